Background: an optimization exercise with open tools, aiming at small area. Do not read the settings as production practice.
Function was checked by simulation only, so behaviour that the tests miss may differ from the original.
The runs stand in the order in which they began. Some may have run side by side, so a run need not build on the results above it, and the first need not be the original design.
Not every run is shown, and edits may drop behaviour that the tests do not exercise.
Power is estimated from default activity; no workload was simulated.

File: design/flow/config.mk
export PLATFORM = sky130hd
export DESIGN_NAME = top
export DESIGN_NICKNAME = top
export VERILOG_FILES = /design/flow/design.v
export SDC_FILE = /design/flow/constraint.sdc
export NUM_CORES = 4
export LEC_CHECK = 0
export CAP_MARGIN = 20
export CORE_MARGIN = 2
export CORE_UTILIZATION = 40
export SLEW_MARGIN = 20
File: design/flow/constraint.sdc
create_clock -name core_clock -period 7.0 [get_ports {clock}]
set_input_delay 1.4000 -clock core_clock [delete_from_list [all_inputs] [get_ports {clock}]]
set_output_delay 1.4000 -clock core_clock [all_outputs]
set_load 0.01 [all_outputs]
File: design/flow/design.v
module top (
    input clock,
    input resetn,
    input pkt_valid,
    input [7:0] data_in,
    input [2:0] read_en,
    output [2:0] vld_out,
    output [7:0] data_out_0,
    output [7:0] data_out_1,
    output [7:0] data_out_2,
    output [2:0] full,
    output [2:0] empty,
    output busy,
    output err
);
    wire [2:0] write_en;
    wire [2:0] soft_reset;
    wire fifo_full;
    wire [1:0] add;
    wire [7:0] dout;
    wire parity_done, low_pkt_valid;
    wire detect_add, lfd_state, ld_state, write_enb_reg, full_state, laf_state, rst_int_reg;
    fifo fifo_0 (
        .clock(clock),
        .resetn(resetn),
        .soft_reset(soft_reset[0]),
        .write_en(write_en[0]),
        .read_en(read_en[0]),
        .lfd_state(lfd_state),
        .data_in(dout),
        .data_out(data_out_0),
        .empty(empty[0]),
        .full(full[0])
    );
    fifo fifo_1 (
        .clock(clock),
        .resetn(resetn),
        .soft_reset(soft_reset[1]),
        .write_en(write_en[1]),
        .read_en(read_en[1]),
        .lfd_state(lfd_state),
        .data_in(dout),
        .data_out(data_out_1),
        .empty(empty[1]),
        .full(full[1])
    );
    fifo fifo_2 (
        .clock(clock),
        .resetn(resetn),
        .soft_reset(soft_reset[2]),
        .write_en(write_en[2]),
        .read_en(read_en[2]),
        .lfd_state(lfd_state),
        .data_in(dout),
        .data_out(data_out_2),
        .empty(empty[2]),
        .full(full[2])
    );
    register reg_inst (
        .clock(clock),
        .resetn(resetn),
        .pkt_valid(pkt_valid),
        .data_in(data_in),
        .fifo_full(fifo_full),
        .rst_int_reg(rst_int_reg),
        .detect_add(detect_add),
        .lfd_state(lfd_state),
        .ld_state(ld_state),
        .laf_state(laf_state),
        .full_state(full_state),
        .parity_done(parity_done),
        .low_pkt_valid(low_pkt_valid),
        .dout(dout),
        .err(err)
    );
    router_sync sync_inst (
        .clock(clock),
        .resetn(resetn),
        .detect_add(detect_add),
        .data_in(data_in[1:0]),
        .write_en_reg(write_enb_reg),
        .empty(empty),
        .full(full),
        .read_en(read_en),
        .write_en(write_en),
        .fifo_full(fifo_full),
        .vld_out(vld_out),
        .soft_reset(soft_reset),
        .add(add)
    );
    router_fsm fsm_inst (
        .clock(clock),
        .resetn(resetn),
        .pkt_valid(pkt_valid),
        .fifo_full(fifo_full),
        .data_in(data_in[1:0]),
        .add(add),
        .fifo_empty(empty),
        .parity_done(parity_done),
        .low_pkt_valid(low_pkt_valid),
        .soft_reset_0(soft_reset[0]),
        .soft_reset_1(soft_reset[1]),
        .soft_reset_2(soft_reset[2]),
        .busy(busy),
        .detect_add(detect_add),
        .lfd_state(lfd_state),
        .ld_state(ld_state),
        .write_enb_reg(write_enb_reg),
        .full_state(full_state),
        .laf_state(laf_state),
        .rst_int_reg(rst_int_reg)
    );
endmodule
module router_fsm (
    input clock,
    input resetn,
    input pkt_valid,
    input fifo_full,
    input [1:0] data_in,
    input [1:0] add,
    input [2:0] fifo_empty,
    input parity_done,
    input low_pkt_valid,
    input soft_reset_0,
    input soft_reset_1,
    input soft_reset_2,
    output reg busy,
    output reg detect_add,
    output reg lfd_state,
    output reg ld_state,
    output reg write_enb_reg,
    output reg full_state,
    output reg laf_state,
    output reg rst_int_reg
);
localparam [3:0] DECODE_ADDRESS  = 4'b0000,
                 LOAD_FIRST_DATA = 4'b0001,
                 LOAD_DATA       = 4'b0010,
                 LOAD_PARITY     = 4'b0011,
                 FIFO_FULL_STATE = 4'b0100,
                 LOAD_AFTER_FULL = 4'b0101,
                 WAIT_TILL_EMPTY = 4'b0110,
                 CHECK_PARITY_ERR= 4'b0111;
    reg [3:0] current_state, next_state;
    reg new_empty, cur_empty, cur_soft_reset;
    always @(*) begin
        case (data_in)
            2'b00: new_empty = fifo_empty[0];
            2'b01: new_empty = fifo_empty[1];
            2'b10: new_empty = fifo_empty[2];
            default: new_empty = 1'b0;
        endcase
        case (add)
            2'b00: begin cur_empty = fifo_empty[0]; cur_soft_reset = soft_reset_0; end
            2'b01: begin cur_empty = fifo_empty[1]; cur_soft_reset = soft_reset_1; end
            2'b10: begin cur_empty = fifo_empty[2]; cur_soft_reset = soft_reset_2; end
            default: begin cur_empty = 1'b0; cur_soft_reset = 1'b0; end
        endcase
    end
    always @(posedge clock) begin
        if (!resetn) begin
            current_state <= DECODE_ADDRESS;
        end else if (current_state != DECODE_ADDRESS && cur_soft_reset) begin
            current_state <= DECODE_ADDRESS;  
        end else begin
            current_state <= next_state;
        end
    end
    always @(*) begin
        next_state = current_state;
        {busy, detect_add, lfd_state, ld_state, write_enb_reg, full_state, laf_state, rst_int_reg} = 0;
        case (current_state)
            DECODE_ADDRESS: begin
                detect_add = 1;
                if (pkt_valid && (data_in != 2'b11)) begin
                    if (new_empty) next_state = LOAD_FIRST_DATA;
                    else next_state = WAIT_TILL_EMPTY;
                end
            end
            LOAD_FIRST_DATA: begin
                lfd_state = 1;
                busy = 1;
                next_state = LOAD_DATA;
            end
            LOAD_DATA: begin
                ld_state = 1;
                write_enb_reg = 1;
                if (fifo_full) next_state = FIFO_FULL_STATE;
                else if (!pkt_valid) next_state = LOAD_PARITY;
            end
            LOAD_PARITY: begin
                busy = 1;
                write_enb_reg = 1;
                if (!fifo_full) next_state = CHECK_PARITY_ERR;
            end
            CHECK_PARITY_ERR: begin
                busy = 1;
                rst_int_reg = 1;
                next_state = DECODE_ADDRESS;
            end
            FIFO_FULL_STATE: begin
                busy = 1;
                full_state = 1;
                if (!fifo_full) next_state = LOAD_AFTER_FULL;
            end
            LOAD_AFTER_FULL: begin
                busy = 1;
                laf_state = 1;
                write_enb_reg = 1;
                if (!parity_done && low_pkt_valid) next_state = LOAD_PARITY;
                else if (parity_done) next_state = DECODE_ADDRESS;
                else next_state = LOAD_DATA;
            end
            WAIT_TILL_EMPTY: begin
                busy = 1;
                if (cur_empty) next_state = LOAD_FIRST_DATA;
            end
            default: next_state = DECODE_ADDRESS;
        endcase
    end
endmodule
module router_sync(
    input clock,
    input resetn,
    input detect_add,
    input [1:0] data_in,
    input write_en_reg,
    input [2:0] empty,
    input [2:0] full,
    input [2:0] read_en,
    output reg [2:0] write_en,
    output reg fifo_full,
  output [2:0]vld_out,
    output reg [2:0] soft_reset,
    output [1:0] add
);
    reg [1:0] add_r;
    reg [4:0] count_read [2:0];  
    assign add = add_r;
    always @(posedge clock) begin
        if (detect_add)
            add_r <= data_in;
    end
    always @(*) begin
        if (!write_en_reg)
            write_en = 3'b000;
        else begin
            case (add_r)
                2'b00: write_en = 3'b001;
                2'b01: write_en = 3'b010;
                2'b10: write_en = 3'b100;
                default: write_en = 3'b000;
            endcase
        end
    end
  assign vld_out[0] = !empty[0];
  assign vld_out[1] = !empty[1];
  assign vld_out[2] = !empty[2];
    genvar i;
    generate
        for (i = 0; i < 3; i = i + 1) begin : soft_reset_logic
            always @(posedge clock) begin
                if (!resetn) begin
                    count_read[i] <= 0;
                    soft_reset[i] <= 0;
                end else if (!vld_out[i]) begin
                    count_read[i] <= 0;
                    soft_reset[i] <= 0;
                end else if (read_en[i]) begin
                    count_read[i] <= 0;
                    soft_reset[i] <= 0;
                end else begin
                    if (count_read[i] == 29) begin
                        count_read[i] <= 0;
                        soft_reset[i] <= 1;  
                    end else begin
                        count_read[i] <= count_read[i] + 1;
                        soft_reset[i] <= 0;
                    end
                end
            end
        end
    endgenerate
   always@(*)
    begin
      case(add_r)
        2'b00:fifo_full=full[0];
        2'b01:fifo_full=full[1];
        2'b10:fifo_full=full[2];
        default:fifo_full=0;
      endcase
    end
endmodule
module fifo(input clock,
            input resetn,
            input soft_reset,
            input write_en,
            input read_en,
            input lfd_state,
            input [7:0] data_in,
            output reg [7:0] data_out,
            output empty,
            output full);
  reg [8:0] memory[15:0];
  reg [4:0] write_ptr,read_ptr;
  reg [6:0] count;
  integer i;
  assign empty=(write_ptr == read_ptr);
  assign full=(write_ptr =={!read_ptr[4],read_ptr[3:0]});
               always@(posedge clock)
                 begin
                   if(!resetn)
                     begin
                       write_ptr<=0;
                       for (i=0;i<16;i=i+1)
                         memory[i]<=0;
                     end
                   else if(soft_reset)
                     begin
                       write_ptr <=0;
                       for(i=0;i<16;i=i+1)
                         memory[i]<=0;
                     end
                   else
                     begin
                       if(write_en && !full)
                       begin
                       write_ptr <=write_ptr+1;
                         memory[write_ptr[3:0]] <={lfd_state,data_in};
                     end
                                end
                  end
 always@(posedge clock) begin
    if (!resetn || soft_reset) begin
        read_ptr <= 0;
        data_out <= 8'h00;
    end else if (read_en && !empty) begin
        data_out <= memory[read_ptr[3:0]][7:0];  
        read_ptr <= read_ptr + 1;
    end else if (!read_en) begin
        data_out <= 8'h00;  
    end
end
   always@(posedge clock)
     begin
       if(!resetn)
         count<=0;
       else if(soft_reset)
         count<=0;
       else if(read_en && !empty)
         begin
         if(memory[read_ptr[3:0]][8] ==1)
           count<=memory[read_ptr[3:0]][7:2]+1'b1;
           else if (count!=0)
			count<=count-1'b1;
         end
     end
         endmodule
 module register(
    input wire clock,
    input wire resetn,
    input wire pkt_valid,
    input wire [7:0] data_in,
    input wire fifo_full,
    input wire rst_int_reg,
    input wire detect_add,
    input wire lfd_state,
    input wire ld_state,
    input wire laf_state,
    input wire full_state,
    output reg parity_done,
    output reg low_pkt_valid,
    output reg [7:0] dout,
    output reg err
);
    reg [7:0] full_state_byte, pkt_parity, first_byte, internal_parity;
    always @(posedge clock) begin
        if (!resetn)
            parity_done <= 1'b0;
        else if ((ld_state && !fifo_full && !pkt_valid) || (laf_state && !parity_done && low_pkt_valid))
            parity_done <= 1'b1;
        else if (detect_add)
            parity_done <= 1'b0;
    end
    always @(posedge clock) begin
        if (!resetn)
            low_pkt_valid <= 1'b0;
        else if (ld_state && !pkt_valid)
            low_pkt_valid <= 1'b1;
        else if (rst_int_reg || detect_add)
            low_pkt_valid <= 1'b0;
    end
    always @(posedge clock) begin
        if (!resetn) begin
            dout <= 8'h00;
            first_byte <= 8'h00;
            full_state_byte <= 8'h00;
        end else begin
            if (detect_add && pkt_valid && data_in[1:0] != 2'b11)
                first_byte <= data_in;
            else if (lfd_state)
                dout <= first_byte;
            else if (laf_state)
                dout <= full_state_byte;
            else if (ld_state) begin
                if (!fifo_full)
                    dout <= data_in;
                else
                    full_state_byte <= data_in;
            end
        end
    end
    always @(posedge clock) begin
        if (!resetn)
            internal_parity <= 8'h00;
        else if (detect_add)
            internal_parity <= 8'h00;
        else if (lfd_state)
            internal_parity <= internal_parity ^ first_byte;
        else if (ld_state && !full_state && pkt_valid)
            internal_parity <= internal_parity ^ data_in;
    end
    always @(posedge clock) begin
        if (!resetn)
            err <= 1'b0;
        else if (!parity_done)
            err <= 1'b0;
        else
            err <= (pkt_parity != internal_parity) ? 1'b1 : 1'b0;
    end
    always @(posedge clock) begin
        if (!resetn)
            pkt_parity <= 8'h00;
        else if (detect_add)
            pkt_parity <= 8'h00;
        else if (ld_state && !pkt_valid && !fifo_full)
            pkt_parity <= data_in;
        else if (laf_state && low_pkt_valid && !parity_done)
            pkt_parity <= full_state_byte;
    end
endmodule
File: design/flow/run.sh
#!/bin/bash
# synth_recipe.tcl (not shown) runs the flow's synth.tcl, then flattens the netlist and writes it again
# the make line also repeats each setting of config.mk as NAME=value (left out here)
make -C /OpenROAD-flow-scripts/flow DESIGN_CONFIG=/design/flow/config.mk WORK_HOME=/design/flow/orfs CLKGATE_MAP_FILE= SYNTH_SCRIPT=/design/flow/synth_recipe.tcl finish
==> results.json, run 1 <==
{
  "outcome": "finished clean",
  "overflow": 0,
  "detail_route.first_pass.iterations": 5,
  "setup_slack_ns": 2.02,
  "nets": 1770,
  "finalSetupViolCount": 0,
  "max_freq_mhz": 201,
  "grt_pass1_wl_um": 85800,
  "synthesis.nets": 1768,
  "core_sq_um": 58800,
  "antenna_found_initial": 5,
  "slew-limit-headroom_pct": 26.9,
  "synth_top_area_cell": "edfxtp_1",
  "cts_buffers": 55,
  "clock-sinks": 516,
  "maxCapViolations": 0,
  "finalSetupTns_ns": 0,
  "rsz0062_at_grt": "no",
  "avgRoutedWirePerCell_um": 21.8,
  "cts_tree": "done",
  "dieHeight_um": 247,
  "clk_pin_slew_ns": 0.06,
  "avgSynthCellArea_sq_um": 13.6,
  "grt_pass1_vias": 13979,
  "fin_util_pct": 45.3,
  "critPathKind": "reg -> out",
  "portBuffers": 48,
  "cts_resized": 0,
  "syn_to_final_growth_pct": 12.5,
  "crit_arrival_ns": 3.58,
  "worstMarginPinSlew_ns": 1.09,
  "endpoint_kind": "output pin",
  "ir_drop_mv": 0.230,
  "rows": 89,
  "hold_viol": 0,
  "synth_edf_count": 386,
  "vias": 13527,
  "synthArstFlopShare_pct": 0,
  "ant_nets": 0,
  "grt_max_degree": 50,
  "required_ns": 5.60,
  "clk_latency_ns": 0.62,
  "synth.ff_latch_count": 516,
  "clockBufferDepth": 3,
  "ys_seq_area_share_pct": 60.0,
  "die_x_um": 247,
  "start_kind": "flip-flop",
  "synth_cells": 1733,
  "gp_congestion": 0.783,
  "grt.total_usage_pct": 18.8,
  "drc": 0,
  "die-area_sq_um": 61100,
  "post_cts_buffers": 0,
  "cts_hold_buffers": 0,
  "period_needed_ns": 4.98,
  "hold_class": "reg -> reg",
  "drt_iter0_drc": 1132,
  "start_util_pct": 40.2,
  "io_pins": 49,
  "crit_fanout": 13,
  "skew_ns": 0.0319,
  "power_leakage_uw": 0.00937,
  "final_min_period_over_clock_period_pct": 71.1,
  "pre_cts_slack_ns": 2.09,
  "totalWireLength_um": 55800,
  "vias_per_cell": 5.30,
  "drv_slew": 0,
  "hpwl_um": 36600,
  "ys_warn_count": 5,
  "n_antenna_cell": 0,
  "yosys_most_used_dff": "edfxtp_1",
  "layout-drive-gt1-share_pct": 16.4,
  "cts_root_buf": "clkbuf_16",
  "synth_top_area_share_pct": 49.0,
  "synth_area_sq_um": 23700,
  "ys_top_cells_by_area": "edfxtp_1 49%, mux4_2 11%, dfxtp_1 11%",
  "power_density_nw_per_um2": 301,
  "htree_levels": 2,
  "netlist-cell-type-count": 58
}
cells in the final DEF, fill, tap and decap left out, drive strengths merged, types with 14 or more instances in the layout:
cell             n
clkinv          14
nor3            14
clkdlybuf4s50   48
nor2           102
and3            17
xnor2           20
edfxtp         386
buf             21
o21ai           38
a21oi           28
and2           390
mux2i           47
nand4           16
inv             14
ha              21
xor2            47
nor2b           31
mux4           120
nand3           19
clkbuf          90
nand2b          30
nand2           78
dfxtp          130
layer usage:
layer	global-route usage, %	share of wire [%]
met5	0	0.077
met3	3.25	5.2
met2	31.3	49
met1	25.1	43
met4	5.88	2.6
cells in the mapped netlist, drive strengths merged (3+ instances only):
master,n
and2,390
edfxtp,386
dfxtp,130
mux4,120
nor2,102
clkbuf,101
nand2,78
mux2i,47
xor2,47
o21ai,38
nor2b,31
nand2b,30
a21oi,28
buf,25
ha,21
xnor2,20
nand3,19
and3,17
nand4,16
nor3,14
inv,13
a22oi,8
mux2,8
nor4,6
nor4b,5
or4,5
a31oi,3
clkinv,3
nand4b,3
where the power goes:
group          switching [uW]  internal [uW]  leakage (uW)
clock                    1190           1720      0.000904
sequential                224           3450       0.00504
combinational             868            562       0.00342
total                    2280           5730       0.00937
worst max-delay path, stage by stage, from the launching register on:
cell             delay, ns
dfxtp_1               0.79
xor2_2                0.14
nor4_2                0.45
nand2_1               0.51
clkinv_1              0.45
clkdlybuf4s50_1       0.61
cell families (layout without fill, tap and decap cells):
| family | after synthesis | in the layout | share of synthesized area [%] |
|---|---|---|---|
| adders and majority gates | 21 | 21 | 1.11 |
| xor gates and xnor gates | 67 | 67 | 2.51 |
| muxes | 175 | 175 | 13.8 |
| AOI/OAI and AO/OA | 84 | 84 | 2.00 |
| and+or+nand+nor | 728 | 728 | 18.1 |
| DFF | 516 | 516 | 60.0 |
| buffers and inverters | 142 | 189 | 2.44 |
registers in the layout (all words and copies together), names as in the netlist, 8 cells and up, named ones only:
name and count:
fifo_1.memory 128, reg_inst.dout 8, reg_inst.pkt_parity 8, fifo_1.data_out 8
fifo_2.data_out 8, fifo_2.memory 128, fifo_0.memory 128, reg_inst.full_state_byte 8
reg_inst.internal_parity 8, sync_inst.count_read 15, fifo_0.data_out 8, reg_inst.first_byte 8
final timing paths:
path / start / to / slack (ns) / cells after the start
max reg2reg: fsm_inst.current_state[2]$_SDFFE_PP0P_ / fifo_0.memory[1][2]$_SDFFCE_PN0P_ / 3.12 / 7
min reg2reg: fifo_1.data_out[7]$_SDFFE_PP0P_ / fifo_1.data_out[7]$_SDFFE_PP0P_ / 0.45 / 2
min: fifo_1.data_out[7]$_SDFFE_PP0P_ / fifo_1.data_out[7]$_SDFFE_PP0P_ / 0.45 / 2
max: fifo_1.write_ptr[3]$_SDFFE_PP0N_ / empty[1] / 2.02 / 5
through the flow:
| stage | instances | total power [uW] | hold slack (ns) | cell area (sq um) |
|---|---|---|---|---|
| 2_1_floorplan | 1733 | 4600 | 0.433 | 23700 |
| 4_1_cts | 2551 | 8100 | 0.453 | 26600 |
| 3_3_place_gp | 2448 | 5180 | 0.443 | 24800 |
| 6_report | 2553 | 8010 | 0.450 | 26600 |
| 5_1_grt | 2553 | 8330 | 0.469 | 26600 |
| 3_5_place_dp | 2449 | 5190 | 0.443 | 24800 |
final cells by class:
cell class	count	area, sq um
Multi-Input combinational cell	1075	8910
Clock buffer	88	1720
Sequential cell	516	14200
Timing Repair Buffer	71	646
Inverter	16	60.1
Tap cell	773	967
Clock inverter	14	109
Fill cell	5304	32200
==> run 2, diff against run 1 <==
==> design/flow/design.v (replaced) <==
module top (
    input clock,
    input resetn,
    input pkt_valid,
    input [7:0] data_in,
    input [2:0] read_en,
    output [2:0] vld_out,
    output [7:0] data_out_0,
    output [7:0] data_out_1,
    output [7:0] data_out_2,
    output [2:0] full,
    output [2:0] empty,
    output busy,
    output err
);
    localparam [2:0] DEC  = 3'd0,    
                     LD   = 3'd1,    
                     LFD  = 3'd2,    
                     LP   = 3'd3,    
                     CPE  = 3'd4,    
                     FFS  = 3'd5,    
                     LAF  = 3'd6,    
                     WTE  = 3'd7;    
    localparam [4:0] S0  = 5'b00001;
    localparam [4:0] S30 = 5'b10000;
    localparam [4:0] ZS  = 5'b00000;
    reg  [2:0] state;
    reg  [1:0] add;
    reg  [7:0] dout, fsb, ip;
    reg        lpv, pd, err_r;
    wire is_dec = (state == DEC);
    wire is_ld  = (state == LD);
    wire is_lp  = (state == LP);
    wire is_laf = (state == LAF);
    wire wen    = is_ld | is_lp | is_laf;
    reg  [3:0] wq [0:2];
    reg  [3:0] rq [0:2];
    reg  [2:0] wrap;
    reg  [4:0] cnt [0:2];
    reg  [7:0] mem0 [0:15];
    reg  [7:0] mem1 [0:15];
    reg  [7:0] mem2 [0:15];
    wire [2:0] eq, srst, zs, wr, rd, sel;
    assign sel = {add[1], add[0], ~(add[1] | add[0])};
    genvar g;
    generate
        for (g = 0; g < 3; g = g + 1) begin : ctl
            assign eq[g]    = (wq[g] == rq[g]);
            assign empty[g] = eq[g] & ~wrap[g];
            assign full[g]  = eq[g] & wrap[g];
            assign vld_out[g] = ~empty[g];
            assign srst[g]  = (cnt[g] == S30);
            assign zs[g]    = (cnt[g] == ZS);
            assign wr[g]    = wen & sel[g] & ~full[g];
            assign rd[g]    = read_en[g] & ~empty[g];
            always @(posedge clock) begin
                if (!resetn || srst[g]) begin
                    wq[g]   <= 4'd0;
                    rq[g]   <= 4'd0;
                    wrap[g] <= 1'b0;
                end else begin
                    wq[g]   <= wq[g] + {3'd0, wr[g]};
                    rq[g]   <= rq[g] + {3'd0, rd[g]};
                    wrap[g] <= wrap[g] ^ (wr[g] & (&wq[g])) ^ (rd[g] & (&rq[g]));
                end
            end
            always @(posedge clock) begin
                if (!resetn)
                    cnt[g] <= S0;
                else if (srst[g])
                    cnt[g] <= ZS;
                else if (empty[g] || read_en[g])
                    cnt[g] <= S0;
                else
                    cnt[g] <= {cnt[g][3:0], cnt[g][4] ^ cnt[g][2]};
            end
        end
    endgenerate
    integer k;
    always @(posedge clock) begin
        for (k = 0; k < 16; k = k + 1) begin
            if (wr[0] && wq[0] == k[3:0] - 4'd1) mem0[k] <= dout;
            if (wr[1] && wq[1] == k[3:0] - 4'd1) mem1[k] <= dout;
            if (wr[2] && wq[2] == k[3:0] - 4'd1) mem2[k] <= dout;
        end
    end
    assign data_out_0 = zs[0] ? 8'h00 : mem0[rq[0]];
    assign data_out_1 = zs[1] ? 8'h00 : mem1[rq[1]];
    assign data_out_2 = zs[2] ? 8'h00 : mem2[rq[2]];
    wire ffull  = add[1] ? full[2]  : add[0] ? full[1]  : full[0];
    wire cempty = add[1] ? empty[2] : add[0] ? empty[1] : empty[0];
    wire csrst  = add[1] ? srst[2]  : add[0] ? srst[1]  : srst[0];
    wire nempty = data_in[1] ? empty[2] : data_in[0] ? empty[1] : empty[0];
    wire hdr    = pkt_valid & ~(data_in[1] & data_in[0]);
    reg [2:0] nxt;
    always @(*) begin
        nxt = state;
        case (state)
            DEC: if (hdr) nxt = nempty ? LFD : WTE;
            LFD: nxt = LD;
            LD:  if (ffull) nxt = FFS; else if (!pkt_valid) nxt = LP;
            LP:  if (!ffull) nxt = CPE;
            CPE: nxt = DEC;
            FFS: if (!ffull) nxt = LAF;
            LAF: nxt = lpv ? LP : LD;
            WTE: if (cempty) nxt = LFD;
        endcase
    end
    always @(posedge clock) begin
        if (!resetn || (!is_dec && csrst))
            state <= DEC;
        else
            state <= nxt;
    end
    assign busy = ~(is_dec | is_ld);
    always @(posedge clock) begin
        if (is_dec) add <= data_in[1:0];
        if (is_dec || is_laf || (is_ld && !ffull))
            dout <= is_laf ? fsb : data_in;
        if (is_ld && ffull) fsb <= data_in;
        if (is_dec) ip <= data_in;
        else if (is_ld) ip <= ip ^ data_in;
        if (is_ld) lpv <= ~pkt_valid;
    end
    always @(posedge clock) begin
        if (!resetn || is_dec)
            pd <= 1'b0;
        else if ((is_ld && !ffull && !pkt_valid) || (is_laf && lpv))
            pd <= 1'b1;
        if (!resetn)
            err_r <= 1'b0;
        else
            err_r <= pd & (|ip);
    end
    assign err = err_r;
endmodule
==> run 2 against run 1 <==
  * Synthesized cell count fell by 21%
  * Area after synthesis fell by 19%
  * Critical path depth rose by 2
  * Count of clock-buffer cells in the layout fell by 21
  * Non-clock buffer count rose by 10
  * Global-route usage rose by 1.0 points
  * Die area fell by 19%
  * Sequential cell count fell by 58
  * First-iteration DRC count fell by 4.0%
  * Via count fell by 12%
  * Setup slack got worse by 0.20 ns
==> results.json, run 2 <==
{
  "cts_root_buf": "clkbuf_16",
  "n_fill_cell": 4276,
  "cp-endpoint": "data_out_1[7]",
  "htree_levels": 2,
  "drc": 0,
  "ys_top_cells_by_area": "edfxtp_1 65%, dfxtp_1 4.9%, nor2_1 2.2%",
  "worstMarginPinSlew_ns": 1.14,
  "final_min_period_over_clock_period_pct": 74.0,
  "dieHeight_um": 223,
  "crit_fanout": 24,
  "die-area_sq_um": 49600,
  "io_pins": 49,
  "clk_latency_ns": 0.60,
  "die_x_um": 223,
  "yosys_most_used_dff": "edfxtp_1",
  "power_uw": 7750,
  "yosys-top-cells-count": "411 x edfxtp_1, 111 x nor2_1, 105 x nand2_1, 60 x a21oi_1, 57 x o21ai_0",
  "synth_top_area_cell": "edfxtp_1",
  "hold_viol": 0,
  "power_frac_clock_pct": 32.0,
  "p_switching_uw": 2320,
  "r2r_start": "state[1]$_SDFFE_PP0P_",
  "cts_hold_buffers": 0,
  "combPwrFrac_pct": 20.9,
  "largest_registers": "mem0 x128, mem1 x128, mem2 x128",
  "portBuffers": 48,
  "switching_share_pct": 30.0,
  "synthMostInstantiatedCell": "edfxtp_1",
  "outcome": "finished clean",
  "synth.ff_latch_count": 458,
  "dpl-instance-area_sq_um": 20300,
  "crit_arrival_ns": 3.78,
  "slew-limit-headroom_pct": 23.8,
  "reg2reg_to": "mem0[11][2]$_DFFE_PP_",
  "start_kind": "flip-flop",
  "final_cell_mix": "411 x edfxtp_1, 108 x nor2_1, 105 x nand2_1",
  "clock-sinks": 458,
  "nets": 1451,
  "period_needed_ns": 5.18,
  "antenna_found_initial": 0,
  "core_sq_um": 47400,
  "synthArstFlopShare_pct": 0,
  "synth_edf_count": 411,
  "clk_pin_slew_ns": 0.06,
  "gp_congestion": 0.837,
  "rows": 80,
  "grt_max_degree": 49,
  "ir_drop_mv": 0.286,
  "skew_ns": 0.0163,
  "vias": 11969,
  "hpwl_um": 30400,
  "post_cts_buffers": 0,
  "drv_slew": 0,
  "grt_pass1_wl_um": 74700,
  "crit_start": "rq[1][1]$_SDFF_PP0_",
  "detail_route.first_pass.iterations": 5,
  "final_area_sq_um": 21800,
  "layout-drive-gt1-share_pct": 11.9,
  "cts_buffers": 49,
  "p_int_uw": 5430,
  "avgRoutedWirePerCell_um": 23.5,
  "start_util_pct": 40.3,
  "synth_cells": 1371,
  "rsz0062_at_grt": "no",
  "endpoint_kind": "output pin",
  "hold_class": "reg -> reg",
  "maxCapViolations": 0,
  "grt.total_usage_pct": 19.8,
  "rrSetupSlack_ns": 3.57,
  "ys_warn_count": 7,
  "power_leakage_uw": 0.00704,
  "synth_area_sq_um": 19100,
  "whs_ns": 0.454,
  "vias_per_cell": 5.75,
  "ant_nets": 0,
  "drt_iter0_drc": 1087,
  "avgSynthCellArea_sq_um": 13.9,
  "synth_top_area_share_pct": 64.6,
  "required_ns": 5.60,
  "n_antenna_cell": 0,
  "grt_pass1_vias": 11816,
  "syn_to_final_growth_pct": 14.3,
  "synthesis.nets": 1397,
  "worst_r2r_path_depth": 6,
  "clockBufferDepth": 3,
  "critPathKind": "reg -> out",
  "cts_tree": "done",
  "max_freq_mhz": 193,
  "finalSetupTns_ns": 0,
  "ys_seq_area_share_pct": 69.5,
  "cts_resized": 0,
  "overflow": 0,
  "netlist-cell-type-count": 68,
  "totalWireLength_um": 48900,
  "seqPwrFrac_pct": 47.1,
  "finalSetupViolCount": 0,
  "layout_commonest_cell": "edfxtp_1",
  "power_density_nw_per_um2": 355
}
run 2: changes by cell type in the layout (fill, tap and decap cells not counted), sizes merged, moves of 16 or more:
cell	before	now
o21ai	38	59
nand3	19	43
clkbuf	90	67
mux4	120	13
a21oi	28	60
edfxtp	386	411
dfxtp	130	47
xor2	47	8
inv	14	30
nand2	78	105
a221oi	0	24
and2	390	16
run 2: kinds of logic after synthesis:
logic type,Yosys count,synth area share [%]
mux,70,4.66
compound gates,283,10.4
simple gates,401,10.1
xor+xnor,41,2.21
buf+inv,106,2.41
fa+ha+maj,12,0.785
flops,458,69.5
run 2: layer usage:
layer,up-vias,GRT usage [%],wire length [um]
met5,-,0,0
met4,0,6.78,1490
met3,99,3.81,3520
met2,481,30.9,22600
met1,5997,28.0,21200
li1,5392,-,-
run 2: how the worst min path moves through the flow:
stage / end / slack (ns) / cells past startpoint / from
2_1_floorplan: err_r$_SDFF_PN0_ / 0.41 / 2 / pd$_SDFFE_PP0P_
3_3_place_gp: cnt[1][2]$_SDFF_PP0_ / 0.44 / 1 / cnt[1][1]$_SDFF_PP0_
3_5_place_dp: cnt[2][1]$_SDFF_PP0_ / 0.45 / 1 / cnt[2][0]$_SDFF_PN1_
4_1_cts: cnt[2][4]$_SDFF_PP0_ / 0.46 / 1 / cnt[2][3]$_SDFF_PP0_
5_1_grt: cnt[2][1]$_SDFF_PP0_ / 0.48 / 1 / cnt[2][0]$_SDFF_PN1_
6_report: cnt[2][4]$_SDFF_PP0_ / 0.45 / 1 / cnt[2][3]$_SDFF_PP0_
run 2: stage by stage:
step | instances | worst slack [ns] | utilization (%)
final | 2080 | 1.82 | 46.0
after global routing | 2080 | 1.63 | 46.0
after CTS | 2080 | 1.81 | 46.0
after detailed placement | 1989 | 2.43 | 42.9
after global placement | 1989 | 2.55 | 42.8
after floorplan | 1371 | 3.79 | -
run 2: power by group through the flow:
stage	Combinational, uW	Clock [uW]	Sequential [uW]
2_1_floorplan	837	0	3710
3_3_place_gp	1600	0	3700
3_5_place_dp	1620	0	3710
4_1_cts	1620	2520	3650
5_1_grt	1750	2620	3680
6_report	1620	2480	3650
run 2: final cells by class:
cell class | instances | area, sq um | area share (%)
clock buffers | 67 | 1320 | 6.06
multi-input cells | 807 | 5450 | 24.9
well taps | 615 | 769 | 3.52
inverters | 28 | 105 | 0.481
clock inverters | 24 | 185 | 0.848
repair buffers | 81 | 728 | 3.33
flip-flops and latches | 458 | 13300 | 60.8
run 2: worst max-delay path: stages, from the launching register on:
cell,delay (ns)
dfxtp_1,0.83
buf_4,0.40
mux2_2,0.37
a22oi_1,0.13
o21ai_0,0.12
a2111oi_0,0.69
nor2_1,0.12
clkdlybuf4s50_1,0.51
==> run 3, diff against run 2 <==
--- a/design/flow/config.mk
+++ b/design/flow/config.mk
@@ -6,6 +6,9 @@
 export NUM_CORES = 4
 export LEC_CHECK = 0
+export ABC_AREA = 1
 export CAP_MARGIN = 20
 export CORE_MARGIN = 2
-export CORE_UTILIZATION = 40
+export CORE_UTILIZATION = 60
+export CTS_BUF_LIST = sky130_fd_sc_hd__clkbuf_8
+export CTS_CLUSTER_SIZE = 40
 export SLEW_MARGIN = 20
==> run 3 against run 2 <==
  * Still clean on timing, DRC and antenna
  * Setup slack better by 0.52 ns
  * Area after synthesis is 3.5% lower
  * Cell count is 2.3% higher
  * Highest routed layer unchanged
==> results.json, run 3 <==
{
  "seqPwrFrac_pct": 50.4,
  "post_cts_buffers": 0,
  "ir_drop_mv": 0.265,
  "drc": 0,
  "final_cell_mix": "419 x nand2_1, 411 x edfxtp_1, 181 x inv_1",
  "critPathKind": "reg -> out",
  "synthMostInstantiatedCell": "nand2_1",
  "switching_share_pct": 29.5,
  "grt_max_degree": 49,
  "required_ns": 5.60,
  "cts_resized": 0,
  "p_switching_uw": 2060,
  "drv_slew": 0,
  "hold_class": "reg -> reg",
  "vias_per_cell": 5.65,
  "detail_route.first_pass.iterations": 5,
  "portBuffers": 48,
  "dieHeight_um": 179,
  "yosys_most_used_dff": "edfxtp_1",
  "start_util_pct": 60.7,
  "htree_levels": 3,
  "nets": 1702,
  "overflow": 0,
  "final_area_sq_um": 20800,
  "dpl-instance-area_sq_um": 19400,
  "synthArstFlopShare_pct": 0,
  "p_int_uw": 4920,
  "ys_seq_area_share_pct": 72.0,
  "gp_congestion": 0.854,
  "finalSetupTns_ns": 0,
  "max_freq_mhz": 214,
  "finalSetupViolCount": 0,
  "vias": 12024,
  "rsz0062_at_grt": "no",
  "synth_area_sq_um": 18500,
  "cts_buffers": 73,
  "power_uw": 6980,
  "grt_pass1_wl_um": 66900,
  "power_leakage_uw": 0.00783,
  "die_x_um": 179,
  "crit_fanout": 11,
  "crit_arrival_ns": 3.27,
  "rows": 64,
  "period_needed_ns": 4.67,
  "totalWireLength_um": 43600,
  "clock-sinks": 458,
  "final_min_period_over_clock_period_pct": 66.6,
  "cts_tree": "done",
  "core_sq_um": 30400,
  "endpoint_kind": "output pin",
  "avgRoutedWirePerCell_um": 20.5,
  "start_kind": "flip-flop",
  "die-area_sq_um": 32200,
  "yosys-top-cells-count": "419 x nand2_1, 411 x edfxtp_1, 153 x inv_1, 146 x nor2_1, 91 x nand3_1",
  "netlist-cell-type-count": 46,
  "ys_top_cells_by_area": "edfxtp_1 67%, nand2_1 8.5%, dfxtp_1 5.1%",
  "combPwrFrac_pct": 19.0,
  "holdPathStages": 2,
  "clk_pin_slew_ns": 0.06,
  "clk_latency_ns": 0.60,
  "ys_warn_count": 7,
  "power_frac_clock_pct": 30.5,
  "drt_iter0_drc": 1140,
  "ant_nets": 0,
  "layout-drive-gt1-share_pct": 9.02,
  "n_fill_cell": 2299,
  "grt.total_usage_pct": 27.2,
  "hold_viol": 0,
  "clockBufferDepth": 3,
  "antenna_found_initial": 1,
  "outcome": "finished clean",
  "worst_r2r_path_depth": 9,
  "synth_top_area_cell": "edfxtp_1",
  "setup_slack_ns": 2.33,
  "io_pins": 49,
  "worstMarginPinSlew_ns": 0.870,
  "slew-limit-headroom_pct": 41.8,
  "cts_root_buf": "clkbuf_8",
  "largest_registers": "mem0 x128, mem1 x128, mem2 x128",
  "hpwl_um": 27600,
  "layout_commonest_cell": "nand2_1",
  "pre_cts_slack_ns": 3.02,
  "whs_ns": 0.429,
  "syn_to_final_growth_pct": 12.6,
  "skew_ns": 0.0245,
  "synth_top_area_share_pct": 66.9,
  "grt_pass1_vias": 11836,
  "synth.ff_latch_count": 458,
  "synth_cells": 1559,
  "synth_edf_count": 411,
  "maxCapViolations": 0,
  "cts_hold_buffers": 0,
  "avgSynthCellArea_sq_um": 11.8,
  "power_density_nw_per_um2": 336,
  "synthesis.nets": 1585
}
run 3: cell count changes in the layout (fill, tap and decap cells not counted), sizes merged, moves of 38 or more:
cell,change
nand4,+43
inv,+175
nand3,+57
a21oi,-41
nor2,+55
o21ai,-38
nand2,+319
run 3: kinds of logic after synthesis:
family / Yosys count / share of synthesized area (%)
buf+inv: 191 / 4.02
xor+xnor: 23 / 1.09
fa+ha+maj: 12 / 0.813
compound gates: 101 / 3.78
flops: 458 / 72.0
simple gates: 774 / 18.3
run 3: final timing paths:
kind	from	slack [ns]	to
worst min-delay path	cnt[0][3]$_SDFF_PP0_	0.43	cnt[0][4]$_SDFF_PP0_
worst max register to register	state[0]$_SDFFE_PP0P_	3.90	mem2[3][6]$_DFFE_PP_
worst max-delay path	rq[0][0]$_SDFF_PP0_	2.33	data_out_0[7]
worst min register to register	cnt[0][3]$_SDFF_PP0_	0.43	cnt[0][4]$_SDFF_PP0_
run 3: final cells by class:
type                            count  area (sq um)  share of cell area [%]
Sequential cell                   458         13300                    63.9
Multi-Input combinational cell    910          4430                    21.3
Clock buffer                       82          1130                    5.43
Inverter                          176           661                    3.18
Timing Repair Buffer               57           548                    2.64
Tap cell                          396           495                    2.38
Clock inverter                     47           230                    1.11
Antenna cell                        1          2.50                  0.0120
run 3: metal layers:
layer	GRT usage, %	vias to the layer above	share of wire [%]
met2	43.3	488	48
met5	0	-	0
met3	4.17	86	7.1
met1	38.6	5798	43
li1	-	5652	-
met4	10.1	0	2.5
run 3: power groups by stage:
stage               logic (uW)  registers (uW)  clock network, uW
floorplan                  578            3680                  0
global placement          1310            3570                  0
detailed placement        1320            3580                  0
CTS                       1330            3520               2160
global route              1440            3530               2290
finish                    1330            3520               2130
run 3: per-stage QoR:
stage	std cells	util (%)
floorplan	1559	-
global placement	1997	63.8
detailed placement	1997	63.8
CTS	2126	68.3
global route	2127	68.3
finish	2127	68.3
run 3: critical path, stage by stage (launching register included):
cell	delay (ns)
dfxtp_1	0.47
inv_2	0.06
nor2_1	0.63
nand2_1	0.10
inv_1	0.25
nand2_1	0.09
o2111ai_1	0.16
nor2_1	0.14
a31oi_1	0.20
clkdlybuf4s50_1	0.57
==> run 4, diff against run 3 <==
--- a/design/flow/config.mk
+++ b/design/flow/config.mk
@@ -10,5 +10,4 @@
 export CORE_MARGIN = 2
 export CORE_UTILIZATION = 60
-export CTS_BUF_LIST = sky130_fd_sc_hd__clkbuf_8
-export CTS_CLUSTER_SIZE = 40
+export CTS_BUF_LIST = sky130_fd_sc_hd__clkbuf_4
 export SLEW_MARGIN = 20
==> run 4 against run 3 <==
  * Critical path depth unchanged
  * Sequential share of layout area down 0.21 points
  * Power up 0.12%
  * Utilization up 0.23 points
  * Largest cell class unchanged
  * Cell area up 0.33%
  * Via count up 1.7%
  * Global-route usage down 0.054 points
  * Largest power group unchanged
  * Register-to-register slack worse by 0.02 ns
  * First-iteration DRC count down 14%
  * Count of clock-buffer cells in the layout up 85
  * Clock power about the same
  * Still clean on timing, DRC and antenna
  * Setup slack worse by 0.18 ns
==> results.json, run 4 <==
{
  "yosys-top-cells-count": "419 x nand2_1, 411 x edfxtp_1, 153 x inv_1, 146 x nor2_1, 91 x nand3_1",
  "synth_top_area_cell": "edfxtp_1",
  "slew-limit-headroom_pct": 40.6,
  "grt_max_degree": 49,
  "dpl-instance-area_sq_um": 19400,
  "cts_hold_buffers": 0,
  "yosys_most_used_dff": "edfxtp_1",
  "portBuffers": 48,
  "whs_ns": 0.401,
  "nets": 1741,
  "overflow": 0,
  "cts_tree": "done",
  "start_kind": "flip-flop",
  "layout_commonest_cell": "nand2_1",
  "io_pins": 49,
  "core_sq_um": 30400,
  "cts_resized": 0,
  "finalSetupTns_ns": 0,
  "critPathKind": "reg -> out",
  "final_cell_mix": "419 x nand2_1, 411 x edfxtp_1, 167 x clkbuf_4",
  "max_freq_mhz": 206,
  "hpwl_um": 27600,
  "layout-drive-gt1-share_pct": 13.2,
  "crit_fanout": 11,
  "die_x_um": 179,
  "drt-met1-wl_um": 18300,
  "clockBufferDepth": 3,
  "vias": 12227,
  "syn_to_final_growth_pct": 13.0,
  "highest_layer": "met4",
  "totalWireLength_um": 43500,
  "avgSynthCellArea_sq_um": 11.8,
  "hold_viol": 0,
  "power_density_nw_per_um2": 335,
  "synth_top_area_share_pct": 66.9,
  "required_ns": 5.60,
  "path_delay_family": "simple AND/OR/NAND/NOR gates",
  "grt.total_usage_pct": 27.1,
  "post_cts_buffers": 0,
  "antenna_found_initial": 2,
  "hold_class": "reg -> reg",
  "synth_cells": 1559,
  "outcome": "finished clean",
  "finalSetupViolCount": 0,
  "cts_root_buf": "clkbuf_4",
  "synthArstFlopShare_pct": 0,
  "n_fill_cell": 2359,
  "gp_congestion": 0.854,
  "crit_arrival_ns": 3.45,
  "max_stage_delay_ns": 0.66,
  "start_util_pct": 60.7,
  "ant_nets": 0,
  "rsz0062_at_grt": "no",
  "worstMarginPinSlew_ns": 0.887,
  "die-area_sq_um": 32200,
  "synthMostInstantiatedCell": "nand2_1",
  "synth_edf_count": 411,
  "final_min_period_over_clock_period_pct": 69.3,
  "cpMaxStageDelayCell": "nor2_1",
  "final_area_sq_um": 20900,
  "skew_ns": 0.0758,
  "drt_iter0_drc": 977,
  "grt_pass1_wl_um": 66900,
  "ir_drop_mv": 0.255,
  "largest_registers": "mem0 x128, mem1 x128, mem2 x128",
  "netlist-cell-type-count": 46,
  "path_cells": "inv_2, nor2_1, nand2_1, inv_1, nand2_1, o2111ai_1, nor2_1, a31oi_1, clkdlybuf4s50_1",
  "power_leakage_uw": 0.00787,
  "synth.ff_latch_count": 458,
  "rows": 64,
  "ys_warn_count": 7,
  "dieHeight_um": 179,
  "clock-sinks": 458,
  "endpoint_kind": "output pin",
  "avgRoutedWirePerCell_um": 19.7,
  "wl_met2_um": 20600,
  "grt_pass1_vias": 12172,
  "cts_buffers": 112,
  "drc": 0,
  "clk_pin_slew_ns": 0.07,
  "htree_levels": 3,
  "ys_top_cells_by_area": "edfxtp_1 67%, nand2_1 8.5%, dfxtp_1 5.1%",
  "synthesis.nets": 1585,
  "wl_met3_um": 3420,
  "drv_slew": 0,
  "ys_seq_area_share_pct": 72.0,
  "vias_per_cell": 5.55,
  "critPathBufInv": 3,
  "synth_area_sq_um": 18500,
  "period_needed_ns": 4.85,
  "clk_latency_ns": 0.80,
  "detail_route.first_pass.iterations": 6,
  "maxCapViolations": 0
}
run 4: path summary, 6_finish.rpt:
| path | cells past startpoint | slack [ns] | to | startpoint |
|---|---|---|---|---|
| worst max register to register | 9 | 3.88 | mem2[3][3]$_DFFE_PP_ | state[0]$_SDFFE_PP0P_ |
| worst max-delay path | 9 | 2.15 | data_out_0[7] | rq[0][0]$_SDFF_PP0_ |
| worst min register to register | 2 | 0.40 | cnt[2][1]$_SDFF_PP0_ | cnt[2][0]$_SDFF_PN1_ |
| worst min-delay path | 2 | 0.40 | cnt[2][1]$_SDFF_PP0_ | cnt[2][0]$_SDFF_PN1_ |
run 4: kinds of logic (layout without fill, tap and decap cells):
family / after synthesis / after routing / synth area share (%)
AO/OA/AOI/OAI: 101 / 101 / 3.78
XOR/XNOR: 23 / 23 / 1.09
adder cells (fa/ha/maj): 12 / 12 / 0.813
buffers and inverters: 191 / 439 / 4.02
flip-flops: 458 / 458 / 72.0
other: 0 / 2 / 0
AND/OR/NAND/NOR: 774 / 774 / 18.3
run 4: worst min-delay path, cell delays in order (launching register included):
cell,delay [ns]
dfxtp_1,0.31
inv_1,0.05
nor2_1,0.04
run 4: per-layer routing:
layer	up-vias	global-route usage (%)
li1	5810	-
met1	5858	37.5
met2	477	43.1
met3	82	5.61
met4	0	10.3
met5	-	0
run 4: cell type report:
cell class	instances	area (sq um)	share of cell area [%]
Antenna cell	2	5.00	0.0240
Clock buffer	167	1250	6.01
Clock inverter	39	171	0.822
Inverter	176	661	3.17
Multi-Input combinational cell	910	4430	21.3
Sequential cell	458	13300	63.7
Tap cell	396	495	2.38
Timing Repair Buffer	57	548	2.63
run 4: power by group:
part / switching (uW) / internal (uW)
Clock: 1050 / 1100
Sequential: 85.4 / 3430
Combinational: 952 / 378
Total: 2080 / 4900
run 4: stage by stage:
stage | total power, uW | cells | util [%] | setup WS (ns)
after global placement | 4880 | 1997 | 63.8 | 3.00
final | 6990 | 2205 | 68.5 | 2.15
after detailed placement | 4900 | 1997 | 63.8 | 3.02
after floorplan | 4260 | 1559 | - | 4.18
after CTS | 7030 | 2203 | 68.5 | 2.17
after global routing | 7300 | 2205 | 68.5 | 1.93
==> run 5, diff against run 4 <==
==> design/flow/flow/run.sh (new file) <==
#!/bin/bash
# Own layout flow:
#  1. the standard synthesis (standard.sh synth), unchanged;
#  2. its combinational logic re-mapped by ABC with an area-oriented script
#     (flow/remap.tcl); every flip-flop instance is kept as it is: same
#     name, same cell;
#  3. the standard layout (standard.sh) on that netlist, with buf_1 as
#     the port buffer and a clock tree built from clkbuf_4 without dummy loads.
# Each tool's output goes to a log file of its own in the work folder.
set -euo pipefail
W=$(pwd)
R=$W/orfs/results/$FLOW_PLATFORM/top/base
YOSYS=$(command -v yosys || echo "$FLOW_HOME/../tools/install/yosys/bin/yosys")

bash standard.sh synth > "$W/1_standard_synth.log" 2>&1
cp "$R/1_2_yosys.v" "$W/standard_synth.v"

LIBFILE=$FLOW_HOME/platforms/$FLOW_PLATFORM/lib/sky130_fd_sc_hd__tt_025C_1v80.lib \
DONT_USE="$(cat "$W/flow/dont_use.txt")" \
NETIN=$W/standard_synth.v NETOUT=$W/remap.v STATOUT=$W/remap_stat.txt \
ABCSCRIPT=$W/flow/area.abc \
    "$YOSYS" -c "$W/flow/remap.tcl" > "$W/2_remap.log" 2>&1

grep -oE '^ *sky130_fd_sc_hd__[a-z0-9_]*df[a-z0-9_]* [^ ]+' "$W/standard_synth.v" | sort > "$W/ff_std.txt"
grep -oE '^ *sky130_fd_sc_hd__[a-z0-9_]*df[a-z0-9_]* [^ ]+' "$W/remap.v" | sort > "$W/ff_remap.txt"
cmp "$W/ff_std.txt" "$W/ff_remap.txt"
if grep -qE 'sky130_fd_sc_hd__(lpflow|probe)' "$W/remap.v"; then
    echo "re-mapped netlist uses a don't-use cell" >&2
    exit 1
fi

cp "$W/remap.v" "$R/1_2_yosys.v"
touch "$R/1_2_yosys.v"

export BUFFER_PORTS_ARGS="-buffer_cell sky130_fd_sc_hd__buf_1"
export CTS_ARGS="$(cat "$W/flow/cts_args.txt")"
bash standard.sh > "$W/3_standard_layout.log" 2>&1
==> design/flow/flow/area.abc (new file) <==
strash; ifraig; scorr; dc2; strash; &get -n; &dch -f; &nf -a -R 1000; &put; topo
==> design/flow/flow/cts_args.txt (new file) <==
-sink_clustering_enable -repair_clock_nets -dont_use_dummy_load -buf_list sky130_fd_sc_hd__clkbuf_16 -sink_clustering_size 22 -sink_clustering_max_diameter 80
==> design/flow/flow/dont_use.txt (new file) <==
sky130_fd_sc_hd__probe_p_8
sky130_fd_sc_hd__probec_p_8
sky130_fd_sc_hd__lpflow_bleeder_1
sky130_fd_sc_hd__lpflow_clkbufkapwr_1
sky130_fd_sc_hd__lpflow_clkbufkapwr_16
sky130_fd_sc_hd__lpflow_clkbufkapwr_2
sky130_fd_sc_hd__lpflow_clkbufkapwr_4
sky130_fd_sc_hd__lpflow_clkbufkapwr_8
sky130_fd_sc_hd__lpflow_clkinvkapwr_1
sky130_fd_sc_hd__lpflow_clkinvkapwr_16
sky130_fd_sc_hd__lpflow_clkinvkapwr_2
sky130_fd_sc_hd__lpflow_clkinvkapwr_4
sky130_fd_sc_hd__lpflow_clkinvkapwr_8
sky130_fd_sc_hd__lpflow_decapkapwr_12
sky130_fd_sc_hd__lpflow_decapkapwr_3
sky130_fd_sc_hd__lpflow_decapkapwr_4
sky130_fd_sc_hd__lpflow_decapkapwr_6
sky130_fd_sc_hd__lpflow_decapkapwr_8
sky130_fd_sc_hd__lpflow_inputiso0n_1
sky130_fd_sc_hd__lpflow_inputiso0p_1
sky130_fd_sc_hd__lpflow_inputiso1n_1
sky130_fd_sc_hd__lpflow_inputiso1p_1
sky130_fd_sc_hd__lpflow_inputisolatch_1
sky130_fd_sc_hd__lpflow_isobufsrc_1
sky130_fd_sc_hd__lpflow_isobufsrc_16
sky130_fd_sc_hd__lpflow_isobufsrc_2
sky130_fd_sc_hd__lpflow_isobufsrc_4
sky130_fd_sc_hd__lpflow_isobufsrc_8
sky130_fd_sc_hd__lpflow_isobufsrckapwr_16
sky130_fd_sc_hd__lpflow_lsbuf_lh_hl_isowell_tap_1
sky130_fd_sc_hd__lpflow_lsbuf_lh_hl_isowell_tap_2
sky130_fd_sc_hd__lpflow_lsbuf_lh_hl_isowell_tap_4
sky130_fd_sc_hd__lpflow_lsbuf_lh_isowell_4
sky130_fd_sc_hd__lpflow_lsbuf_lh_isowell_tap_1
sky130_fd_sc_hd__lpflow_lsbuf_lh_isowell_tap_2
sky130_fd_sc_hd__lpflow_lsbuf_lh_isowell_tap_4
==> design/flow/flow/remap.tcl (new file) <==
# Re-map the combinational logic of the standard synthesis netlist with an
# area-oriented ABC script. Flip-flops are kept as they are (same instances,
# names and cell types).
yosys -import
set lib $::env(LIBFILE)
set in  $::env(NETIN)
set out $::env(NETOUT)
set script $::env(ABCSCRIPT)
read_liberty -overwrite -ignore_miss_func -setattr liberty_cell $lib
read_verilog -overwrite $in
hierarchy -top top
set ffs [list]
foreach c [split [string trim [tee -q -s result.string select -list-mod =A:liberty_cell]] "\n"] {
    if {[regexp {__(df|edf|sdf|dl|sedf)} $c]} { lappend ffs $c }
}
foreach c $ffs { setattr -mod -set keep_hierarchy 1 $c }
flatten
foreach c $ffs { blackbox $c }
opt_clean -purge
set du [list]
foreach c $::env(DONT_USE) { lappend du -dont_use $c }
abc -liberty $lib {*}$du -script $script
opt_clean -purge
setundef -zero
hilomap -singleton -hicell sky130_fd_sc_hd__conb_1 HI -locell sky130_fd_sc_hd__conb_1 LO
splitnets
opt_clean -purge
insbuf -buf sky130_fd_sc_hd__buf_4 A X
# left out here: hide names made inside functions
yosys tee -o $::env(STATOUT) stat -liberty $lib
write_verilog -noattr -nohex -nodec $out
==> design/flow/standard.sh (new file) <==
#!/bin/bash
# synth_recipe.tcl (not shown) runs the flow's synth.tcl, then flattens the netlist and writes it again
# the make line also repeats each setting of config.mk as NAME=value (left out here)
make -C /OpenROAD-flow-scripts/flow DESIGN_CONFIG=/design/flow/config.mk WORK_HOME=/design/flow/orfs CLKGATE_MAP_FILE= SYNTH_SCRIPT=/design/flow/synth_recipe.tcl "${@:-finish}"
--- a/design/flow/config.mk
+++ b/design/flow/config.mk
@@ -9,5 +9,4 @@
 export CAP_MARGIN = 20
 export CORE_MARGIN = 2
-export CORE_UTILIZATION = 60
-export CTS_BUF_LIST = sky130_fd_sc_hd__clkbuf_4
+export CORE_UTILIZATION = 70
 export SLEW_MARGIN = 20
removed: design/flow/run.sh
==> run 5 against run 4 <==
  * Largest power group unchanged
  * Critical path type unchanged
  * Critical endpoint is now data_out_2[0]
  * Maximum frequency up 6.6%
  * Sequential cell count unchanged
  * Cell count down 32%
  * Critical path depth down 1
  * Largest cell class unchanged
  * Power down 14%
  * Worst hold slack better by 0.067 ns
  * Register-to-register slack worse by 0.51 ns
  * Still clean
==> results.json, run 5 <==
{
  "drt_iter0_drc": 1756,
  "grt_pass1_wl_um": 62300,
  "cts_tree": "done",
  "overflow": 0,
  "totalWireLength_um": 41300,
  "power_density_nw_per_um2": 326,
  "vias_per_cell": 7.04,
  "cpMaxStageDelayCell": "nor2_1",
  "path_cells": "nand2_1, nor2_1, a22oi_1, nand4_1, a221oi_1, a31oi_1, o21a_1, buf_1",
  "synthesis.nets": 1077,
  "die-area_sq_um": 25500,
  "largest_registers": "mem0 x128, mem1 x128, mem2 x128",
  "clk_pin_slew_ns": 0.10,
  "n_fill_cell": 1469,
  "slew-limit-headroom_pct": 24.5,
  "synth_area_sq_um": 17000,
  "hold_class": "reg -> reg",
  "clockBufferDepth": 3,
  "clk_latency_ns": 0.55,
  "portBuffers": 48,
  "layout_commonest_cell": "edfxtp_1",
  "ys_warn_count": 7,
  "clock-sinks": 458,
  "whs_ns": 0.467,
  "cts_resized": 0,
  "final_min_period_over_clock_period_pct": 65.0,
  "final_cell_mix": "411 x edfxtp_1, 98 x nor2_1, 80 x nand2_1",
  "hold_viol": 0,
  "syn_to_final_growth_pct": 8.90,
  "nets": 1185,
  "holdPathStages": 1,
  "crit_arrival_ns": 3.15,
  "r2r_start": "rq[2][2]$_SDFF_PP0_",
  "post_cts_buffers": 0,
  "cts_buffers": 24,
  "detail_route.first_pass.iterations": 8,
  "min_from": "cnt[2][1]$_SDFF_PP0_",
  "critPathKind": "reg -> out",
  "avgRoutedWirePerCell_um": 27.7,
  "drv_slew": 0,
  "ant_nets": 0,
  "worstMarginPinSlew_ns": 1.13,
  "power_uw": 6030,
  "hpwl_um": 26000,
  "skew_ns": 0.0195,
  "start_util_pct": 70.5,
  "finalSetupViolCount": 0,
  "pre_cts_slack_ns": 3.02,
  "gp_congestion": 0.876,
  "ir_drop_mv": 0.311,
  "drc": 0,
  "crit_start": "rq[2][2]$_SDFF_PP0_",
  "required_ns": 5.60,
  "start_kind": "flip-flop",
  "power_leakage_uw": 0.00578,
  "outcome": "finished clean",
  "grt_pass1_vias": 10046,
  "max_freq_mhz": 220,
  "path_delay_family": "simple AND/OR/NAND/NOR gates",
  "rsz0062_at_grt": "no",
  "critPathBufInv": 1,
  "core_sq_um": 24100,
  "maxCapViolations": 0,
  "dieHeight_um": 160,
  "die_x_um": 160,
  "n_antenna_cell": 0,
  "max_stage_delay_ns": 0.78,
  "crit_fanout": 11,
  "vias": 10515,
  "io_pins": 49,
  "rrSetupSlack_ns": 3.37,
  "synth_cells": 1063,
  "rows": 57,
  "layout-drive-gt1-share_pct": 6.24,
  "reg2reg_to": "state[2]$_SDFFE_PP0P_",
  "grt_max_degree": 49,
  "period_needed_ns": 4.55,
  "cts_hold_buffers": 0,
  "cts_root_buf": "clkbuf_16",
  "endpoint_kind": "output pin",
  "avgSynthCellArea_sq_um": 16.0,
  "htree_levels": 1,
  "holdPathEnd": "cnt[2][2]$_SDFF_PP0_",
  "finalSetupTns_ns": 0,
  "antenna_found_initial": 0,
  "worst_r2r_path_depth": 9,
  "grt.total_usage_pct": 32.8,
  "setup_slack_ns": 2.45
}
==> run 5: worst register-to-register path, delay by kind of cell, from the launching register on <==
family	cells	cell delay, ns
flops	1	0.60
compound gates	2	1.15
simple gates	6	1.65
xor+xnor	1	0.13
==> run 5: per-layer routing <==
layer | up-vias | GRT usage (%) | share of wire (%)
li1 | 4546 | - | -
met1 | 5179 | 49.4 | 38
met2 | 701 | 51.4 | 48
met3 | 89 | 4.99 | 11
met4 | 0 | 9.66 | 2.8
met5 | - | 0 | 0
==> run 5: power breakdown <==
| group | switching (uW) | internal [uW] | total, uW |
|---|---|---|---|
| clock network | 782 | 611 | 1390 |
| registers | 121 | 3470 | 3600 |
| logic | 785 | 255 | 1040 |
| total | 1690 | 4340 | 6030 |
==> run 5: area by class of cell <==
cell class	count	area [sq um]	share of cell area, %
sequential	458	13300	71.8
multi-input combinational	594	3740	20.2
clock buffer	24	601	3.25
timing repair buffer	82	435	2.35
tap	324	405	2.19
inverter	11	41.3	0.223
==> run 5: how the worst max path moves through the flow <==
| stage | slack [ns] | endpoint | cells past startpoint |
|---|---|---|---|
| 2_1_floorplan | 3.73 | data_out_0[5] | 6 |
| 3_3_place_gp | 2.99 | data_out_2[6] | 8 |
| 3_5_place_dp | 3.02 | data_out_2[7] | 8 |
| 4_1_cts | 2.42 | data_out_1[5] | 8 |
| 5_1_grt | 2.29 | data_out_1[1] | 8 |
| 6_report | 2.45 | data_out_2[0] | 8 |
==> run 5: stage by stage <==
stage          utilization [%]  std cells  cell area [sq um]
6_report                  76.8       1493              18500
5_1_grt                   76.8       1493              18500
4_1_cts                   76.6       1492              18500
3_5_place_dp              74.1       1468              17900
3_3_place_gp              74.1       1468              17900
2_1_floorplan                -       1063              17000
==> run 6, diff against run 5 <==
==> design/flow/flow/cts_args.txt (replaced) <==
-sink_clustering_enable -repair_clock_nets -dont_use_dummy_load -buf_list sky130_fd_sc_hd__clkbuf_8 -sink_clustering_size 14 -sink_clustering_max_diameter 60
==> run 6 against run 5 <==
  * Still clean on timing, DRC and antenna
  * Highest routed layer unchanged
  * Setup slack better by 0.0069 ns
  * Largest power group unchanged
  * Combinational power about the same
  * Power fell by 2.1%
  * Sequential share of layout area increased by 0.29 points
==> results.json, run 6 <==
{
  "max_freq_mhz": 220,
  "dieHeight_um": 160,
  "largest_registers": "mem0 x128, mem1 x128, mem2 x128",
  "drv_slew": 0,
  "synthesis.nets": 1077,
  "cts_tree": "done",
  "start_util_pct": 70.5,
  "finalSetupViolCount": 0,
  "antenna_found_initial": 0,
  "dpl-instance-area_sq_um": 17900,
  "multi_input_area_sq_um": 3740,
  "htree_levels": 2,
  "power_leakage_uw": 0.00576,
  "grt_pass1_wl_um": 62400,
  "rows": 57,
  "period_needed_ns": 4.54,
  "slew-limit-headroom_pct": 25.2,
  "final_area_sq_um": 18400,
  "endpoint_kind": "output pin",
  "crit_fanout": 11,
  "clock-sinks": 458,
  "nets": 1199,
  "clk_pin_slew_ns": 0.09,
  "vias": 10458,
  "crit_arrival_ns": 3.14,
  "path_cells": "nand2_1, nor2_1, a22oi_1, nand4_1, a221oi_1, a31oi_1, o21a_1, buf_1",
  "required_ns": 5.60,
  "final_cell_mix": "411 x edfxtp_1, 98 x nor2_1, 80 x nand2_1",
  "ir_drop_mv": 0.304,
  "totalWireLength_um": 41300,
  "syn_to_final_growth_pct": 8.46,
  "synth_cells": 1063,
  "avgRoutedWirePerCell_um": 27.4,
  "hold_viol": 0,
  "hold_class": "reg -> reg",
  "final-seq-area_sq_um": 13300,
  "rsz0062_at_grt": "no",
  "finalSetupTns_ns": 0,
  "hpwl_um": 26000,
  "skew_ns": 0.0587,
  "max_stage_delay_ns": 0.79,
  "ys_warn_count": 7,
  "power_density_nw_per_um2": 320,
  "grt.total_usage_pct": 32.9,
  "gp_congestion": 0.876,
  "layout_commonest_cell": "edfxtp_1",
  "core_sq_um": 24100,
  "cts_root_buf": "clkbuf_8",
  "n_antenna_cell": 0,
  "grt_max_degree": 49,
  "drc": 0,
  "outcome": "finished clean",
  "overflow": 0,
  "portBuffers": 48,
  "layout-drive-gt1-share_pct": 7.35,
  "synth_area_sq_um": 17000,
  "drt_iter0_drc": 1716,
  "post_cts_buffers": 0,
  "die_x_um": 160,
  "cts_buffers": 38,
  "cts_resized": 0,
  "worstMarginPinSlew_ns": 1.12,
  "start_kind": "flip-flop",
  "io_pins": 49,
  "die-area_sq_um": 25500,
  "detail_route.first_pass.iterations": 6,
  "avgSynthCellArea_sq_um": 16.0,
  "cpMaxStageDelayCell": "nor2_1",
  "final_min_period_over_clock_period_pct": 64.9,
  "clk_latency_ns": 0.57,
  "ant_nets": 0,
  "grt_pass1_vias": 10085,
  "cts_hold_buffers": 0,
  "n_fill_cell": 1492,
  "vias_per_cell": 6.94,
  "maxCapViolations": 0,
  "clockBufferDepth": 3,
  "critPathKind": "reg -> out"
}
[run 6: cell type report]
class	count	share of cell area, %
Inverter	11	0.224
Timing Repair Buffer	82	2.38
Tap cell	324	2.20
Clock buffer	38	2.84
Multi-Input combinational cell	594	20.3
Sequential cell	458	72.1
[run 6: worst max-delay path: cells and delay by family, from the launching register on]
family	cells	cell delay (ns)
DFF	1	0.60
and+or+nand+nor	3	1.17
AOI/OAI and AO/OA	4	0.64
buffers and inverters	1	0.16
[run 6: power breakdown]
group / total (uW) / switching [uW] / internal (uW)
combinational: 1040 / 783 / 255
sequential: 3590 / 120 / 3470
clock: 1270 / 782 / 488
total: 5900 / 1690 / 4220
[run 6: per-stage QoR]
| step | utilization [%] | instances | worst slack (ns) | hold slack, ns | total power [uW] |
|---|---|---|---|---|---|
| floorplan | - | 1063 | 3.73 | 0.418 | 4180 |
| global placement | 74.1 | 1468 | 2.99 | 0.440 | 4650 |
| detailed placement | 74.1 | 1468 | 3.02 | 0.450 | 4680 |
| CTS | 76.3 | 1506 | 2.39 | 0.464 | 5900 |
| global route | 76.5 | 1507 | 2.30 | 0.485 | 6100 |
| finish | 76.5 | 1507 | 2.46 | 0.466 | 5900 |
[run 6: routing by layer]
metal / up-vias / track usage [%] / routed length [um]
met5: - / 0 / 0
met4: 0 / 9.66 / 1080
met3: 84 / 5.95 / 4610
met2: 658 / 51.6 / 19600
met1: 5150 / 48.8 / 15900
li1: 4566 / - / -
[run 6: final timing paths]
check                                           from                    end  slack, ns  depth (start not counted)
worst max-delay path             rq[2][2]$_SDFF_PP0_          data_out_2[0]       2.46                          8
worst min register to register  cnt[2][3]$_SDFF_PP0_   cnt[2][4]$_SDFF_PP0_       0.47                          1
worst max register to register   rq[2][2]$_SDFF_PP0_  state[2]$_SDFFE_PP0P_       3.38                          9
worst min-delay path            cnt[2][3]$_SDFF_PP0_   cnt[2][4]$_SDFF_PP0_       0.47                          1
==> run 7, diff against run 6 <==
--- a/design/flow/config.mk
+++ b/design/flow/config.mk
@@ -10,3 +10,4 @@
 export CORE_MARGIN = 2
 export CORE_UTILIZATION = 70
+export GPL_TIMING_DRIVEN = 0
 export SLEW_MARGIN = 20
==> run 7 against run 6 <==
  * Still clean on timing, DRC and antenna
  * Combinational power rose by 12%
  * Power increased by 2.4%
  * Sequential share of layout area fell by 0.73 points
  * Non-clock buffer count fell by 10
  * Maximum frequency down 5.5%
  * Setup slack got worse by 0.26 ns
  * Global-route usage fell by 0.73 points
  * Area after synthesis did not move
  * Clock skew fell by 0.014 ns
  * Via count about the same
  * Die area did not move
  * Register-to-register slack worse by 0.03 ns
  * Critical path type unchanged
==> results.json, run 7 <==
{
  "finalSetupTns_ns": 0,
  "crit_fanout": 10,
  "clockBufferDepth": 3,
  "setup_slack_ns": 2.19,
  "detail_route.first_pass.iterations": 7,
  "clk_pin_slew_ns": 0.08,
  "critPathKind": "reg -> out",
  "drv_slew": 0,
  "final_cell_count_no_fill": 1497,
  "nets": 1189,
  "hold_viol": 0,
  "endpoint_kind": "output pin",
  "synth_cells": 1063,
  "crit_start": "rq[0][1]$_SDFF_PP0_",
  "layout-drive-gt1-share_pct": 8.18,
  "vias_per_cell": 6.99,
  "grt_max_degree": 28,
  "ir_drop_mv": 0.327,
  "start_kind": "flip-flop",
  "dpl.cell_count": 1459,
  "synth_area_sq_um": 17000,
  "cts_resized": 0,
  "largest_registers": "mem0 x128, mem1 x128, mem2 x128",
  "io_pins": 49,
  "ant_nets": 0,
  "hpwl_um": 26800,
  "die-area_sq_um": 25500,
  "portBuffers": 48,
  "min_from": "pd$_SDFFE_PP0P_",
  "crit_arrival_ns": 3.41,
  "htree_levels": 2,
  "dpl-instance-area_sq_um": 18100,
  "dieHeight_um": 160,
  "post_cts_buffers": 0,
  "cts_root_buf": "clkbuf_8",
  "drt_iter0_drc": 1790,
  "ys_warn_count": 7,
  "skew_ns": 0.0447,
  "n_fill_cell": 1488,
  "final_cell_mix": "411 x edfxtp_1, 99 x nor2_1, 80 x nand2_1",
  "final_area_sq_um": 18600,
  "multi_input_area_sq_um": 3840,
  "totalWireLength_um": 40500,
  "power_density_nw_per_um2": 325,
  "hold_class": "reg -> reg",
  "worstMarginPinSlew_ns": 1.17,
  "avgRoutedWirePerCell_um": 27.1,
  "slew-limit-headroom_pct": 21.6,
  "rows": 57,
  "maxCapViolations": 0,
  "grt_pass1_vias": 9917,
  "cts_hold_buffers": 0,
  "antenna_found_initial": 0,
  "syn_to_final_growth_pct": 9.57,
  "overflow": 0,
  "clock-sinks": 458,
  "outcome": "finished clean",
  "start_util_pct": 70.5,
  "final_min_period_over_clock_period_pct": 68.7,
  "synthesis.nets": 1077,
  "whs_ns": 0.457,
  "drc": 0,
  "core_sq_um": 24100,
  "finalSetupViolCount": 0,
  "cts_tree": "done",
  "rsz0062_at_grt": "no",
  "grt.total_usage_pct": 32.2,
  "gp_congestion": 0.854,
  "vias": 10461,
  "power_leakage_uw": 0.00584,
  "final-seq-area_sq_um": 13300,
  "cts_buffers": 38,
  "avgSynthCellArea_sq_um": 16.0,
  "n_antenna_cell": 0,
  "max_freq_mhz": 208,
  "period_needed_ns": 4.81,
  "r2r_start": "rq[2][2]$_SDFF_PP0_",
  "layout_commonest_cell": "edfxtp_1",
  "clk_latency_ns": 0.58,
  "grt_pass1_wl_um": 60200,
  "pre_cts_slack_ns": 2.84,
  "required_ns": 5.60,
  "die_x_um": 160
}
## run 7: metrics by stage
| stage | total power, uW | util (%) |
|---|---|---|
| after floorplan | 4180 | - |
| after global placement | 4610 | 72.9 |
| after detailed placement | 4820 | 75.0 |
| after CTS | 6020 | 77.2 |
| after global routing | 6250 | 77.2 |
| final | 6040 | 77.2 |
## run 7: worst paths after layout
check             slack (ns)                     to  cells after the start
setup / recovery        2.19          data_out_0[5]                      8
hold / removal          0.46       err_r$_SDFF_PN0_                      2
setup reg to reg        3.35  state[1]$_SDFFE_PP0P_                      9
hold reg to reg         0.46       err_r$_SDFF_PN0_                      2
## run 7: cell type report
cell class / count / share of cell area (%)
Timing Repair Buffer: 72 / 2.82
Sequential cell: 458 / 71.3
Inverter: 11 / 0.222
Clock buffer: 38 / 2.81
Multi-Input combinational cell: 594 / 20.6
Tap cell: 324 / 2.18
## run 7: worst max-delay path, stage by stage (launching register included)
cell      delay [ns]
dfxtp_1         0.59
nand2_1         0.22
nor2_1          0.85
a22oi_1         0.29
nand4_1         0.27
a221oi_1        0.08
a31o_1          0.26
a21oi_1         0.12
buf_1           0.18
## run 7: power by group
part	internal, uW	leakage, uW	switching (uW)
clock network	488	0.000273	782
logic	371	0.00147	788
registers	3470	0.00409	147
## run 7: metal layers
metal / part of all wire (%) / vias up / GRT usage [%]
met5: 0 / - / 0
met4: 3.0 / 0 / 10.1
met3: 11 / 90 / 6.81
met2: 47 / 658 / 50.6
met1: 39 / 5157 / 46.6
li1: - / 4556 / -
==> run 8, diff against run 7 <==
--- a/design/flow/config.mk
+++ b/design/flow/config.mk
@@ -7,7 +7,7 @@
 export LEC_CHECK = 0
 export ABC_AREA = 1
-export CAP_MARGIN = 20
+export CAP_MARGIN = 10
 export CORE_MARGIN = 2
 export CORE_UTILIZATION = 70
 export GPL_TIMING_DRIVEN = 0
-export SLEW_MARGIN = 20
+export SLEW_MARGIN = 10
==> run 8 against run 7 <==
  * Sequential cell count unchanged
  * Wire length decreased by 0.17%
  * Critical path depth increased by 1
  * Cell count decreased by 0.13%
  * Maximum frequency decreased by 0.22%
  * Utilization about the same
  * First-iteration DRC count decreased by 1.7%
  * Clock skew decreased by 0.0080 ns
  * Register-to-register slack got worse by 0.12 ns
  * Still clean on timing, DRC and antenna
==> results.json, run 8 <==
{
  "antenna_found_initial": 0,
  "drc": 0,
  "grt_max_degree": 30,
  "power_leakage_uw": 0.00583,
  "ant_nets": 0,
  "avgSynthCellArea_sq_um": 16.0,
  "finalSetupTns_ns": 0,
  "cts_resized": 0,
  "dieHeight_um": 160,
  "power_uw": 6080,
  "r2r_start": "wq[2][2]$_SDFF_PP0_",
  "hpwl_um": 26600,
  "hold_class": "reg -> reg",
  "required_ns": 5.60,
  "largest_registers": "mem0 x128, mem1 x128, mem2 x128",
  "ys_warn_count": 7,
  "drt_iter0_drc": 1760,
  "layout_commonest_cell": "edfxtp_1",
  "totalWireLength_um": 40500,
  "rrSetupSlack_ns": 3.23,
  "power_density_nw_per_um2": 326,
  "grt_pass1_vias": 9861,
  "outcome": "finished clean",
  "clockBufferDepth": 3,
  "critPathKind": "reg -> out",
  "period_needed_ns": 4.82,
  "max_freq_mhz": 207,
  "synth_cells": 1063,
  "final_area_sq_um": 18600,
  "rsz0062_at_grt": "no",
  "grt_pass1_wl_um": 60500,
  "syn_to_final_growth_pct": 9.61,
  "io_pins": 49,
  "fin_util_pct": 77.3,
  "clk_pin_slew_ns": 0.08,
  "layout-drive-gt1-share_pct": 7.26,
  "clk_latency_ns": 0.55,
  "portBuffers": 48,
  "pre_cts_slack_ns": 2.78,
  "core_sq_um": 24100,
  "crit_arrival_ns": 3.42,
  "cts_tree": "done",
  "final_cell_mix": "411 x edfxtp_1, 101 x nor2_1, 80 x nand2_1",
  "synthesis.nets": 1077,
  "synth_area_sq_um": 17000,
  "reg2reg_to": "state[1]$_SDFFE_PP0P_",
  "crit_fanout": 12,
  "post_cts_buffers": 0,
  "start_util_pct": 70.5,
  "cts_hold_buffers": 0,
  "nets": 1187,
  "dpl-instance-area_sq_um": 18100,
  "slew-limit-headroom_pct": 15.7,
  "vias": 10488,
  "worstMarginPinSlew_ns": 1.25,
  "vias_per_cell": 7.02,
  "crit_start": "rq[1][2]$_SDFF_PP0_",
  "rows": 57,
  "gp_congestion": 0.854,
  "overflow": 0,
  "skew_ns": 0.0367,
  "clock-sinks": 458,
  "final_min_period_over_clock_period_pct": 68.8,
  "grt.total_usage_pct": 32.2,
  "cts_buffers": 38,
  "setup_slack_ns": 2.18,
  "die_x_um": 160,
  "start_kind": "flip-flop",
  "cts_root_buf": "clkbuf_8",
  "worst_r2r_path_depth": 9,
  "finalSetupViolCount": 0,
  "hold_viol": 0,
  "holdPathStages": 1,
  "min_from": "cnt[1][1]$_SDFF_PP0_",
  "n_antenna_cell": 0,
  "endpoint_kind": "output pin",
  "drv_slew": 0,
  "maxCapViolations": 0,
  "ir_drop_mv": 0.301,
  "detail_route.first_pass.iterations": 6,
  "htree_levels": 2,
  "die-area_sq_um": 25500,
  "holdPathEnd": "cnt[1][2]$_SDFF_PP0_",
  "avgRoutedWirePerCell_um": 27.1
}
-- run 8: final cells by class --
type,instances,area (sq um)
Multi-Input combinational cell,594,3800
Fill cell,1450,5480
Sequential cell,458,13300
Clock buffer,38,523
Timing Repair Buffer,70,574
Inverter,11,41.3
Tap cell,324,405
-- run 8: per-stage QoR --
stage | cells | hold WS, ns
floorplan | 1063 | 0.418
global placement | 1435 | 0.442
detailed placement | 1456 | 0.453
CTS | 1494 | 0.470
global route | 1495 | 0.489
finish | 1495 | 0.474
-- run 8: where the power goes --
part	internal [uW]	leakage, uW	switching [uW]
combinational	404	0.00146	765
clock	488	0.000273	777
sequential	3470	0.00409	174
total	4360	0.00583	1720
-- run 8: metal layers --
metal  track usage (%)  vias up  wire length, um
met2              51.4      692            19500
met1              47.7     5156            15400
met4              8.23        0              993
met3              5.38       83             4480
li1                  -     4557                -
met5                 0        -                0
-- run 8: worst max-delay path by stage --
stage | endpoint | slack [ns] | cells after the start
finish | data_out_1[2] | 2.18 | 9
global route | data_out_1[2] | 2.00 | 9
CTS | data_out_0[5] | 2.11 | 8
detailed placement | data_out_0[5] | 2.78 | 8
global placement | data_out_0[7] | 2.47 | 5
floorplan | data_out_0[5] | 3.73 | 6
-- run 8: worst max-delay path: stages (launching register included) --
cell      delay, ns
dfxtp_1        0.61
nand2b_1       0.19
nor3_1         0.89
a222oi_1       0.30
nand2_1        0.17
a221oi_1       0.10
nand3_1        0.21
a221oi_1       0.07
nor2_1         0.17
buf_1          0.16
==> run 9, diff against run 8 <==
--- a/design/flow/config.mk
+++ b/design/flow/config.mk
@@ -7,7 +7,6 @@
 export LEC_CHECK = 0
 export ABC_AREA = 1
-export CAP_MARGIN = 10
+export CAP_MARGIN = 20
 export CORE_MARGIN = 2
-export CORE_UTILIZATION = 70
-export GPL_TIMING_DRIVEN = 0
-export SLEW_MARGIN = 10
+export CORE_UTILIZATION = 80
+export SLEW_MARGIN = 20
==> run 9 against run 8 <==
  * Critical path depth down 1
  * Setup slack worse by 0.066 ns
  * Combinational power decreased by 5%
  * Synthesized cell count is the same
  * Via count up 7.4%
  * Global-route usage up 9.7 points
  * Power fell by 1.5%
  * Register-to-register slack got worse by 0.02 ns
  * Largest power group unchanged
  * Highest routed layer unchanged
==> results.json, run 9 <==
{
  "finalSetupViolCount": 0,
  "clockBufferDepth": 3,
  "ys_warn_count": 7,
  "path_cells": "nand2_1, nor2_1, a22oi_1, nand4_1, a221oi_1, a31o_1, a21oi_1, buf_1",
  "rows": 53,
  "dieHeight_um": 150,
  "final_cell_mix": "411 x edfxtp_1, 100 x nor2_1, 80 x nand2_1",
  "rsz0062_at_grt": "no",
  "totalWireLength_um": 45500,
  "ant_nets": 0,
  "critPathKind": "reg -> out",
  "core_sq_um": 21000,
  "max_stage_delay_ns": 0.88,
  "final_cell_count_no_fill": 1454,
  "layout_commonest_cell": "edfxtp_1",
  "power_leakage_uw": 0.00574,
  "slew-limit-headroom_pct": 19.0,
  "endpoint_kind": "output pin",
  "avgRoutedWirePerCell_um": 31.3,
  "drc": 0,
  "hold_viol": 0,
  "grt_max_degree": 49,
  "final_min_period_over_clock_period_pct": 69.8,
  "cpMaxStageDelayCell": "nor2_1",
  "avgSynthCellArea_sq_um": 16.0,
  "hpwl_um": 27200,
  "largest_registers": "mem0 x128, mem1 x128, mem2 x128",
  "ir_drop_mv": 0.346,
  "outcome": "finished clean",
  "finalSetupTns_ns": 0,
  "worstMarginPinSlew_ns": 1.20,
  "n_fill_cell": 802,
  "max_freq_mhz": 205,
  "cts_buffers": 38,
  "htree_levels": 2,
  "hold_class": "reg -> reg",
  "synth_cells": 1063,
  "skew_ns": 0.0431,
  "n_antenna_cell": 0,
  "clk_latency_ns": 0.57,
  "clk_pin_slew_ns": 0.09,
  "vias": 11264,
  "required_ns": 5.60,
  "crit_arrival_ns": 3.49,
  "cts_hold_buffers": 0,
  "syn_to_final_growth_pct": 7.86,
  "grt_pass1_wl_um": 67400,
  "grt.total_usage_pct": 41.9,
  "die-area_sq_um": 22400,
  "synth_area_sq_um": 17000,
  "start_kind": "flip-flop",
  "overflow": 0,
  "power_density_nw_per_um2": 327,
  "nets": 1195,
  "detail_route.first_pass.iterations": 13,
  "cts_tree": "done",
  "critPathBufInv": 1,
  "gp_congestion": 0.933,
  "period_needed_ns": 4.89,
  "cts_resized": 0,
  "synthesis.nets": 1077,
  "io_pins": 49,
  "path_delay_family": "simple AND/OR/NAND/NOR gates",
  "die_x_um": 150,
  "post_cts_buffers": 0,
  "maxCapViolations": 0,
  "grt_pass1_vias": 10912,
  "portBuffers": 48,
  "vias_per_cell": 7.75,
  "crit_fanout": 11,
  "cts_root_buf": "clkbuf_8",
  "dpl.cell_count": 1415,
  "drv_slew": 0,
  "antenna_found_initial": 0,
  "drt_iter0_drc": 2352,
  "start_util_pct": 81.1,
  "layout-drive-gt1-share_pct": 6.87,
  "clock-sinks": 458
}
[run 9: path summary, 6_finish.rpt]
kind / slack, ns / endpoint / from / cells after the start
max: 2.11 / data_out_0[5] / rq[0][2]$_SDFF_PP0_ / 8
min reg2reg: 0.46 / cnt[0][2]$_SDFF_PP0_ / cnt[0][1]$_SDFF_PP0_ / 1
max reg2reg: 3.21 / state[2]$_SDFFE_PP0P_ / rq[2][2]$_SDFF_PP0_ / 9
min: 0.46 / cnt[0][2]$_SDFF_PP0_ / cnt[0][1]$_SDFF_PP0_ / 1
[run 9: layer usage]
layer  vias up  global-route usage, %  wire [um]
met5         -                      0          0
met4         0                   17.0       2330
met3       216                   10.6       7060
met2      1186                   66.7      21900
met1      5306                   56.8      14200
li1       4556                      -          -
[run 9: layout make-up]
type | count | area, sq um | area share, %
well taps | 275 | 344 | 1.88
multi-input cells | 594 | 3730 | 20.4
flip-flops and latches | 458 | 13300 | 72.5
clock buffers | 38 | 523 | 2.85
inverters | 11 | 41.3 | 0.225
repair buffers | 78 | 403 | 2.20
[run 9: stage by stage]
step | total power [uW] | area [sq um] | hold slack, ns | setup slack [ns] | utilization [%]
6_report | 5980 | 18300 | 0.456 | 2.11 | 87.5
2_1_floorplan | 4180 | 17000 | 0.418 | 3.73 | -
4_1_cts | 5900 | 18300 | 0.452 | 2.09 | 87.3
3_3_place_gp | 4610 | 17700 | 0.440 | 2.94 | 84.7
3_5_place_dp | 4660 | 17800 | 0.450 | 2.89 | 84.8
5_1_grt | 6110 | 18300 | 0.475 | 2.01 | 87.5
[run 9: worst reg2reg max path, cell delays in order (launching register included)]
cell	delay (ns)
dfxtp_1	0.64
xor2_1	0.15
nor4_1	0.45
nand2_1	0.25
and2_0	0.32
a211o_1	0.37
and2_0	0.19
a2111oi_0	0.94
nor3b_1	0.28
nor3_1	0.07
[run 9: where the power goes]
group          internal (uW)  leakage, uW  switching [uW]  total, uW
combinational            249      0.00137             857       1110
clock                    489     0.000273             822       1310
sequential              3470      0.00409            93.1       3570
==> run 10, diff against run 9 <==
--- a/design/flow/config.mk
+++ b/design/flow/config.mk
@@ -9,4 +9,4 @@
 export CAP_MARGIN = 20
 export CORE_MARGIN = 2
-export CORE_UTILIZATION = 80
+export CORE_UTILIZATION = 75
 export SLEW_MARGIN = 20
==> run 10 against run 9 <==
  * Still clean
  * Critical endpoint is now data_out_1[2]
  * Area after synthesis unchanged
  * Via count decreased by 5.6%
  * Largest cell class unchanged
  * Largest power group unchanged
  * Register-to-register slack improved by 0.24 ns
  * Highest routed layer unchanged
==> results.json, run 10 <==
{
  "ys_warn_count": 7,
  "largest_registers": "mem0 x128, mem1 x128, mem2 x128",
  "required_ns": 5.60,
  "die_x_um": 155,
  "worstMarginPinSlew_ns": 1.32,
  "grt_max_degree": 49,
  "clockBufferDepth": 3,
  "grtUsageMet1_pct": 49.5,
  "post_cts_buffers": 0,
  "crit_fanout": 11,
  "cts_tree": "done",
  "final_min_period_over_clock_period_pct": 67.1,
  "antenna_found_initial": 0,
  "drc": 0,
  "rows": 55,
  "syn_to_final_growth_pct": 7.87,
  "period_needed_ns": 4.70,
  "finalSetupViolCount": 0,
  "layout_commonest_cell": "edfxtp_1",
  "hold_viol": 0,
  "avgSynthCellArea_sq_um": 16.0,
  "crit_arrival_ns": 3.30,
  "cts_buffers": 38,
  "totalWireLength_um": 41400,
  "slew-limit-headroom_pct": 11.3,
  "finalSetupTns_ns": 0,
  "endpoint_kind": "output pin",
  "critPathKind": "reg -> out",
  "ir_drop_mv": 0.287,
  "ant_nets": 0,
  "hpwl_um": 26200,
  "synthesis.nets": 1077,
  "start_util_pct": 75.7,
  "maxCapViolations": 0,
  "power_leakage_uw": 0.00572,
  "die-area_sq_um": 23900,
  "pre_cts_slack_ns": 2.92,
  "vias": 10630,
  "met3_usage_pct": 7.23,
  "gp_congestion": 0.916,
  "synth_cells": 1063,
  "hold_class": "reg -> reg",
  "synth_area_sq_um": 17000,
  "portBuffers": 48,
  "power_density_nw_per_um2": 321,
  "grt_pass1_vias": 10233,
  "layout-drive-gt1-share_pct": 6.88,
  "cts_root_buf": "clkbuf_8",
  "nets": 1193,
  "dieHeight_um": 155,
  "final_cell_mix": "411 x edfxtp_1, 98 x nor2_1, 80 x nand2_1",
  "grt.total_usage_pct": 35.0,
  "avgRoutedWirePerCell_um": 28.3,
  "drv_slew": 0,
  "outcome": "finished clean",
  "cts_hold_buffers": 0,
  "core_sq_um": 22400,
  "drt_iter0_drc": 1826,
  "setup_slack_ns": 2.30,
  "io_pins": 49,
  "skew_ns": 0.0500,
  "detail_route.first_pass.iterations": 7,
  "grt_pass1_wl_um": 61100,
  "top_usage_layer": "met2",
  "start_kind": "flip-flop",
  "clk_pin_slew_ns": 0.09,
  "clk_latency_ns": 0.56,
  "clock-sinks": 458,
  "rsz0062_at_grt": "no",
  "n_antenna_cell": 0,
  "htree_levels": 2,
  "overflow": 0,
  "vias_per_cell": 7.27,
  "max_freq_mhz": 213,
  "grt_use_met2_pct": 56.1,
  "cts_resized": 0
}
[run 10: changes by cell type in the layout (fill, tap and decap cells not counted), sizes merged]
| cell | delta |
|---|---|
| buf | -2 |
[run 10: where the power goes]
part	switching [uW]	total [uW]	internal [uW]
clock	778	1270	488
sequential	77.0	3550	3470
combinational	824	1080	253
[run 10: through the flow]
stage	std cells	hold WS, ns	power [uW]	instance area (sq um)	util, %
after floorplan	1063	0.418	4180	17000	-
after CTS	1462	0.463	5870	18300	81.6
after detailed placement	1424	0.441	4670	17800	79.3
after global routing	1462	0.491	6060	18300	81.7
final	1462	0.463	5890	18300	81.7
after global placement	1422	0.439	4630	17800	79.1
[run 10: cell type report]
cell class	instances	area (sq um)
repair buffers	76	388
inverters	11	41.3
multi-input cells	594	3740
well taps	285	357
fillers	1237	4110
flip-flops and latches	458	13300
clock buffers	38	523
[run 10: path summary, 6_finish.rpt]
kind	start	endpoint	slack [ns]	depth (start not counted)
setup reg to reg	rq[2][2]$_SDFF_PP0_	state[2]$_SDFFE_PP0P_	3.45	9
hold / removal	pd$_SDFFE_PP0P_	err_r$_SDFF_PN0_	0.46	2
setup / recovery	rq[1][1]$_SDFF_PP0_	data_out_1[2]	2.30	9
hold reg to reg	pd$_SDFFE_PP0P_	err_r$_SDFF_PN0_	0.46	2
[run 10: critical path: stages, from the launching register on]
cell and delay, ns:
dfxtp_1 0.56, nand2b_1 0.17, nor3_1 1.02, a222oi_1 0.21, nand2_1 0.15, a221oi_1 0.10, nand3_1 0.19, a221oi_1 0.06
nor2_1 0.13, buf_1 0.16
[run 10: metal layers]
metal	vias up	part of all wire, %
met4	0	3.5
li1	4570	-
met3	138	13
met5	-	0
met1	5083	36
met2	839	47
==> run 11, diff against run 10 <==
==> design/flow/flow/cts_args.txt (replaced) <==
-sink_clustering_enable -repair_clock_nets -dont_use_dummy_load -buf_list sky130_fd_sc_hd__clkbuf_8 -sink_clustering_size 18 -sink_clustering_max_diameter 70
--- a/design/flow/config.mk
+++ b/design/flow/config.mk
@@ -9,4 +9,4 @@
 export CAP_MARGIN = 20
 export CORE_MARGIN = 2
-export CORE_UTILIZATION = 75
+export CORE_UTILIZATION = 80
 export SLEW_MARGIN = 20
==> run 11 against run 10 <==
  * Largest cell class unchanged
  * Count of clock-buffer cells in the layout shrank 9
  * Critical path type unchanged
  * Register-to-register slack lost 0.35 ns
  * Power shrank 1.5%
  * Sequential share of layout area grew 0.47 points
  * Critical path depth shrank 1
  * Highest routed layer unchanged
  * Area after synthesis is the same
  * First-iteration DRC count grew 30%
  * Maximum frequency shrank 5.1%
  * Largest power group unchanged
  * Worst hold slack gained 0.0063 ns
  * Clock power shrank 11%
==> results.json, run 11 <==
{
  "cpMaxStageDelayCell": "nor2_1",
  "rrSetupSlack_ns": 3.10,
  "grt_max_degree": 49,
  "required_ns": 5.60,
  "largest_registers": "mem0 x128, mem1 x128, mem2 x128",
  "htree_levels": 1,
  "max_stage_delay_ns": 0.86,
  "skew_ns": 0.0345,
  "cts_buffers": 29,
  "worstMarginPinSlew_ns": 1.16,
  "combPwrFrac_pct": 19.0,
  "clk_latency_ns": 0.61,
  "antenna_found_initial": 0,
  "power_uw": 5800,
  "power_density_nw_per_um2": 319,
  "cts_tree": "done",
  "drc": 0,
  "die-area_sq_um": 22400,
  "hold_viol": 0,
  "drv_slew": 0,
  "final_cell_mix": "411 x edfxtp_1, 100 x nor2_1, 80 x nand2_1",
  "hold_class": "reg -> reg",
  "slew-limit-headroom_pct": 21.8,
  "avgRoutedWirePerCell_um": 30.8,
  "cts_root_buf": "clkbuf_8",
  "rows": 53,
  "worst_r2r_path_depth": 9,
  "start_kind": "flip-flop",
  "ir_drop_mv": 0.355,
  "post_cts_buffers": 0,
  "clock-sinks": 458,
  "maxCapViolations": 0,
  "synth_area_sq_um": 17000,
  "start_util_pct": 81.1,
  "overflow": 0,
  "grt_pass1_wl_um": 66100,
  "synthesis.nets": 1077,
  "layout_commonest_cell": "edfxtp_1",
  "cts_resized": 0,
  "period_needed_ns": 4.95,
  "grt_pass1_vias": 10799,
  "avgSynthCellArea_sq_um": 16.0,
  "ant_nets": 0,
  "io_pins": 49,
  "layout-drive-gt1-share_pct": 6.24,
  "finalSetupViolCount": 0,
  "finalSetupTns_ns": 0,
  "portBuffers": 48,
  "seqPwrFrac_pct": 61.5,
  "grt.total_usage_pct": 41.0,
  "drt_iter0_drc": 2365,
  "rsz0062_at_grt": "no",
  "crit_arrival_ns": 3.55,
  "nets": 1186,
  "switching_share_pct": 29.4,
  "setup_slack_ns": 2.05,
  "gp_congestion": 0.933,
  "hpwl_um": 27200,
  "totalWireLength_um": 44500,
  "path_cells": "nand2_1, nor2_1, a22oi_1, nand4_1, a221oi_1, a31o_1, a21oi_1, buf_1",
  "holdPathStages": 1,
  "critPathKind": "reg -> out",
  "core_sq_um": 21000,
  "n_antenna_cell": 0,
  "vias": 11144,
  "clk_pin_slew_ns": 0.11,
  "synth_cells": 1063,
  "pre_cts_slack_ns": 2.89,
  "final_area_sq_um": 18200,
  "power_leakage_uw": 0.00568,
  "endpoint_kind": "output pin",
  "power_frac_clock_pct": 19.5,
  "clockBufferDepth": 3,
  "vias_per_cell": 7.71,
  "p_int_uw": 4090,
  "ys_warn_count": 7,
  "p_switching_uw": 1710,
  "crit_fanout": 11,
  "outcome": "finished clean",
  "dpl-instance-area_sq_um": 17800,
  "fin_util_pct": 86.9,
  "syn_to_final_growth_pct": 7.17,
  "max_freq_mhz": 202,
  "cts_hold_buffers": 0,
  "die_x_um": 150,
  "detail_route.first_pass.iterations": 10,
  "dieHeight_um": 150,
  "final_min_period_over_clock_period_pct": 70.7
}
[run 11: per-stage QoR]
step | instances | hold WS [ns]
4_1_cts | 1444 | 0.473
6_report | 1445 | 0.470
3_3_place_gp | 1415 | 0.440
2_1_floorplan | 1063 | 0.418
3_5_place_dp | 1415 | 0.450
5_1_grt | 1445 | 0.499
[run 11: final timing paths]
| kind | startpoint | endpoint |
|---|---|---|
| max | rq[0][2]$_SDFF_PP0_ | data_out_0[5] |
| min | cnt[2][1]$_SDFF_PP0_ | cnt[2][2]$_SDFF_PP0_ |
| min reg2reg | cnt[2][1]$_SDFF_PP0_ | cnt[2][2]$_SDFF_PP0_ |
| max reg2reg | rq[2][2]$_SDFF_PP0_ | state[2]$_SDFFE_PP0P_ |
[run 11: metal layers]
layer	share of wire [%]	vias to the layer above	GRT usage (%)
met5	0	-	0
met1	31	5211	56.0
met4	5.4	0	18.8
li1	-	4535	-
met3	16	206	9.91
met2	48	1192	64.3
[run 11: power groups by stage]
stage	clock, uW	sequential (uW)	combinational [uW]
5_1_grt	1200	3580	1160
2_1_floorplan	0	3760	425
3_3_place_gp	0	3610	999
4_1_cts	1110	3560	1060
6_report	1130	3570	1100
3_5_place_dp	0	3620	1040
[run 11: layout make-up]
| cell class | instances | area, sq um |
|---|---|---|
| flip-flops and latches | 458 | 13300 |
| multi-input cells | 594 | 3740 |
| fillers | 845 | 2750 |
| repair buffers | 78 | 405 |
| clock buffers | 29 | 399 |
| well taps | 275 | 344 |
| inverters | 11 | 41.3 |
[run 11: critical path: cells and delay by family (launching register included)]
family	cells	cell delay, ns
buffers and inverters	1	0.17
AO/OA/AOI/OAI	4	0.77
flip-flops	1	0.61
AND/OR/NAND/NOR	3	1.39
==> run 12, diff against run 11 <==
==> design/flow/flow/cts_args.txt (replaced) <==
-sink_clustering_enable -repair_clock_nets -dont_use_dummy_load -buf_list sky130_fd_sc_hd__clkbuf_4 -sink_clustering_size 9 -sink_clustering_max_diameter 45
--- a/design/flow/config.mk
+++ b/design/flow/config.mk
@@ -9,4 +9,4 @@
 export CAP_MARGIN = 20
 export CORE_MARGIN = 2
-export CORE_UTILIZATION = 80
+export CORE_UTILIZATION = 75
 export SLEW_MARGIN = 20
==> run 12 against run 11 <==
  * Sequential power about the same
  * Power down 0.58%
  * Highest routed layer unchanged
  * Combinational power about the same
  * Still clean
  * Clock skew grew 0.025 ns
  * Via count down 4.1%
==> results.json, run 12 <==
{
  "rows": 55,
  "vias": 10685,
  "clk_latency_ns": 0.74,
  "layout_commonest_cell": "edfxtp_1",
  "p_switching_uw": 1680,
  "hold_class": "reg -> reg",
  "cts_hold_buffers": 0,
  "clockBufferDepth": 3,
  "drc": 0,
  "avgRoutedWirePerCell_um": 27.9,
  "endpoint_kind": "output pin",
  "synth_area_sq_um": 17000,
  "required_ns": 5.60,
  "reg2reg_to": "state[2]$_SDFFE_PP0P_",
  "grt_max_degree": 49,
  "seqPwrFrac_pct": 61.5,
  "final_min_period_over_clock_period_pct": 68.4,
  "rsz0062_at_grt": "no",
  "grt.total_usage_pct": 35.1,
  "die-area_sq_um": 23900,
  "vias_per_cell": 7.21,
  "syn_to_final_growth_pct": 7.28,
  "totalWireLength_um": 41300,
  "skew_ns": 0.0594,
  "fin_util_pct": 81.3,
  "finalSetupViolCount": 0,
  "synth_cells": 1063,
  "cts_resized": 0,
  "antenna_found_initial": 1,
  "maxCapViolations": 0,
  "n_fill_cell": 1269,
  "min_from": "pd$_SDFFE_PP0P_",
  "power_frac_clock_pct": 19.8,
  "drt_iter0_drc": 1753,
  "dpl-instance-area_sq_um": 17800,
  "start_util_pct": 75.7,
  "finalSetupTns_ns": 0,
  "hpwl_um": 26200,
  "period_needed_ns": 4.79,
  "cts_buffers": 56,
  "critPathKind": "reg -> out",
  "power_density_nw_per_um2": 316,
  "crit_arrival_ns": 3.39,
  "final_cell_count_no_fill": 1481,
  "holdPathStages": 2,
  "cts_tree": "done",
  "drv_slew": 0,
  "dieHeight_um": 155,
  "clk_pin_slew_ns": 0.10,
  "switching_share_pct": 29.1,
  "avgSynthCellArea_sq_um": 16.0,
  "cts_root_buf": "clkbuf_4",
  "nets": 1211,
  "grt_pass1_vias": 10268,
  "hold_viol": 0,
  "r2r_start": "rq[2][2]$_SDFF_PP0_",
  "rrSetupSlack_ns": 3.44,
  "max_freq_mhz": 209,
  "p_int_uw": 4090,
  "io_pins": 49,
  "combPwrFrac_pct": 18.6,
  "grt_pass1_wl_um": 61100,
  "clock-sinks": 458,
  "largest_registers": "mem0 x128, mem1 x128, mem2 x128",
  "synthesis.nets": 1077,
  "start_kind": "flip-flop",
  "htree_levels": 2,
  "crit_fanout": 11,
  "gp_congestion": 0.916,
  "power_leakage_uw": 0.00571,
  "layout-drive-gt1-share_pct": 8.28,
  "whs_ns": 0.472,
  "final_area_sq_um": 18200,
  "core_sq_um": 22400,
  "die_x_um": 155,
  "portBuffers": 48,
  "dpl.cell_count": 1424,
  "worst_r2r_path_depth": 9,
  "ys_warn_count": 7,
  "detail_route.first_pass.iterations": 8,
  "slew-limit-headroom_pct": 19.2,
  "ir_drop_mv": 0.351,
  "holdPathEnd": "err_r$_SDFF_PN0_",
  "ant_nets": 0,
  "worstMarginPinSlew_ns": 1.20,
  "overflow": 0,
  "final_cell_mix": "411 x edfxtp_1, 98 x nor2_1, 80 x nand2_1",
  "outcome": "finished clean",
  "post_cts_buffers": 0
}
run 12: worst max path at each step:
stage | start | slack (ns) | endpoint | cells after the start
floorplan | rq[0][3]$_SDFF_PP0_ | 3.73 | data_out_0[5] | 6
global placement | rq[2][2]$_SDFF_PP0_ | 2.89 | data_out_2[5] | 8
detailed placement | rq[2][2]$_SDFF_PP0_ | 2.92 | data_out_2[7] | 8
CTS | rq[2][2]$_SDFF_PP0_ | 2.15 | data_out_2[7] | 8
global route | rq[2][0]$_SDFF_PP0_ | 1.99 | data_out_2[5] | 8
finish | rq[1][0]$_SDFF_PP0_ | 2.21 | data_out_1[6] | 8
run 12: layout make-up:
class                      count  area, sq um  share of cell area, %
multi-input combinational    594         3740                   20.5
sequential                   458        13300                   72.9
tap                          285          357                   1.96
inverter                      11         41.3                  0.227
antenna                        1         2.50                 0.0137
timing repair buffer          76          388                   2.13
clock buffer                  56          420                   2.31
run 12: routing by layer:
layer  track usage, %  part of all wire (%)  up-vias
met2             55.5                    48      812
met3             7.87                    13      125
met1             49.6                    36     5126
met5                0                     0        -
li1                 -                     -     4622
met4             12.3                   3.0        0
run 12: critical path: stages, from the launching register on:
cell,delay [ns]
dfxtp_1,0.57
nand2_1,0.19
nor3_1,0.87
a22oi_1,0.20
nand4_1,0.22
a221oi_1,0.07
a31oi_1,0.22
o21a_1,0.17
buf_1,0.18
run 12: through the flow:
| step | power (uW) | setup WS [ns] |
|---|---|---|
| finish | 5770 | 2.21 |
| global route | 5950 | 1.99 |
| CTS | 5740 | 2.15 |
| detailed placement | 4670 | 2.92 |
| global placement | 4630 | 2.89 |
| floorplan | 4180 | 3.73 |
run 12: power by group through the flow:
stage                     sequential (uW)  combinational, uW  clock, uW
final                                3550               1080       1140
after global placement               3600               1030          0
after floorplan                      3760                425          0
after global routing                 3570               1150       1230
after detailed placement             3610               1060          0
after CTS                            3550               1060       1140
==> run 13, diff against run 12 <==
--- a/design/flow/config.mk
+++ b/design/flow/config.mk
@@ -7,6 +7,6 @@
 export LEC_CHECK = 0
 export ABC_AREA = 1
-export CAP_MARGIN = 20
+export CAP_MARGIN = 10
 export CORE_MARGIN = 2
 export CORE_UTILIZATION = 75
-export SLEW_MARGIN = 20
+export SLEW_MARGIN = 10
==> run 13 against run 12 <==
  * Wire length up 0.42%
  * Sequential power barely moved
  * Sequential share of layout area rose by 0.11 points
  * Area after synthesis stayed put
  * Global-route usage barely moved
  * Power increased by 0.36%
  * Cell count about the same
  * Sequential cell count unchanged
  * Critical endpoint is now data_out_2[7]
  * Setup slack got worse by 0.11 ns
  * Utilization fell by 0.13 points
  * Still clean on timing, DRC and antenna
  * Clock power barely moved
==> results.json, run 13 <==
{
  "rsz0062_at_grt": "no",
  "final_min_period_over_clock_period_pct": 69.9,
  "cts_root_buf": "clkbuf_4",
  "cts_hold_buffers": 0,
  "finalSetupViolCount": 0,
  "layout-drive-gt1-share_pct": 7.71,
  "reg2reg_to": "state[2]$_SDFFE_PP0P_",
  "totalWireLength_um": 41400,
  "clk_latency_ns": 0.74,
  "critPathKind": "reg -> out",
  "r2r_start": "rq[2][2]$_SDFF_PP0_",
  "final_cell_count_no_fill": 1480,
  "multi_input_area_sq_um": 3710,
  "fin_util_pct": 81.1,
  "period_needed_ns": 4.89,
  "start_kind": "flip-flop",
  "ir_drop_mv": 0.284,
  "drt_iter0_drc": 1645,
  "largest_registers": "mem0 x128, mem1 x128, mem2 x128",
  "hpwl_um": 26200,
  "final-seq-area_sq_um": 13300,
  "min_from": "cnt[2][3]$_SDFF_PP0_",
  "grt_max_degree": 49,
  "post_cts_buffers": 0,
  "drv_slew": 0,
  "slew-limit-headroom_pct": 17.4,
  "avgRoutedWirePerCell_um": 28.0,
  "ys_warn_count": 7,
  "cts_tree": "done",
  "clockBufferDepth": 3,
  "rows": 55,
  "synth_area_sq_um": 17000,
  "die_x_um": 155,
  "holdPathEnd": "cnt[2][4]$_SDFF_PP0_",
  "outcome": "finished clean",
  "cts_resized": 0,
  "clock-sinks": 458,
  "start_util_pct": 75.7,
  "htree_levels": 2,
  "required_ns": 5.60,
  "nets": 1210,
  "final_cell_mix": "411 x edfxtp_1, 101 x nor2_1, 80 x nand2_1",
  "vias_per_cell": 7.24,
  "max_stage_delay_ns": 0.95,
  "core_sq_um": 22400,
  "max_freq_mhz": 204,
  "path_cells": "nand2_1, nor3_1, a22o_1, a221oi_1, nand4_1, a221oi_1, nor3_1, buf_1",
  "hold_viol": 0,
  "grt.total_usage_pct": 35.1,
  "syn_to_final_growth_pct": 7.11,
  "synth_cells": 1063,
  "dieHeight_um": 155,
  "power_density_nw_per_um2": 318,
  "ant_nets": 0,
  "crit_fanout": 11,
  "detail_route.first_pass.iterations": 8,
  "drc": 0,
  "overflow": 0,
  "gp_congestion": 0.916,
  "endpoint_kind": "output pin",
  "worstMarginPinSlew_ns": 1.23,
  "whs_ns": 0.444,
  "rrSetupSlack_ns": 3.33,
  "skew_ns": 0.0651,
  "n_fill_cell": 1230,
  "io_pins": 49,
  "layout_commonest_cell": "edfxtp_1",
  "dpl.cell_count": 1422,
  "maxCapViolations": 0,
  "holdPathStages": 1,
  "power_leakage_uw": 0.00569,
  "worst_r2r_path_depth": 9,
  "cts_buffers": 57,
  "clk_pin_slew_ns": 0.10,
  "antenna_found_initial": 1,
  "synthesis.nets": 1077,
  "grt_pass1_wl_um": 61300,
  "vias": 10722,
  "avgSynthCellArea_sq_um": 16.0,
  "finalSetupTns_ns": 0,
  "cpMaxStageDelayCell": "nor3_1",
  "setup_slack_ns": 2.11,
  "crit_arrival_ns": 3.49,
  "pre_cts_slack_ns": 2.88,
  "hold_class": "reg -> reg",
  "die-area_sq_um": 23900,
  "portBuffers": 48,
  "grt_pass1_vias": 10336
}
==> run 13: cell types whose count changed in the layout (fill, tap and decap cells not counted), moves of 3 or more <==
cell / delta
nor2_2: -3
nor3_1: +3
nor3_2: -3
nor2_1: +3
==> run 13: worst max-delay path by stage <==
stage / endpoint / slack [ns] / start
5_1_grt: data_out_2[5] / 1.89 / rq[2][2]$_SDFF_PP0_
6_report: data_out_2[7] / 2.11 / rq[2][2]$_SDFF_PP0_
3_5_place_dp: data_out_1[5] / 2.88 / rq[1][3]$_SDFF_PP0_
3_3_place_gp: data_out_2[5] / 2.89 / rq[2][2]$_SDFF_PP0_
2_1_floorplan: data_out_0[5] / 3.73 / rq[0][3]$_SDFF_PP0_
4_1_cts: data_out_1[5] / 2.10 / rq[1][3]$_SDFF_PP0_
==> run 13: power by group <==
group / internal, uW / switching, uW
Clock: 373 / 789
Combinational: 252 / 827
Sequential: 3470 / 75.4
==> run 13: cell type report <==
| class | count | area share (%) |
|---|---|---|
| Tap cell | 285 | 1.96 |
| Multi-Input combinational cell | 594 | 20.4 |
| Antenna cell | 1 | 0.0137 |
| Timing Repair Buffer | 74 | 2.06 |
| Clock buffer | 57 | 2.35 |
| Sequential cell | 458 | 73.0 |
| Inverter | 11 | 0.227 |
==> run 13: worst max-delay path: cells and delay by family (launching register included) <==
| family | cells | cell delay [ns] |
|---|---|---|
| and+or+nand+nor | 4 | 1.58 |
| buffers and inverters | 1 | 0.17 |
| DFF | 1 | 0.57 |
| AOI/OAI and AO/OA | 3 | 0.43 |
==> run 13: layer usage <==
layer	GRT usage [%]	wire, um
met3	8.35	5500
met1	49.6	14900
met2	55.4	19700
met5	0	0
met4	11.9	1290
==> run 13: stage by stage <==
step | power, uW | cell area (sq um)
floorplan | 4180 | 17000
global placement | 4630 | 17800
detailed placement | 4660 | 17800
CTS | 5760 | 18200
global route | 5960 | 18200
finish | 5790 | 18200
==> run 14, diff against run 13 <==
==> design/flow/flow/cts_args.txt (replaced) <==
-sink_clustering_enable -repair_clock_nets -dont_use_dummy_load -buf_list sky130_fd_sc_hd__clkbuf_4 -sink_clustering_size 10 -sink_clustering_max_diameter 40
==> run 14 against run 13 <==
  * Sequential cell count unchanged
  * Sequential share of layout area increased by 0.10 points
  * Maximum frequency increased by 1.4%
  * Die area unchanged
  * Non-clock buffer count increased by 1
  * Critical endpoint is now data_out_2[5]
==> results.json, run 14 <==
{
  "crit_fanout": 10,
  "rows": 55,
  "grt.total_usage_pct": 35.2,
  "grt_max_degree": 49,
  "final_min_period_over_clock_period_pct": 68.9,
  "dieHeight_um": 155,
  "portBuffers": 48,
  "ant_nets": 0,
  "finalSetupViolCount": 0,
  "cts_hold_buffers": 0,
  "die-area_sq_um": 23900,
  "power_density_nw_per_um2": 317,
  "maxCapViolations": 0,
  "max_freq_mhz": 207,
  "path_delay_family": "simple AND/OR/NAND/NOR gates",
  "gp_congestion": 0.916,
  "endpoint_kind": "output pin",
  "dpl-instance-area_sq_um": 17800,
  "detail_route.first_pass.iterations": 7,
  "n_fill_cell": 1237,
  "cts_resized": 0,
  "synthesis.nets": 1077,
  "skew_ns": 0.0903,
  "path_common_cell": "nor3_1",
  "layout_commonest_cell": "edfxtp_1",
  "cts_buffers": 53,
  "die_x_um": 155,
  "path_cells": "nand2_1, nor3_1, a222oi_1, nand4_1, a221oi_1, nor3_1, buf_1",
  "start_kind": "flip-flop",
  "cpMaxStageDelayCell": "nor3_1",
  "setup_slack_ns": 2.18,
  "overflow": 0,
  "drt_iter0_drc": 1785,
  "crit_arrival_ns": 3.42,
  "clk_pin_slew_ns": 0.10,
  "cts_tree": "done",
  "fin_util_pct": 81.0,
  "hold_viol": 0,
  "avgRoutedWirePerCell_um": 28.2,
  "synth_cells": 1063,
  "outcome": "finished clean",
  "rsz0062_at_grt": "no",
  "period_needed_ns": 4.82,
  "final_cell_mix": "411 x edfxtp_1, 101 x nor2_1, 80 x nand2_1",
  "worstMarginPinSlew_ns": 1.26,
  "clockBufferDepth": 3,
  "vias": 10723,
  "clk_latency_ns": 0.73,
  "critPathBufInv": 1,
  "clock-sinks": 458,
  "layout-drive-gt1-share_pct": 7.47,
  "core_sq_um": 22400,
  "cts_root_buf": "clkbuf_4",
  "hpwl_um": 26200,
  "grt_pass1_vias": 10292,
  "syn_to_final_growth_pct": 6.97,
  "pre_cts_slack_ns": 2.88,
  "slew-limit-headroom_pct": 15.8,
  "finalSetupTns_ns": 0,
  "max_stage_delay_ns": 0.93,
  "drc": 0,
  "hold_class": "reg -> reg",
  "totalWireLength_um": 41600,
  "critPathKind": "reg -> out",
  "io_pins": 49,
  "vias_per_cell": 7.26,
  "final_area_sq_um": 18200,
  "largest_registers": "mem0 x128, mem1 x128, mem2 x128",
  "required_ns": 5.60,
  "nets": 1207,
  "ir_drop_mv": 0.280,
  "synth_area_sq_um": 17000,
  "power_leakage_uw": 0.00567,
  "post_cts_buffers": 0,
  "htree_levels": 2,
  "ys_warn_count": 7,
  "grt_pass1_wl_um": 61300,
  "avgSynthCellArea_sq_um": 16.0,
  "drv_slew": 0,
  "start_util_pct": 75.7,
  "antenna_found_initial": 1
}
-- run 14: final cells by class --
| type | instances | area, sq um | area share (%) |
|---|---|---|---|
| Antenna cell | 1 | 2.50 | 0.0138 |
| Inverter | 11 | 41.3 | 0.227 |
| Tap cell | 285 | 357 | 1.96 |
| Sequential cell | 458 | 13300 | 73.1 |
| Clock buffer | 53 | 398 | 2.19 |
| Multi-Input combinational cell | 594 | 3710 | 20.4 |
| Timing Repair Buffer | 75 | 380 | 2.09 |
-- run 14: worst paths after layout --
path	startpoint	to	slack (ns)	cells past startpoint
setup reg to reg	rq[2][2]$_SDFF_PP0_	state[2]$_SDFFE_PP0P_	3.28	9
hold reg to reg	fsb[6]$_DFFE_PP_	dout[6]$_DFFE_PP_	0.45	2
setup / recovery	rq[2][1]$_SDFF_PP0_	data_out_2[5]	2.18	7
hold / removal	fsb[6]$_DFFE_PP_	dout[6]$_DFFE_PP_	0.45	2
-- run 14: report_power, final --
group	internal (uW)	switching (uW)	total, uW
Clock	347	786	1130
Combinational	252	823	1070
Sequential	3470	75.4	3550
Total	4070	1680	5760
-- run 14: metrics by stage --
step | hold slack, ns | total power (uW) | std cells
floorplan | 0.418 | 4180 | 1063
global placement | 0.439 | 4630 | 1422
detailed placement | 0.447 | 4660 | 1422
CTS | 0.446 | 5720 | 1475
global route | 0.480 | 5930 | 1477
finish | 0.447 | 5760 | 1477
-- run 14: worst register-to-register path, stage by stage (launching register included) --
cell	delay, ns
dfxtp_1	0.59
xor2_1	0.12
nor4_1	0.44
nand2_1	0.26
and2_0	0.32
a211o_1	0.36
and2_0	0.20
a2111oi_0	0.95
nor3b_1	0.28
nor3_1	0.07
-- run 14: per-layer routing --
layer | part of all wire (%) | track usage, % | up-vias
met5 | 0 | 0 | -
met3 | 13 | 8.01 | 117
met1 | 36 | 50.0 | 5156
met2 | 48 | 55.4 | 841
li1 | - | - | 4609
met4 | 3.0 | 12.0 | 0
==> run 15, diff against run 14 <==
--- a/design/flow/config.mk
+++ b/design/flow/config.mk
@@ -7,6 +7,6 @@
 export LEC_CHECK = 0
 export ABC_AREA = 1
-export CAP_MARGIN = 10
+export CAP_MARGIN = 5
 export CORE_MARGIN = 2
 export CORE_UTILIZATION = 75
-export SLEW_MARGIN = 10
+export SLEW_MARGIN = 5
==> run 15 against run 14 <==
  * Still clean on timing, DRC and antenna
  * Worst hold slack better by 0.027 ns
  * Critical path depth increased by 1
  * Via count decreased by 0.39%
  * Cell count about the same
  * Setup slack got worse by 0.17 ns
  * Area after synthesis did not move
  * Sequential share of layout area is 0.060 points higher
  * Power is 0.36% lower
  * Sequential power about the same
  * Global-route usage decreased by 0.17 points
  * Largest cell class unchanged
  * Largest power group unchanged
==> results.json, run 15 <==
{
  "outcome": "finished clean",
  "dpl-instance-area_sq_um": 17800,
  "crit_arrival_ns": 3.59,
  "cts_tree": "done",
  "worst_r2r_path_depth": 9,
  "worstMarginPinSlew_ns": 1.36,
  "crit_fanout": 12,
  "cts_buffers": 53,
  "ys_warn_count": 7,
  "final_min_period_over_clock_period_pct": 71.3,
  "cts_hold_buffers": 0,
  "finalSetupViolCount": 0,
  "grt_pass1_vias": 10244,
  "r2r_start": "rq[2][2]$_SDFF_PP0_",
  "power_leakage_uw": 0.00566,
  "synth_area_sq_um": 17000,
  "clock-sinks": 458,
  "die-area_sq_um": 23900,
  "hpwl_um": 26200,
  "rrSetupSlack_ns": 3.31,
  "holdPathStages": 1,
  "slew-limit-headroom_pct": 8.43,
  "ant_nets": 0,
  "final_cell_mix": "411 x edfxtp_1, 101 x nor2_1, 80 x nand2_1",
  "grt_max_degree": 49,
  "critPathKind": "reg -> out",
  "period_needed_ns": 4.99,
  "nets": 1206,
  "required_ns": 5.60,
  "hold_class": "reg -> reg",
  "cts_root_buf": "clkbuf_4",
  "start_util_pct": 75.7,
  "die_x_um": 155,
  "gp_congestion": 0.916,
  "layout_commonest_cell": "edfxtp_1",
  "avgSynthCellArea_sq_um": 16.0,
  "whs_ns": 0.474,
  "fin_util_pct": 80.9,
  "start_kind": "flip-flop",
  "clk_pin_slew_ns": 0.10,
  "synthesis.nets": 1077,
  "drc": 0,
  "grt_pass1_wl_um": 61100,
  "htree_levels": 2,
  "ir_drop_mv": 0.326,
  "rsz0062_at_grt": "no",
  "totalWireLength_um": 41200,
  "reg2reg_to": "state[2]$_SDFFE_PP0P_",
  "rows": 55,
  "vias": 10681,
  "clk_latency_ns": 0.71,
  "post_cts_buffers": 0,
  "antenna_found_initial": 1,
  "endpoint_kind": "output pin",
  "power_density_nw_per_um2": 316,
  "clockBufferDepth": 3,
  "path_delay_family": "simple AND/OR/NAND/NOR gates",
  "max_freq_mhz": 200,
  "skew_ns": 0.0620,
  "holdPathEnd": "cnt[0][2]$_SDFF_PP0_",
  "cpMaxStageDelayCell": "nor3_1",
  "avgRoutedWirePerCell_um": 27.9,
  "drt_iter0_drc": 1797,
  "finalSetupTns_ns": 0,
  "core_sq_um": 22400,
  "path_cells": "nand2b_1, nor3_1, a22oi_1, nand4_1, a221oi_1, a31oi_1, o21a_1, buf_1",
  "hold_viol": 0,
  "drv_slew": 0,
  "grt.total_usage_pct": 35.0,
  "final_area_sq_um": 18200,
  "synth_cells": 1063,
  "overflow": 0,
  "maxCapViolations": 0,
  "syn_to_final_growth_pct": 6.88,
  "vias_per_cell": 7.24,
  "min_from": "cnt[0][1]$_SDFF_PP0_",
  "io_pins": 49,
  "critPathBufInv": 1,
  "dieHeight_um": 155,
  "portBuffers": 48,
  "detail_route.first_pass.iterations": 7,
  "layout-drive-gt1-share_pct": 7.23,
  "max_stage_delay_ns": 1.06,
  "cts_resized": 0,
  "largest_registers": "mem0 x128, mem1 x128, mem2 x128"
}
## run 15: cell types whose count changed in the layout (fill, tap and decap cells not counted), sizes merged
cell  delta
buf      -1
## run 15: final cells by class
type | instances | area [sq um]
flip-flops and latches | 458 | 13300
fillers | 1250 | 4270
multi-input cells | 594 | 3700
clock buffers | 53 | 398
well taps | 285 | 357
diodes | 1 | 2.50
repair buffers | 74 | 375
inverters | 11 | 41.3
## run 15: stage by stage
stage | power [uW] | instances | worst slack, ns
detailed placement | 4660 | 1422 | 2.85
floorplan | 4180 | 1063 | 3.73
global route | 5920 | 1476 | 1.90
CTS | 5720 | 1475 | 2.08
finish | 5740 | 1476 | 2.01
global placement | 4630 | 1422 | 2.89
## run 15: layer usage
layer,share of wire [%],vias to the layer above,GRT usage (%)
li1,-,4611,-
met1,36,5134,49.7
met2,47,810,54.6
met3,13,126,8.01
met4,3.5,0,13.1
met5,0,-,0
## run 15: report_power, final
group          leakage (uW)  internal [uW]  switching (uW)
combinational       0.00132            252             820
clock              0.000244            348             769
sequential          0.00409           3470            75.2
## run 15: how the worst max path moves through the flow
stage / startpoint / endpoint / slack (ns) / cells after the start
2_1_floorplan: rq[0][3]$_SDFF_PP0_ / data_out_0[5] / 3.73 / 6
4_1_cts: rq[2][2]$_SDFF_PP0_ / data_out_2[7] / 2.08 / 7
3_3_place_gp: rq[2][2]$_SDFF_PP0_ / data_out_2[5] / 2.89 / 8
5_1_grt: rq[1][3]$_SDFF_PP0_ / data_out_1[5] / 1.90 / 8
3_5_place_dp: rq[2][2]$_SDFF_PP0_ / data_out_2[7] / 2.85 / 7
6_report: rq[1][2]$_SDFF_PP0_ / data_out_1[5] / 2.01 / 8

==> port drivers added, routing unchanged <==
The flow's constraints put no driver on any port. The routed layouts listed below were extracted and timed again, unchanged, in two steps. Step 1: set_driving_cell puts a clkbuf_16 on clock and a buf_2 on each other input, an assumption about the parent block. Step 2, shift: input delay + t, output delay - t, t = (earliest + latest rising clock arrival at the registers) / 2. This alone moves slack from input paths to output paths. Three values: no drivers, after step 1, after step 2; two values: the first two.
| run | t, ns | setup slack, ns | hold slack, ns | pins driven straight from the clock port |
|---|---|---|---|---|
| run 1 | 0.665 | 2.024 / 1.965 / 2.289 | 0.450 / 0.450 / 0.450 | 1 |
| run 2 | 0.637 | 1.820 / 1.771 / 2.408 | 0.454 / 0.454 / 0.454 | 1 |
| run 3 | 0.632 | 2.335 / 2.287 / 2.919 | 0.429 / 0.429 / 0.429 | 1 |
| run 4 | 0.806 | 2.150 / 2.101 / 2.907 | 0.401 / 0.401 / 0.401 | 1 |
| run 5 | 0.594 | 2.448 / 2.395 / 2.989 | 0.467 / 0.467 / 0.467 | 1 |
| run 6 | 0.584 | 2.455 / 2.408 / 2.992 | 0.466 / 0.466 / 0.466 | 1 |
| run 7 | 0.603 | 2.191 / 2.144 / 2.746 | 0.457 / 0.457 / 0.457 | 1 |
| run 8 | 0.584 | 2.181 / 2.132 / 2.716 | 0.474 / 0.474 / 0.474 | 1 |
| run 9 | 0.596 | 2.114 / 2.070 / 2.666 | 0.456 / 0.456 / 0.456 | 1 |
| run 10 | 0.587 | 2.304 / 2.257 / 2.843 | 0.463 / 0.463 / 0.463 | 1 |
| run 11 | 0.645 | 2.053 / 2.007 / 2.651 | 0.470 / 0.470 / 0.470 | 1 |
| run 12 | 0.754 | 2.214 / 2.172 / 2.926 | 0.472 / 0.472 / 0.472 | 1 |
| run 13 | 0.742 | 2.108 / 2.068 / 2.810 | 0.444 / 0.444 / 0.444 | 1 |
| run 14 | 0.742 | 2.178 / 2.129 / 2.872 | 0.447 / 0.447 / 0.447 | 1 |
| run 15 | 0.720 | 2.007 / 1.966 / 2.686 | 0.474 / 0.474 / 0.474 | 1 |
After both steps every run listed still meets setup and hold.
